This design comes from an exercise in tuning for a short achievable clock period and few clock cycles on the open sky130 flow, not from production work.
RTL that was checked went through simulation tests only; none was proved equivalent to the original.
The runs stand in the order in which they began. Some may have run side by side, so a run need not build on the results above it, and the first need not be the original design.
Not every run is shown, and edits may drop behaviour that the tests do not exercise.
The RTL of runs 2 to 4 was laid out without a check of its function.
The clock port is modelled as an ideal driver; clocking choices that lean on that would not hold on a real chip.

File: design/flow/run.sh
#!/bin/bash
# synth_recipe.tcl (not shown) runs the flow's synth.tcl, then flattens the netlist and writes it again
# the make line also repeats each setting of config.mk as NAME=value (left out here)
make -C /OpenROAD-flow-scripts/flow DESIGN_CONFIG=/design/flow/config.mk WORK_HOME=/design/flow/orfs CLKGATE_MAP_FILE= SYNTH_SCRIPT=/design/flow/synth_recipe.tcl finish
File: design/flow/config.mk
export PLATFORM = sky130hd
export DESIGN_NAME = cpu16
export DESIGN_NICKNAME = cpu16
export VERILOG_FILES = /design/flow/design.v
export SDC_FILE = /design/flow/constraint.sdc
export NUM_CORES = 4
export LEC_CHECK = 0
export CAP_MARGIN = 20
export CORE_MARGIN = 2
export CORE_UTILIZATION = 40
export SLEW_MARGIN = 20
File: design/flow/constraint.sdc
create_clock -name core_clock -period 12.5 [get_ports {clk}]
set_input_delay 2.5000 -clock core_clock [delete_from_list [all_inputs] [get_ports {clk}]]
set_output_delay 2.5000 -clock core_clock [all_outputs]
set_load 0.01 [all_outputs]
File: design/flow/design.v
module adder(
        input [15:0]a,
		input [15:0]b,
		output  [15:0]out
	);
	assign 	out=a+b;
endmodule
module sign_extend(
	input [3:0] imm,
	output [16-1:0] imm_sign_extend
);
assign imm_sign_extend = {{12{imm[3]}}, imm[3:0]};
endmodule
module PC1(
       	clk,
		rst,       
		nextPC,		 
		currPC);
		input clk,rst;		 
		input [16 - 1:0]nextPC;		  
		output reg [16 - 1:0]currPC;
always @( posedge clk)
begin
	if (rst) 
	begin
		 currPC <= 0;
	end 
	else 
	begin
		 currPC <= nextPC;
	end
end
endmodule	
module control(
  input [3:0] inst,
  output reg wen,
  output reg [2:0] aluop,
  output reg branch,
  output reg mem_to_reg,
  output reg mem_write,
  output reg ALUSrc,
  output reg RegDst
  );
  always@(*)
  begin
    wen = 1'b0;
    aluop = inst[2:0];
    case(inst)
        4'b0000, 4'b0001, 4'b0010, 4'b0011, 4'b0100, 4'b0101, 4'b0110, 4'b0111: begin
            wen=1;
            aluop=inst[2:0];
        end
        4'b1000:  begin
            wen=1;
            aluop=4'b0000;
        end
        4'b1001:  begin
            wen=0;
            aluop=4'b0000;
        end
        4'b1010: begin
            wen=0;
            aluop=4'b0001;
        end
        default: begin
            wen=0;
            aluop=inst[2:0];
        end
    endcase
    branch = (inst == 4'b1010)? 1'b1 : 1'b0;
    mem_to_reg = (inst == 4'b1000)? 1'b1 : 1'b0;
    mem_write = (inst == 4'b1001)? 1'b1 : 1'b0;
    ALUSrc = (inst == 4'b0100 || inst == 4'b0101 || inst == 4'b1000 || inst == 4'b1001)? 1'b1 : 1'b0;
    RegDst = (inst == 4'b1001 || inst == 4'b1010)? 1'b1 : 1'b0;
  end
endmodule
module alu(
   a,    
   b,    
   op,    
   result,    
   zero
   );
   input [16-1:0] a, b;
   input [2:0] op;
	output reg zero;
   output reg [16-1:0] result;
always @(*)
begin
   case(op)
       4'b0000: result = a + b;
       4'b0001: result = a - b;
       4'b0010: result = a & b;
       4'b0011:  result = a ^ b;
       4'b0100: result = a << b;
       4'b0101: result = a >> b;
       4'b0110: result = a <= b;
       4'b0111: result = a * b;
       default: result = a + b;  
   endcase
   zero = (a == b)? 1'b1 : 1'b0;
end
endmodule
module regfile (
	clk,
	rst,
	wen,
	raddr1, 
	raddr2, 
	waddr, 
	wdata, 
	rdata1,
	rdata2
	);
	input clk;
	input rst;
	input wen;
	input [4-1:0] raddr1; 
	input [4-1:0] raddr2; 
	input [4-1:0] waddr; 
	input [16-1:0] wdata; 
	output [16-1:0] rdata1;
	output [16-1:0] rdata2;
	reg [16-1:0] regdata [0:16-1];
integer i;
	always@(posedge clk)
		begin
			if(rst)
				begin
					for (i=0; i<16; i=i+1)
					regdata[i] <=0;
					regdata[1] <=5; 
				end
			else
				regdata[waddr] <= ((wen == 1) && (waddr != 0)) ? wdata : regdata[waddr];
		end
	assign rdata1 = regdata[raddr1];
	assign rdata2 = regdata[raddr2];
endmodule 
module cpu16(clk, rst, imem_addr, imem_data, dmem_we, dmem_addr, dmem_wdata, dmem_rdata);
input clk;
input rst;
output [16-1:0] imem_addr;
input  [16-1:0] imem_data;
output dmem_we;
output [4-1:0] dmem_addr;
output [16-1:0] dmem_wdata;
input  [16-1:0] dmem_rdata;
wire [16-1:0] rdata1;
wire [16-1:0] rdata2;
wire [4-1:0] raddr2;
wire [16-1:0] alu_in2;
wire [16-1:0] aluout;
wire [16-1:0] INST;
wire [2:0] aluop;
wire [16-1:0] imm_extended;
wire [16-1:0] branch_adder_out;
wire mem_write, mem_to_reg;
wire branch, zero, PCSrc;
wire RegDst;
wire ALUSrc;
wire [16-1:0] PCOUT, nPC;
wire [16-1:0] PCIN;
wire wen;
wire [16-1:0] wdata;
PC1 pc(.clk(clk),.rst(rst),.nextPC(PCIN),.currPC(PCOUT));
assign imem_addr = PCOUT;
assign INST = imem_data;
assign PCSrc = (branch & zero)? 1'b1: 1'b0;
adder PCAdder(.a(PCOUT), .b(16'b1), .out(nPC));
adder BranchAdder(.a(nPC), .b(imm_extended), .out(branch_adder_out));
assign PCIN = (PCSrc)? branch_adder_out : nPC;
assign raddr2 = (RegDst)? INST[11:8] : INST[3:0];
assign alu_in2 = (ALUSrc)? imm_extended : rdata2;
assign wdata = (mem_to_reg)? dmem_rdata : aluout;
sign_extend SE (.imm(INST[3:0]), .imm_sign_extend(imm_extended));
control C0 (.inst(INST[15:12]), .wen(wen), .aluop(aluop), .branch(branch), .mem_to_reg(mem_to_reg), .mem_write(mem_write), .ALUSrc(ALUSrc), .RegDst(RegDst));
regfile  RF0 ( .clk(clk), .rst(rst), .wen(wen), .raddr1(INST[7:4]), .raddr2(raddr2), .waddr(INST[11:8]), .wdata(wdata), .rdata1(rdata1), .rdata2(rdata2));
alu ALU0 ( .a(rdata1), .b(alu_in2), .op(aluop), .result(aluout), .zero(zero));
assign dmem_we = mem_write & ~rst;
assign dmem_addr = aluout[4-1:0];
assign dmem_wdata = rdata2;
endmodule
==> summary.txt, run 1 <==
- DR iter-0 viols: 3,402
- Clk sinks: 272
- Number of gates resized after CTS: 0
- Via count: 24,100
- P&R area growth vs syn: 11.9%
- Final Critical Period: 12.22 ns
- GRT Total Usage: 34.5%
- Synth area leaders: edfxtp_1 30%, mux4_2 7.1%, fa_1 6.5%, nor2_1 5.4%, ha_1 4.8%
- Flops & latches, synth: 272
- Fin Setup TNS: 0 ns
- Die area: 65,500 um2
- Most common cell after layout, fill and taps aside: nor2_1
- Dominant synthesized flop cell: edfxtp_1
- Worst setup path start: imem_data[12]
- Status: complete, no violations
- Post-synthesis async set-or-reset flop share: 0%
- Arr. time, crit path: 9.72 ns
- Max Fclk: 81.9 MHz
- Cell area after synthesis: 25,400 um2
- TritonCTS clock tree: done
- GP Congestion: 1.01
- Final setup fails: 0
- Distinct cells, synth: approximately 110
- Clock root buffer: clkbuf_16
- Post-CTS Setup Bufs: 0
- Final hold violations: 0
- Rows: 92
- Final nets: 3,002
- Non-filler instance count after layout: 3,660
- Pins Over Slew Limit: 0
- Min-Delay Path Class: register to register
- CP Data Required Time: 10.00 ns
- Synth Area per Inst: roughly 9.2 um2
- Global-route wire length before repair: around 170 mm
- Area of the core: 63,000 um2
- Cts bufs inserted: 34
- Pre-antenna DRT Iters: 8
- Warnings from Yosys: 4
- Vias per cell: 6.58
- Post-synth EDFFs: approximately 260
- Longest Clk Path Bufs: 3
- Initial antenna violation count: 0
- Most frequent cells in the layout: 366 x nor2_1, 256 x edfxtp_1, 231 x nand2_1
- Hold buffers post-CTS: 0
- Max-slew headroom: 23.5%
- PortBufs: 70
- Routed Antenna Nets: 0
- Seq/Total Area, Yosys: 31.5%
- I/O pin count: 71
- Vias in the first global route: approximately 24,000
- Worst-Skew Late Latency: roughly 0.58 ns
- Worst r2r src: RF0.regdata[2][7]
- Placed cell count: ~3,600
- Final wirelength: 115 mm
- Die Height: 256 um
- Starting Density: 40.3%
- DP Wirelength: 83.0 mm
- WL per Instance: 31.5 um
- CTS H-Tree Depth: 2
- Max-Cap Viols: 0
- Overflow after GRT: 0
- HP Start: pc.currPC[15]
- Setup crit end kind: output pin
- Final Core Density: between 40% and 50%
- WHS: 0.637 ns
- Critical path class: input port to output pin
- Tcrit/Tclk final: 97.7%
- Actual slew at the worst max-slew pin: 1.14 ns
- Share of cells above drive strength 1: approximately an eighth
- Clock skew: approximately 0.044 ns
- Critical Path Source Type: input port
- Die span in x: roughly 260 um
- Yosys top cell by area: edfxtp_1
- RSZ-0062 raised after global routing: no
- Yosys top cell area share: a little under a third
- Cells after synthesis: ~2,800
- Largest net degree at the start of global routing: 51
- # DRC: 0
- Clock transition at path regs: around 0.060 ns
- Max FO, Critical Path: 13
==> synthesized netlist by cell type, types with 27 or more instances <==
| master | instances |
|---|---|
| edfxtp_1 | 256 |
| nand3_1 | 99 |
| o21ai_0 | 102 |
| ha_1 | 97 |
| nor2_1 | 366 |
| nand2_1 | 233 |
| and3_1 | 27 |
| mux2i_1 | 51 |
| buf_2 | 79 |
| inv_1 | 164 |
| a22oi_1 | 27 |
| a311oi_1 | 49 |
| nand2b_1 | 131 |
| nor3_1 | 30 |
| clkbuf_1 | 111 |
| fa_1 | 83 |
| a21oi_1 | 139 |
| a211oi_1 | 85 |
| xnor2_1 | 47 |
| and2_1 | 29 |
| mux4_2 | 80 |
==> stage by stage <==
stage | setup slack, ns | instance area, um2
2_1_floorplan | 2.12 | 25500
3_3_place_gp | 0.294 | 27300
3_5_place_dp | 0.149 | 27300
4_1_cts | 0.454 | 28400
5_1_grt | 0.0937 | 28400
6_report | 0.284 | 28400
==> final timing paths <==
path / to / slack [ns] / depth (start not counted)
setup reg to reg: RF0.regdata[4][15] / 4.00 / 29
hold reg to reg: pc.currPC[15] / 0.64 / 3
hold / removal: pc.currPC[15] / 0.64 / 3
setup / recovery: dmem_addr[3] / 0.28 / 20
==> cell type report <==
cell class	count	area [um2]
flip-flops and latches	272	8010
clock inverters	21	235
repair buffers	211	1820
well taps	846	1060
inverters	171	644
fillers	6070	34500
multi-input cells	2098	15800
diodes	1	2.50
clock buffers	40	895
==> worst max-delay path, cell delays in order <==
cell,delay (ns)
clkdlybuf4s50_1,0.62
xnor2_4,0.57
o21ai_1,0.35
a211oi_1,1.03
a32oi_1,0.30
and4_1,0.46
nor3_4,0.20
inv_2,0.20
ha_1,0.33
ha_1,0.21
ha_1,0.28
ha_1,0.30
ha_1,0.27
ha_1,0.28
a221oi_1,0.56
nand2_1,0.11
a21oi_1,0.24
o221ai_1,0.16
and3_1,0.24
clkdlybuf4s50_1,0.49
==> per-layer routing <==
metal | GRT usage (%) | vias up | share of wire [%]
li1 | - | 10100 | -
met1 | 44.9 | 11900 | 38
met2 | 54.7 | 1680 | 45
met3 | 6.14 | 361 | 10
met4 | 18.6 | 0 | 6.5
met5 | 0 | - | 0
==> sequential cells by signal (all words and copies together), names as in the netlist <==
signal and flops:
RF0.regdata 256, pc.currPC 16
==> cell families (layout without fill, tap and decap cells) <==
family	count (synthesis)	in the layout	share of synthesized area, %
mux	146	146	9.79
buf+inv	399	443	6.89
flops	272	272	31.5
fa+ha+maj	180	180	11.3
other cells	1	17	0.0148
xor+xnor	70	70	2.83
simple gates	1016	1016	18.9
compound gates	670	670	18.7
Power of run 1 is not shown: the default activity estimate is doubtful for this run.
==> run 2, diff against run 1 <==
==> design/flow/design.v (replaced) <==
module adder(
        input [15:0]a,
		input [15:0]b,
		output  [15:0]out
	);
	assign 	out=a+b;
endmodule
module mul_csa(
	input  [15:0] a,
	input  [15:0] b,
	output [15:0] s,
	output [15:0] c
);
wire [15:0] p0  = b[0]  ? a         : 16'd0;
wire [15:0] p1  = b[1]  ? a << 1    : 16'd0;
wire [15:0] p2  = b[2]  ? a << 2    : 16'd0;
wire [15:0] p3  = b[3]  ? a << 3    : 16'd0;
wire [15:0] p4  = b[4]  ? a << 4    : 16'd0;
wire [15:0] p5  = b[5]  ? a << 5    : 16'd0;
wire [15:0] p6  = b[6]  ? a << 6    : 16'd0;
wire [15:0] p7  = b[7]  ? a << 7    : 16'd0;
wire [15:0] p8  = b[8]  ? a << 8    : 16'd0;
wire [15:0] p9  = b[9]  ? a << 9    : 16'd0;
wire [15:0] p10 = b[10] ? a << 10   : 16'd0;
wire [15:0] p11 = b[11] ? a << 11   : 16'd0;
wire [15:0] p12 = b[12] ? a << 12   : 16'd0;
wire [15:0] p13 = b[13] ? a << 13   : 16'd0;
wire [15:0] p14 = b[14] ? a << 14   : 16'd0;
wire [15:0] p15 = b[15] ? a << 15   : 16'd0;
wire [15:0] s1a, c1a, s1b, c1b, s1c, c1c, s1d, c1d, s1e, c1e;
csa3 l1a(p0, p1, p2, s1a, c1a);
csa3 l1b(p3, p4, p5, s1b, c1b);
csa3 l1c(p6, p7, p8, s1c, c1c);
csa3 l1d(p9, p10, p11, s1d, c1d);
csa3 l1e(p12, p13, p14, s1e, c1e);
wire [15:0] s2a, c2a, s2b, c2b, s2c, c2c;
csa3 l2a(s1a, c1a, s1b, s2a, c2a);
csa3 l2b(c1b, s1c, c1c, s2b, c2b);
csa3 l2c(s1d, c1d, s1e, s2c, c2c);
wire [15:0] s3a, c3a, s3b, c3b;
csa3 l3a(s2a, c2a, s2b, s3a, c3a);
csa3 l3b(c2b, s2c, c2c, s3b, c3b);
wire [15:0] s4a, c4a, s4b, c4b;
csa3 l4a(s3a, c3a, s3b, s4a, c4a);
csa3 l4b(c3b, c1e, p15, s4b, c4b);
wire [15:0] s5, c5;
csa3 l5(s4a, c4a, s4b, s5, c5);
csa3 l6(s5, c5, c4b, s, c);
endmodule
module csa3(
	input  [15:0] x,
	input  [15:0] y,
	input  [15:0] z,
	output [15:0] s,
	output [15:0] c
);
assign s = x ^ y ^ z;
wire [15:0] m = (x & y) | (x & z) | (y & z);
assign c = {m[14:0], 1'b0};
endmodule
module sign_extend(
	input [3:0] imm,
	output [16-1:0] imm_sign_extend
);
assign imm_sign_extend = {{12{imm[3]}}, imm[3:0]};
endmodule
module PC1(
       	clk,
		rst,
		en,
		nextPC,
		currPC);
		input clk,rst,en;
		input [16 - 1:0]nextPC;
		output reg [16 - 1:0]currPC;
always @( posedge clk)
begin
	if (rst)
		 currPC <= 0;
	else if (en)
		 currPC <= nextPC;
end
endmodule
module control(
  input  [3:0] op,
  output is_alu,     
  output is_lw,
  output is_sw,
  output is_mul,
  output is_beq,
  output uses_rt,    
  output uses_rd     
);
  assign is_alu  = (op[3] == 1'b0) & (op[2:0] != 3'b111);
  assign is_mul  = (op == 4'b0111);
  assign is_lw   = (op == 4'b1000);
  assign is_sw   = (op == 4'b1001);
  assign is_beq  = (op == 4'b1010);
  assign uses_rt = (op[3] == 1'b0) & (op[2:1] != 2'b10);
  assign uses_rd = is_sw | is_beq;
endmodule
module alu(
   input  [16-1:0] a,
   input  [16-1:0] b,
   input  [3:0] imm,
   input  [2:0] op,
   output reg [16-1:0] result
);
wire [3:0] sh = imm[3] ? 4'd0 : imm[3:0];    
wire       shz = imm[3];                      
always @(*) begin
   case(op)
       3'd0: result = a + b;
       3'd1: result = a - b;
       3'd2: result = a & b;
       3'd3: result = a ^ b;
       3'd4: result = shz ? 16'd0 : (a << sh);
       3'd5: result = shz ? 16'd0 : (a >> sh);
       3'd6: result = {15'd0, (a <= b)};
       default: result = a + b;
   endcase
end
endmodule
module regfile #(parameter NR = 8) (
	input clk,
	input rst,
	input [4*NR-1:0] raddr,
	input f0_en,
	input [3:0] f0_addr,
	input [15:0] f0_data,
	input f1_en,
	input [3:0] f1_addr,
	input [15:0] f1_data,
	input w2_en,
	input [3:0] w2_addr,
	input [15:0] w2_data,
	output [16*NR-1:0] rdata
);
reg [15:0] r [1:15];
wire [15:0] v [0:15];
assign v[0] = 16'd0;
genvar j, k;
generate
	for (j = 1; j < 16; j = j + 1) begin : g
		assign v[j] = (f1_en && f1_addr == j) ? f1_data :
		              (f0_en && f0_addr == j) ? f0_data : r[j];
		always @(posedge clk) begin
			if (rst)
				r[j] <= (j == 1) ? 16'd5 : 16'd0;
			else if ((f1_en && f1_addr == j) || (f0_en && f0_addr == j))
				r[j] <= v[j];
			else if (w2_en && w2_addr == j)
				r[j] <= w2_data;
		end
	end
	for (k = 0; k < NR; k = k + 1) begin : rd
		assign rdata[16*k +: 16] = v[raddr[4*k +: 4]];
	end
endgenerate
endmodule
module cpu16(clk, rst, imem_addr, imem_data, dmem_we, dmem_addr, dmem_wdata, dmem_rdata);
input clk;
input rst;
output [16-1:0] imem_addr;
input  [16-1:0] imem_data;
output dmem_we;
output [4-1:0] dmem_addr;
output [16-1:0] dmem_wdata;
input  [16-1:0] dmem_rdata;
reg        x0_wr, x0_lw;     
reg  [2:0] x0_op;
reg  [3:0] x0_rd, x0_imm;
reg [15:0] x0_a, x0_b;
reg        x1_wr, x1_lw;     
reg  [2:0] x1_op;
reg  [3:0] x1_rd, x1_imm;
reg [15:0] x1_a, x1_b;
reg        x_sw;             
reg  [3:0] x_addr;           
reg [15:0] x_wdata;          
reg        xm_wr;            
reg  [3:0] xm_rd;
reg [15:0] x_ma, x_mb;
reg        m_wr;             
reg  [3:0] m_rd;
reg [15:0] m_s, m_c;         
reg        bt_v, bt_cj;      
reg [15:0] bt_trig;          
reg [15:0] bt_jt;            
reg [15:0] bt_ct;            
reg  [3:0] bt_crd, bt_crs;   
reg        v_pend;           
reg        p_cnt;            
reg [15:0] p_ct;
reg  [3:0] p_crd, p_crs;
localparam NC = 8;
reg        c_v   [0:NC-1];
reg [15:0] c_tag [0:NC-1];
reg [15:0] c_dat [0:NC-1];
reg  [2:0] c_ptr;
wire [16-1:0] pc;
wire [16-1:0] pc1, pc2;
adder PCAdder(.a(pc), .b(16'd1), .out(pc1));
adder PCAdder2(.a(pc), .b(16'd2), .out(pc2));
wire [NC-1:0] hv0, hv1;
wire [15:0] cd [0:NC];
assign cd[0] = 16'd0;
genvar ci;
generate
    for (ci = 0; ci < NC; ci = ci + 1) begin : cl
        assign hv0[ci] = c_v[ci] & (c_tag[ci] == pc);
        assign hv1[ci] = c_v[ci] & (c_tag[ci] == pc1);
        assign cd[ci+1] = cd[ci] | (hv1[ci] ? c_dat[ci] : 16'd0);
        always @(posedge clk) begin
            if (rst)
                c_v[ci] <= 1'b0;
            else if (~|hv0 && c_ptr == ci) begin
                c_v[ci]   <= 1'b1;
                c_tag[ci] <= pc;
                c_dat[ci] <= imem_data;
            end
        end
    end
endgenerate
always @(posedge clk) begin
    if (~|hv0)
        c_ptr <= c_ptr + 3'd1;
end
wire h1 = |hv1;
wire [15:0] ins0 = imem_data;
wire [15:0] ins1 = cd[NC];
wire [3:0] op0 = ins0[15:12], rd0 = ins0[11:8], rs0 = ins0[7:4], rt0 = ins0[3:0];
wire [3:0] op1 = ins1[15:12], rd1 = ins1[11:8], rs1 = ins1[7:4], rt1 = ins1[3:0];
wire [15:0] imm0;
sign_extend SE(.imm(rt0), .imm_sign_extend(imm0));
wire is_alu0, is_lw0, is_sw0, is_mul0, is_beq0, uses_rt0, uses_rd0;
wire is_alu1, is_lw1, is_sw1, is_mul1, is_beq1, uses_rt1, uses_rd1;
control C0(.op(op0), .is_alu(is_alu0), .is_lw(is_lw0), .is_sw(is_sw0), .is_mul(is_mul0),
           .is_beq(is_beq0), .uses_rt(uses_rt0), .uses_rd(uses_rd0));
control C1(.op(op1), .is_alu(is_alu1), .is_lw(is_lw1), .is_sw(is_sw1), .is_mul(is_mul1),
           .is_beq(is_beq1), .uses_rt(uses_rt1), .uses_rd(uses_rd1));
wire is_jmp0  = is_beq0 & (rd0 == rs0);      
wire is_cbeq0 = is_beq0 & (rd0 != rs0);
wire d_wr0 = (is_alu0 | is_lw0 | is_mul0) & (rd0 != 4'd0);
wire d_wr1 = (is_alu1 | is_lw1 | is_mul1) & (rd1 != 4'd0);
wire mem0 = is_lw0 | is_sw0;
wire mem1 = is_lw1 | is_sw1;
wire [15:0] alu0_out, alu1_out;
alu ALU0(.a(x0_a), .b(x0_b), .imm(x0_imm), .op(x0_op), .result(alu0_out));
alu ALU1(.a(x1_a), .b(x1_b), .imm(x1_imm), .op(x1_op), .result(alu1_out));
wire [15:0] x0_res = x0_lw ? dmem_rdata : alu0_out;
wire [15:0] x1_res = x1_lw ? dmem_rdata : alu1_out;
wire [15:0] pp_s, pp_c;
mul_csa MUL0(.a(x_ma), .b(x_mb), .s(pp_s), .c(pp_c));
wire [15:0] product;
adder MADD(.a(m_s), .b(m_c), .out(product));
function pend_mul(input [3:0] r);
    pend_mul = (xm_wr & (xm_rd == r)) | (m_wr & (m_rd == r));
endfunction
wire stall = pend_mul(rs0) | (uses_rt0 & pend_mul(rt0)) | (uses_rd0 & pend_mul(rd0));
wire blk1  = pend_mul(rs1) | (uses_rt1 & pend_mul(rt1)) | (uses_rd1 & pend_mul(rd1));
wire [15:0] va0, vb0, vd0, va1, vb1, vd1, vc1, vc2;
regfile #(.NR(8)) RF0(.clk(clk), .rst(rst),
            .raddr({bt_crs, bt_crd, rd1, rt1, rs1, rd0, rt0, rs0}),
            .f0_en(x0_wr), .f0_addr(x0_rd), .f0_data(x0_res),
            .f1_en(x1_wr), .f1_addr(x1_rd), .f1_data(x1_res),
            .w2_en(m_wr), .w2_addr(m_rd), .w2_data(product),
            .rdata({vc2, vc1, vd1, vb1, va1, vd0, vb0, va0}));
wire taken  = is_beq0 & (vd0 == va0);
wire squash = v_pend & (vc1 == vc2);
wire go     = ~squash & ~stall;
wire raw    = d_wr0 & ((rd0 == rs1) | (uses_rt1 & (rd0 == rt1)) | (uses_rd1 & (rd0 == rd1)));
wire ok     = h1 & ~is_beq1 & ~blk1 & ~is_beq0 & ~raw &
              ~(mem0 & mem1) & ~(is_mul0 & is_mul1) & ~(is_mul0 & d_wr1 & (rd1 == rd0));
wire [16-1:0] target;
adder BranchAdder(.a(pc1), .b(imm0), .out(target));
wire hit_p0 = bt_v & (pc == bt_trig);
wire hit_p1 = bt_v & (pc1 == bt_trig);
wire fold   = ok ? hit_p1 : (hit_p0 & ~taken);
function wr_c(input d_wr, input [3:0] r);
    wr_c = d_wr & ((r == bt_crd) | (r == bt_crs));
endfunction
function sub_c(input d_wr, input [3:0] o, input [3:0] r);
    sub_c = d_wr & ((o == 4'b0001) | (o == 4'b0011)) &
            (((r == bt_crd) & (bt_crs == 4'd0)) | ((r == bt_crs) & (bt_crd == 4'd0)));
endfunction
wire wc0   = wr_c(d_wr0, rd0);
wire wc1   = wr_c(d_wr1, rd1);
wire wc    = wc0 | (ok & wc1);
wire xc    = xm_wr & ((xm_rd == bt_crd) | (xm_rd == bt_crs));
wire mc    = m_wr & ((m_rd == bt_crd) | (m_rd == bt_crs));
wire subx  = ok ? sub_c(d_wr1, op1, rd1) : sub_c(d_wr0, op0, rd0);
wire eqx   = ok ? (va1 == vb1) : (va0 == vb0);
wire c_now = (~wc & ~xc & ~mc) | subx;
wire c_tk  = subx ? eqx : (vc1 == vc2);
wire blk   = bt_cj & ((is_mul0 & wc0) | (ok & is_mul1 & wc1) | xc);
wire fold_ok = fold & ~blk;
wire fold_c  = fold_ok & bt_cj & c_now & c_tk;    
wire pend    = fold_ok & bt_cj & ~c_now;           
wire [16-1:0] npc = squash  ? bt_ct :
                        taken   ? target :
                        fold_c  ? bt_ct :
                        fold_ok ? bt_jt :
                        ok      ? pc2 : pc1;
PC1 pc0(.clk(clk), .rst(rst), .en(go | squash), .nextPC(npc), .currPC(pc));
wire [15:0] pcm1 = pc - 16'd1;
wire [15:0] pcm2 = pc - 16'd2;
always @(posedge clk) begin
    if (rst) begin
        bt_v   <= 1'b0;
        v_pend <= 1'b0;
        p_cnt  <= 1'b0;
    end else begin
        v_pend <= go & pend;
        p_cnt  <= go & is_cbeq0 & ~taken & ~fold_ok;
        if (go & is_jmp0) begin
            bt_v  <= 1'b1;
            bt_cj <= p_cnt;
            bt_trig <= p_cnt ? pcm2 : pcm1;
            bt_jt <= target;
            bt_ct <= p_ct;
            bt_crd <= p_crd;
            bt_crs <= p_crs;
        end
    end
    p_ct  <= target;
    p_crd <= rd0;
    p_crs <= rs0;
end
wire go1 = go & ok;
always @(posedge clk) begin
    if (rst) begin
        x0_wr <= 1'b0;
        x1_wr <= 1'b0;
        x_sw  <= 1'b0;
        xm_wr <= 1'b0;
        m_wr  <= 1'b0;
    end else begin
        x0_wr <= go & (is_alu0 | is_lw0) & (rd0 != 4'd0);
        x1_wr <= go1 & (is_alu1 | is_lw1) & (rd1 != 4'd0);
        x_sw  <= go & is_sw0 | go1 & is_sw1;
        xm_wr <= go & is_mul0 & (rd0 != 4'd0) | go1 & is_mul1 & (rd1 != 4'd0);
        m_wr  <= xm_wr;
    end
    x0_lw   <= is_lw0;
    x0_op   <= op0[2:0];
    x0_rd   <= rd0;
    x0_imm  <= rt0;
    x0_a    <= va0;
    x0_b    <= vb0;
    x1_lw   <= is_lw1;
    x1_op   <= op1[2:0];
    x1_rd   <= rd1;
    x1_imm  <= rt1;
    x1_a    <= va1;
    x1_b    <= vb1;
    x_addr  <= mem0 ? va0[3:0] + rt0 : va1[3:0] + rt1;
    x_wdata <= mem0 ? vd0 : vd1;
    xm_rd   <= is_mul0 ? rd0 : rd1;
    x_ma    <= is_mul0 ? va0 : va1;
    x_mb    <= is_mul0 ? vb0 : vb1;
    m_rd    <= xm_rd;
    m_s     <= pp_s;
    m_c     <= pp_c;
end
assign imem_addr  = pc;
assign dmem_we    = x_sw & ~rst;
assign dmem_addr  = x_addr;
assign dmem_wdata = x_wdata;
endmodule
==> design/flow/flow/run.sh (new file) <==
#!/bin/bash
# The standard layout, with the timing repair aiming for more setup slack
# than the clock needs, so that it shortens paths below the period.
set -euo pipefail
bash standard.sh SETUP_SLACK_MARGIN=8 TNS_END_PERCENT=100 MATCH_CELL_FOOTPRINT=0 finish > make_finish.log 2>&1
==> design/flow/standard.sh (new file) <==
#!/bin/bash
# synth_recipe.tcl (not shown) runs the flow's synth.tcl, then flattens the netlist and writes it again
# the make line also repeats each setting of config.mk as NAME=value (left out here)
make -C /OpenROAD-flow-scripts/flow DESIGN_CONFIG=/design/flow/config.mk WORK_HOME=/design/flow/orfs CLKGATE_MAP_FILE= SYNTH_SCRIPT=/design/flow/synth_recipe.tcl "${@:-finish}"
--- a/design/flow/config.mk
+++ b/design/flow/config.mk
@@ -5,6 +5,7 @@
 export SDC_FILE = /design/flow/constraint.sdc
 export NUM_CORES = 4
 export LEC_CHECK = 0
+export ABC_CLOCK_PERIOD_IN_PS = 3000
 export CAP_MARGIN = 20
 export CORE_MARGIN = 2
 export CORE_UTILIZATION = 40
removed: design/flow/run.sh
==> run 2 against run 1 <==
- synthesized cell count increased to 3.6 times the previous value
- area after synthesis increased to 3.0 times the previous value
- the flow now stops in global routing (5_1_grt)
==> summary.txt, run 2 <==
- I/O pin count: 71 (unchanged)
- Yosys top cell area share: 12.7% (-18 points)
- Cts bufs inserted: 98 (+190%)
- Die Height: 437 um (+71%)
- Post-synth EDFFs: 316 (+23%)
- Clock root buffer: clkbuf_16
- Dominant synthesized flop cell: dfxtp_1
- Synth cell count leaders: 1,169 x nor2_1, 1,096 x nand2_1, 628 x a21oi_1, 526 x clkbuf_1, 465 x dfxtp_1
- Overflow after GRT: 2,080
- Global-route wire length before repair: 1170 mm
- Distinct cells, synth: 127 (+18%)
- Rows: 158 (+72%)
- Warnings from Yosys: 8 (+4)
- Yosys top cell by area: edfxtp_1
- DP Wirelength: 556 mm (+570%)
- Post-synthesis async set-or-reset flop share: 0% (unchanged)
- GP Congestion: 1.52 (+50%)
- Hold buffers post-CTS: 0 (unchanged)
- Vias in the first global route: 122,000
- Starting Density: 40.3% (about the same)
- PortBufs: 70 (unchanged)
- Run Error: [ERROR GRT-0116] Global routing finished with congestion. Check the congestion regions in the DRC Viewer.
- Flops & latches, synth: 781 (+190%)
- Count leader, synth: nor2_1
- Synth area leaders: edfxtp_1 13%, dfxtp_1 12%, nor2_1 5.9%, nand2_1 5.5%, a21oi_1 4.2%
- Longest Clk Path Bufs: 3 (unchanged)
- Stop stage: global routing (5_1_grt)
- Largest net degree at the start of global routing: 131
- Clk sinks: 781 (+190%)
- Status: aborted with a tool error
- CTS H-Tree Depth: 3 (+1)
- Die span in x: 437 um (+71%)
- Cells after synthesis: 9,930 (+260%)
- GRT Total Usage: a little under nine tenths
- Seq/Total Area, Yosys: 25.1% (-6.4 points)
- Synth Area per Inst: 7.55 um2 (-18%)
- Cell area after synthesis: 75,000 um2 (+200%)
-- run 2: worst max-delay path by stage --
| stage | start | end | slack (ns) | depth (start not counted) |
|---|---|---|---|---|
| after floorplan | imem_data[4] | pc0.currPC[4] | 5.81 | 19 |
| after global placement | pc0.currPC[1] | pc0.currPC[7] | 0.86 | 22 |
| after detailed placement | pc0.currPC[1] | pc0.currPC[3] | 1.42 | 21 |
| after CTS | imem_data[10] | pc0.currPC[10] | 5.49 | 25 |
-- run 2: what timing repair did --
item,CTS
resized for setup,1544
pin swaps,250
setup endpoints to repair,637
cloned,33
buffers inserted,496
endpoints found under the hold margin,0
-- run 2: through the flow --
step / instance area (um2) / setup WS (ns) / hold WS (ns) / std cells
floorplan: 76400 / 5.81 / 0.329 / 9930
global placement: 83300 / 0.863 / 0.386 / 12500
detailed placement: 83500 / 1.42 / 0.389 / 12500
CTS: 98400 / 5.49 / 0.402 / 13200
-- run 2: logic make-up after synthesis --
group	Yosys count	synth area share, %
AND/OR/NAND/NOR	3814	24.3
AO/OA/AOI/OAI	3382	31.4
buffers and inverters	1020	5.52
flip-flops	781	25.1
XOR/XNOR	458	5.39
multiplexers	248	3.60
adder cells (fa/ha/maj)	227	4.70
-- run 2: metal layers --
layer,global-route usage (%),GRT overflow
met5,57.6,46
met4,81.2,626
met3,76.7,266
met2,96.1,892
met1,88.2,250
==> run 3, diff against run 2 <==
--- a/design/flow/design.v
+++ b/design/flow/design.v
@@ -134,7 +134,8 @@
 	input w2_en,
 	input [3:0] w2_addr,
 	input [15:0] w2_data,
-	output [16*NR-1:0] rdata
+	output [16*NR-1:0] rdata,
+	output [255:0] eq          
 );
 reg [15:0] r [1:15];
 wire [15:0] v [0:15];
@@ -156,6 +157,17 @@
 	for (k = 0; k < NR; k = k + 1) begin : rd
 		assign rdata[16*k +: 16] = v[raddr[4*k +: 4]];
 	end
+	for (j = 0; j < 16; j = j + 1) begin : ea
+		for (k = 0; k < 16; k = k + 1) begin : eb
+			if (j == k) begin : same
+				assign eq[16*j + k] = 1'b1;
+			end else if (j < k) begin : cmp
+				assign eq[16*j + k] = (v[j] == v[k]);
+			end else begin : sym
+				assign eq[16*j + k] = eq[16*k + j];
+			end
+		end
+	end
 endgenerate
 endmodule
 module cpu16(clk, rst, imem_addr, imem_data, dmem_we, dmem_addr, dmem_wdata, dmem_rdata);
@@ -259,15 +271,20 @@
 endfunction
 wire stall = pend_mul(rs0) | (uses_rt0 & pend_mul(rt0)) | (uses_rd0 & pend_mul(rd0));
 wire blk1  = pend_mul(rs1) | (uses_rt1 & pend_mul(rt1)) | (uses_rd1 & pend_mul(rd1));
-wire [15:0] va0, vb0, vd0, va1, vb1, vd1, vc1, vc2;
-regfile #(.NR(8)) RF0(.clk(clk), .rst(rst),
-            .raddr({bt_crs, bt_crd, rd1, rt1, rs1, rd0, rt0, rs0}),
+wire [15:0] va0, vb0, vd0, va1, vb1, vd1;
+wire [255:0] eqm;
+regfile #(.NR(6)) RF0(.clk(clk), .rst(rst),
+            .raddr({rd1, rt1, rs1, rd0, rt0, rs0}),
             .f0_en(x0_wr), .f0_addr(x0_rd), .f0_data(x0_res),
             .f1_en(x1_wr), .f1_addr(x1_rd), .f1_data(x1_res),
             .w2_en(m_wr), .w2_addr(m_rd), .w2_data(product),
-            .rdata({vc2, vc1, vd1, vb1, va1, vd0, vb0, va0}));
-wire taken  = is_beq0 & (vd0 == va0);
-wire squash = v_pend & (vc1 == vc2);
+            .rdata({vd1, vb1, va1, vd0, vb0, va0}), .eq(eqm));
+wire eq_d0  = eqm[{rd0, rs0}];           
+wire eq_st0 = eqm[{rs0, rt0}];           
+wire eq_st1 = eqm[{rs1, rt1}];           
+wire eq_c   = eqm[{bt_crd, bt_crs}];     
+wire taken  = is_beq0 & eq_d0;
+wire squash = v_pend & eq_c;
 wire go     = ~squash & ~stall;
 wire raw    = d_wr0 & ((rd0 == rs1) | (uses_rt1 & (rd0 == rt1)) | (uses_rd1 & (rd0 == rd1)));
 wire ok     = h1 & ~is_beq1 & ~blk1 & ~is_beq0 & ~raw &
@@ -290,9 +307,9 @@
 wire xc    = xm_wr & ((xm_rd == bt_crd) | (xm_rd == bt_crs));
 wire mc    = m_wr & ((m_rd == bt_crd) | (m_rd == bt_crs));
 wire subx  = ok ? sub_c(d_wr1, op1, rd1) : sub_c(d_wr0, op0, rd0);
-wire eqx   = ok ? (va1 == vb1) : (va0 == vb0);
+wire eqx   = ok ? eq_st1 : eq_st0;
 wire c_now = (~wc & ~xc & ~mc) | subx;
-wire c_tk  = subx ? eqx : (vc1 == vc2);
+wire c_tk  = subx ? eqx : eq_c;
 wire blk   = bt_cj & ((is_mul0 & wc0) | (ok & is_mul1 & wc1) | xc);
 wire fold_ok = fold & ~blk;
 wire fold_c  = fold_ok & bt_cj & c_now & c_tk;    
==> run 3 against run 2 <==
- the run again fails in global routing (5_1_grt)
- area after synthesis rose by 31%
- synthesized cell count rose by 32%
==> summary.txt, run 3 <==
- Status: aborted with a tool error
- Stop stage: global routing (5_1_grt)
- Run Error: [ERROR GRT-0116] Global routing finished with congestion. Check the congestion regions in the DRC Viewer.
- Flops & latches, synth: 781 (unchanged)
- Cts bufs inserted: 98 (unchanged)
- Clk sinks: 781 (unchanged)
- Clock root buffer: clkbuf_16
- Overflow after GRT: 5,170
- Yosys top cell area share: 11.7% (-1.0 points)
- Synth area leaders: xnor2_1 12%, edfxtp_1 9.6%, dfxtp_1 9.5%, xor2_1 4.8%, nand2_1 4.4%
- Synth cell count leaders: 1,311 x xnor2_1, 1,163 x nand2_1, 1,099 x nor2_1, 690 x a21oi_1, 686 x clkbuf_1
- Dominant synthesized flop cell: dfxtp_1
- Post-synth EDFFs: 316 (unchanged)
- Post-synthesis async set-or-reset flop share: 0% (unchanged)
- Synth Area per Inst: 7.53 um2 (-0.24%)
- Hold buffers post-CTS: 0 (unchanged)
- Warnings from Yosys: 8 (unchanged)
- CTS H-Tree Depth: 3 (unchanged)
- Starting Density: 40.1% (-0.23 points)
- Vias in the first global route: 166,000
- Die Height: 500 um (+14%)
- DP Wirelength: 692 mm (+24%)
- Cells after synthesis: 13,100 (+32%)
- Cell area after synthesis: 98,500 um2 (+31%)
- GRT Total Usage: 89.7%
- Global-route wire length before repair: approximately 1600 mm
- Longest Clk Path Bufs: 3 (unchanged)
- Die span in x: 500 um (+14%)
- Distinct cells, synth: 150 (+18%)
- Rows: 182 (+15%)
- I/O pin count: 71 (unchanged)
- Placed cell count: 16,100 (+29%)
- Seq/Total Area, Yosys: 19.1% (-6.0 points)
- GP Congestion: 1.39 (-9.1%)
- Largest net degree at the start of global routing: 80
- Yosys top cell by area: xnor2_1
- PortBufs: 70 (unchanged)
- Count leader, synth: xnor2_1
## run 3: worst max path at each step
| stage | to | slack (ns) | cells past startpoint |
|---|---|---|---|
| floorplan | bt_cj | 4.63 | 18 |
| global placement | pc0.currPC[7] | 0.64 | 20 |
| detailed placement | pc0.currPC[5] | 1.05 | 20 |
| CTS | pc0.currPC[7] | 4.77 | 24 |
## run 3: kinds of logic after synthesis
kind of cell / Yosys count / synth area share [%]
buffers and inverters: 1541 / 6.72
AOI/OAI and AO/OA: 3896 / 28.0
DFF: 781 / 19.1
xor gates and xnor gates: 1855 / 16.5
muxes: 281 / 3.34
and+or+nand+nor: 4494 / 22.7
adders and majority gates: 227 / 3.58
## run 3: repair_timing
item | in CTS
endpoints found under the setup margin | 688
pin swaps | 486
gates cloned | 46
resized for setup | 2192
buffers inserted | 924
## run 3: per-layer routing
metal,overflow,GRT usage (%)
met1,284,88.7
met2,2949,99.9
met3,308,81.3
met4,1590,90.3
met5,39,62.6
## run 3: through the flow
step / worst slack, ns / hold WS [ns] / area [um2]
2_1_floorplan: 4.63 / 0.329 / 101000
3_3_place_gp: 0.639 / 0.387 / 108000
4_1_cts: 4.77 / 0.396 / 130000
3_5_place_dp: 1.05 / 0.389 / 108000
==> run 4, diff against run 3 <==
--- a/design/flow/design.v
+++ b/design/flow/design.v
@@ -135,7 +135,9 @@
 	input [3:0] w2_addr,
 	input [15:0] w2_data,
 	output [16*NR-1:0] rdata,
-	output [255:0] eq          
+	input [3:0] qaddr1,        
+	input [3:0] qaddr2,
+	output eq_q                
 );
 reg [15:0] r [1:15];
 wire [15:0] v [0:15];
@@ -154,20 +156,15 @@
 				r[j] <= w2_data;
 		end
 	end
+	wire [15:0] q [0:15];
+	assign q[0] = 16'd0;
+	for (j = 1; j < 16; j = j + 1) begin : gq
+		assign q[j] = r[j];
+	end
+	assign eq_q = (q[qaddr1] == q[qaddr2]);
 	for (k = 0; k < NR; k = k + 1) begin : rd
 		assign rdata[16*k +: 16] = v[raddr[4*k +: 4]];
 	end
-	for (j = 0; j < 16; j = j + 1) begin : ea
-		for (k = 0; k < 16; k = k + 1) begin : eb
-			if (j == k) begin : same
-				assign eq[16*j + k] = 1'b1;
-			end else if (j < k) begin : cmp
-				assign eq[16*j + k] = (v[j] == v[k]);
-			end else begin : sym
-				assign eq[16*j + k] = eq[16*k + j];
-			end
-		end
-	end
 endgenerate
 endmodule
 module cpu16(clk, rst, imem_addr, imem_data, dmem_we, dmem_addr, dmem_wdata, dmem_rdata);
@@ -188,47 +185,55 @@
 reg  [3:0] x1_rd, x1_imm;
 reg [15:0] x1_a, x1_b;
 reg        x_sw;             
-reg  [3:0] x_addr;           
+reg  [3:0] x_base, x_off;    
 reg [15:0] x_wdata;          
 reg        xm_wr;            
 reg  [3:0] xm_rd;
 reg [15:0] x_ma, x_mb;
+reg        x_br;             
+reg        x_pt;             
+reg [15:0] x_alt;            
+reg [15:0] x_bd;             
+reg        x_f0, x_f1;       
+reg [15:0] x_falt;           
 reg        m_wr;             
 reg  [3:0] m_rd;
 reg [15:0] m_s, m_c;         
 reg        bt_v, bt_cj;      
 reg [15:0] bt_trig;          
+reg [15:0] bt_trigm1;        
 reg [15:0] bt_jt;            
 reg [15:0] bt_ct;            
 reg  [3:0] bt_crd, bt_crs;   
-reg        v_pend;           
+reg  [3:0] bt_trs, bt_trt;   
 reg        p_cnt;            
 reg [15:0] p_ct;
 reg  [3:0] p_crd, p_crs;
 localparam NC = 8;
 reg        c_v   [0:NC-1];
-reg [15:0] c_tag [0:NC-1];
+reg [15:0] c_tag [0:NC-1];   
 reg [15:0] c_dat [0:NC-1];
 reg  [2:0] c_ptr;
 wire [16-1:0] pc;
 wire [16-1:0] pc1, pc2;
 adder PCAdder(.a(pc), .b(16'd1), .out(pc1));
 adder PCAdder2(.a(pc), .b(16'd2), .out(pc2));
+wire [15:0] pcm1 = pc - 16'd1;
 wire [NC-1:0] hv0, hv1;
 wire [15:0] cd [0:NC];
 assign cd[0] = 16'd0;
 genvar ci;
 generate
     for (ci = 0; ci < NC; ci = ci + 1) begin : cl
-        assign hv0[ci] = c_v[ci] & (c_tag[ci] == pc);
-        assign hv1[ci] = c_v[ci] & (c_tag[ci] == pc1);
+        assign hv0[ci] = c_v[ci] & (c_tag[ci] == pcm1);
+        assign hv1[ci] = c_v[ci] & (c_tag[ci] == pc);
         assign cd[ci+1] = cd[ci] | (hv1[ci] ? c_dat[ci] : 16'd0);
         always @(posedge clk) begin
             if (rst)
                 c_v[ci] <= 1'b0;
             else if (~|hv0 && c_ptr == ci) begin
                 c_v[ci]   <= 1'b1;
-                c_tag[ci] <= pc;
+                c_tag[ci] <= pcm1;
                 c_dat[ci] <= imem_data;
             end
         end
@@ -272,77 +277,110 @@
 wire stall = pend_mul(rs0) | (uses_rt0 & pend_mul(rt0)) | (uses_rd0 & pend_mul(rd0));
 wire blk1  = pend_mul(rs1) | (uses_rt1 & pend_mul(rt1)) | (uses_rd1 & pend_mul(rd1));
 wire [15:0] va0, vb0, vd0, va1, vb1, vd1;
-wire [255:0] eqm;
+wire eq_t;
 regfile #(.NR(6)) RF0(.clk(clk), .rst(rst),
             .raddr({rd1, rt1, rs1, rd0, rt0, rs0}),
             .f0_en(x0_wr), .f0_addr(x0_rd), .f0_data(x0_res),
             .f1_en(x1_wr), .f1_addr(x1_rd), .f1_data(x1_res),
             .w2_en(m_wr), .w2_addr(m_rd), .w2_data(product),
-            .rdata({vd1, vb1, va1, vd0, vb0, va0}), .eq(eqm));
-wire eq_d0  = eqm[{rd0, rs0}];           
-wire eq_st0 = eqm[{rs0, rt0}];           
-wire eq_st1 = eqm[{rs1, rt1}];           
-wire eq_c   = eqm[{bt_crd, bt_crs}];     
-wire taken  = is_beq0 & eq_d0;
-wire squash = v_pend & eq_c;
-wire go     = ~squash & ~stall;
+            .rdata({vd1, vb1, va1, vd0, vb0, va0}),
+            .qaddr1(e_trs), .qaddr2(e_trt), .eq_q(eq_t));
+reg        l_en, l_cj;
+reg [15:0] l_trig, l_trigm1, l_jt, l_ct;
+reg  [3:0] l_crd, l_crs, l_trs, l_trt;
+reg  [3:0] q_rs, q_rt;       
+reg  [3:0] p_trs, p_trt;     
+wire        e_v    = l_en | bt_v;
+wire        e_cj   = l_en ? l_cj   : bt_cj;
+wire [15:0] e_trig = l_en ? l_trig : bt_trig;
+wire [15:0] e_trigm1 = l_en ? l_trigm1 : bt_trigm1;
+wire [15:0] e_jt   = l_en ? l_jt   : bt_jt;
+wire [15:0] e_ct   = l_en ? l_ct   : bt_ct;
+wire  [3:0] e_crd  = l_en ? l_crd  : bt_crd;
+wire  [3:0] e_crs  = l_en ? l_crs  : bt_crs;
+wire  [3:0] e_trs  = l_en ? l_trs  : bt_trs;
+wire  [3:0] e_trt  = l_en ? l_trt  : bt_trt;
+wire ptk    = is_jmp0 | (is_cbeq0 & imm0[15]);           
+wire x_beq  = x_br & (x_bd == x0_a);                     
+wire mis    = (x_br & (x_beq != x_pt)) |
+              (x_f0 & (x0_a == x0_b)) | (x_f1 & (x1_a == x1_b));
+wire go     = ~mis & ~stall;
 wire raw    = d_wr0 & ((rd0 == rs1) | (uses_rt1 & (rd0 == rt1)) | (uses_rd1 & (rd0 == rd1)));
 wire ok     = h1 & ~is_beq1 & ~blk1 & ~is_beq0 & ~raw &
               ~(mem0 & mem1) & ~(is_mul0 & is_mul1) & ~(is_mul0 & d_wr1 & (rd1 == rd0));
 wire [16-1:0] target;
 adder BranchAdder(.a(pc1), .b(imm0), .out(target));
-wire hit_p0 = bt_v & (pc == bt_trig);
-wire hit_p1 = bt_v & (pc1 == bt_trig);
-wire fold   = ok ? hit_p1 : (hit_p0 & ~taken);
-function wr_c(input d_wr, input [3:0] r);
-    wr_c = d_wr & ((r == bt_crd) | (r == bt_crs));
-endfunction
+wire hit_p0 = e_v & (pc == e_trig);
+wire hit_p1 = e_v & (pc == e_trigm1);
 function sub_c(input d_wr, input [3:0] o, input [3:0] r);
     sub_c = d_wr & ((o == 4'b0001) | (o == 4'b0011)) &
-            (((r == bt_crd) & (bt_crs == 4'd0)) | ((r == bt_crs) & (bt_crd == 4'd0)));
+            (((r == e_crd) & (e_crs == 4'd0)) | ((r == e_crs) & (e_crd == 4'd0)));
 endfunction
-wire wc0   = wr_c(d_wr0, rd0);
-wire wc1   = wr_c(d_wr1, rd1);
-wire wc    = wc0 | (ok & wc1);
-wire xc    = xm_wr & ((xm_rd == bt_crd) | (xm_rd == bt_crs));
-wire mc    = m_wr & ((m_rd == bt_crd) | (m_rd == bt_crs));
-wire subx  = ok ? sub_c(d_wr1, op1, rd1) : sub_c(d_wr0, op0, rd0);
-wire eqx   = ok ? eq_st1 : eq_st0;
-wire c_now = (~wc & ~xc & ~mc) | subx;
-wire c_tk  = subx ? eqx : eq_c;
-wire blk   = bt_cj & ((is_mul0 & wc0) | (ok & is_mul1 & wc1) | xc);
-wire fold_ok = fold & ~blk;
-wire fold_c  = fold_ok & bt_cj & c_now & c_tk;    
-wire pend    = fold_ok & bt_cj & ~c_now;           
-wire [16-1:0] npc = squash  ? bt_ct :
-                        taken   ? target :
-                        fold_c  ? bt_ct :
-                        fold_ok ? bt_jt :
-                        ok      ? pc2 : pc1;
-PC1 pc0(.clk(clk), .rst(rst), .en(go | squash), .nextPC(npc), .currPC(pc));
-wire [15:0] pcm1 = pc - 16'd1;
-wire [15:0] pcm2 = pc - 16'd2;
+wire f_p1   = hit_p1 & (~e_cj | sub_c(d_wr1, op1, rd1));
+wire f_p0   = hit_p0 & ~ptk & (~e_cj | sub_c(d_wr0, op0, rd0));
+wire fold   = ok ? f_p1 : f_p0;
+function w_t(input [3:0] r);
+    w_t = (x0_wr & (x0_rd == r)) | (x1_wr & (x1_rd == r)) | pend_mul(r);
+endfunction
+wire t_src  = ok ? ((rs1 == e_trs) & (rt1 == e_trt)) : ((rs0 == e_trs) & (rt0 == e_trt));
+wire t_now  = t_src & ~w_t(e_trs) & ~w_t(e_trt);
+wire fold_c = fold & e_cj & t_now & eq_t;        
+wire fold_j = fold & ~(e_cj & t_now & eq_t);     
+wire [16-1:0] npc = mis  ? (x_br ? x_alt : x_falt) :
+                        ptk  ? target :
+                        fold_c ? e_ct :
+                        fold_j ? e_jt :
+                        ok   ? pc2 : pc1;
+PC1 pc0(.clk(clk), .rst(rst), .en(go | mis), .nextPC(npc), .currPC(pc));
 always @(posedge clk) begin
     if (rst) begin
         bt_v   <= 1'b0;
-        v_pend <= 1'b0;
+        l_en   <= 1'b0;
         p_cnt  <= 1'b0;
+        x_br   <= 1'b0;
+        x_f0   <= 1'b0;
+        x_f1   <= 1'b0;
     end else begin
-        v_pend <= go & pend;
-        p_cnt  <= go & is_cbeq0 & ~taken & ~fold_ok;
-        if (go & is_jmp0) begin
+        l_en   <= go & is_jmp0;
+        p_cnt  <= go & is_cbeq0 & ~ptk & ~fold;
+        x_br   <= go & is_cbeq0;
+        x_f0   <= go & fold & e_cj & ~t_now & ~ok;
+        x_f1   <= go & fold & e_cj & ~t_now & ok;
+        if (l_en) begin
             bt_v  <= 1'b1;
-            bt_cj <= p_cnt;
-            bt_trig <= p_cnt ? pcm2 : pcm1;
-            bt_jt <= target;
-            bt_ct <= p_ct;
-            bt_crd <= p_crd;
-            bt_crs <= p_crs;
+            bt_cj <= l_cj;
+            bt_trig <= l_trig;
+            bt_trigm1 <= l_trigm1;
+            bt_jt <= l_jt;
+            bt_ct <= l_ct;
+            bt_crd <= l_crd;
+            bt_crs <= l_crs;
+            bt_trs <= l_trs;
+            bt_trt <= l_trt;
         end
     end
+    l_cj  <= p_cnt;
+    l_trig <= p_cnt ? pc - 16'd2 : pcm1;
+    l_trigm1 <= p_cnt ? pc - 16'd3 : pc - 16'd2;
+    l_jt  <= target;
+    l_ct  <= p_ct;
+    l_crd <= p_crd;
+    l_crs <= p_crs;
+    l_trs <= p_trs;
+    l_trt <= p_trt;
+    if (go) begin
+        q_rs <= ok ? rs1 : rs0;
+        q_rt <= ok ? rt1 : rt0;
+    end
+    p_trs <= q_rs;
+    p_trt <= q_rt;
     p_ct  <= target;
     p_crd <= rd0;
     p_crs <= rs0;
+    x_pt  <= ptk;
+    x_alt <= ptk ? pc1 : target;
+    x_bd  <= vd0;
+    x_falt <= e_ct;
 end
 wire go1 = go & ok;
 always @(posedge clk) begin
@@ -371,7 +409,8 @@
     x1_imm  <= rt1;
     x1_a    <= va1;
     x1_b    <= vb1;
-    x_addr  <= mem0 ? va0[3:0] + rt0 : va1[3:0] + rt1;
+    x_base  <= mem0 ? va0[3:0] : va1[3:0];
+    x_off   <= mem0 ? rt0 : rt1;
     x_wdata <= mem0 ? vd0 : vd1;
     xm_rd   <= is_mul0 ? rd0 : rd1;
     x_ma    <= is_mul0 ? va0 : va1;
@@ -382,6 +421,6 @@
 end
 assign imem_addr  = pc;
 assign dmem_we    = x_sw & ~rst;
-assign dmem_addr  = x_addr;
+assign dmem_addr  = x_base + x_off;
 assign dmem_wdata = x_wdata;
 endmodule
==> design/flow/flow/run.sh (replaced) <==
#!/bin/bash
# The standard layout, with these changes to how it is made:
#  - the timing repair aims for more setup slack than the clock needs, so
#    that it shortens paths below the period;
#  - rst and dmem_we get neighbouring pins (flow/io.tcl);
#  - after CTS, flow/post_cts.tcl sizes the port buffers and the rst ->
#    dmem_we path (see that file);
#  - the global router gets less of met1 and met2 (flow/fastroute.tcl).
set -euo pipefail
here=$(pwd)
bash standard.sh SETUP_SLACK_MARGIN=7.2 TNS_END_PERCENT=10 MATCH_CELL_FOOTPRINT=0 \
  PRE_IO_PLACEMENT_TCL="$here/flow/io.tcl" POST_CTS_TCL="$here/flow/post_cts.tcl" \
  FASTROUTE_TCL="$here/flow/fastroute.tcl" finish > make_finish.log 2>&1
==> design/flow/flow/fastroute.tcl (new file) <==
# FASTROUTE_TCL: the platform's global routing setup, but with less of met1
# and met2 offered to the global router, so that the detailed router is
# left room for pin access and more wiring goes to met3 and met4.
set_global_routing_layer_adjustment met1 0.55
set_global_routing_layer_adjustment met2 0.4
set_global_routing_layer_adjustment met3-$::env(MAX_ROUTING_LAYER) 0.2

set_routing_layers -clock $::env(MIN_CLK_ROUTING_LAYER)-$::env(MAX_ROUTING_LAYER)
set_routing_layers -signal $::env(MIN_ROUTING_LAYER)-$::env(MAX_ROUTING_LAYER)
==> design/flow/flow/io.tcl (new file) <==
# IO_CONSTRAINTS: keep rst and dmem_we next to each other on one edge, so
# that the rst -> dmem_we path (the only port-to-port path) stays short.
set_io_pin_constraint -pin_names {rst dmem_we} -group -order
==> design/flow/flow/post_cts.tcl (new file) <==
# Sourced by ORFS at the end of CTS (POST_CTS_TCL), before 4_1_cts.odb is
# written. The only path from an input port to an output port is rst ->
# dmem_we (the store enable is forced low during reset); it sets the
# shortest period the design can reach, so give it strong cells and keep
# the rst input buffer's other loads off it. Port buffers that came out as
# delay cells are replaced with plain buffers. Only buffers are added and
# cells resized: the logic and the registers stay as they are.

proc drv_pin {net} {
  foreach p [get_pins -of_objects $net] {
    if {[get_property $p direction] == "output"} { return $p }
  }
  return ""
}
proc lib_cell_name {inst} { return [get_property $inst ref_name] }
proc try_replace {inst cell} {
  if {[lib_cell_name $inst] != $cell} {
    puts "post_cts: [get_full_name $inst] [lib_cell_name $inst] -> $cell"
    replace_cell $inst [get_lib_cells */$cell]
  }
}

# port buffers: plain strong buffers
foreach port [get_ports -filter "direction==input"] {
  set pname [get_full_name $port]
  if {$pname == "clk"} { continue }
  set net [get_nets [get_full_name $port]]
  foreach p [get_pins -of_objects $net] {
    set inst [get_cells -of_objects $p]
    set cell [lib_cell_name $inst]
    if {[string match "*buf*" $cell] || [string match "*dly*" $cell]} {
      try_replace $inst sky130_fd_sc_hd__buf_12
    }
  }
}
foreach port [get_ports -filter "direction==output"] {
  set net [get_nets [get_full_name $port]]
  set d [drv_pin $net]
  if {$d == ""} { continue }
  set inst [get_cells -of_objects $d]
  set cell [lib_cell_name $inst]
  if {[string match "*buf*" $cell] || [string match "*dly*" $cell]} {
    try_replace $inst sky130_fd_sc_hd__buf_6
  }
}

# rst -> dmem_we
set ob [get_cells -of_objects [drv_pin [get_nets dmem_we]]]
set ob_in ""
foreach p [get_pins -of_objects $ob -filter "direction==input"] { set ob_in [get_nets -of_objects $p] }
set g [get_cells -of_objects [drv_pin $ob_in]]
set gcell [lib_cell_name $g]
regsub {_[0-9]+$} $gcell {_4} g4
if {[llength [get_lib_cells -quiet */$g4]] > 0} { try_replace $g $g4 }
# the rst buffer's net: keep only the gate (and a new buffer for the rest) on it
set rbuf ""
foreach p [get_pins -of_objects [get_nets rst]] {
  set i [get_cells -of_objects $p]
  if {[get_property $p direction] == "input"} { set rbuf $i }
}
if {$rbuf != ""} {
  set rnet [get_nets -of_objects [get_pins -of_objects $rbuf -filter "direction==output"]]
  set gpin ""
  set others {}
  foreach p [get_pins -of_objects $rnet -filter "direction==input"] {
    if {[get_full_name [get_cells -of_objects $p]] == [get_full_name $g]} {
      set gpin $p
    } else {
      lappend others $p
    }
  }
  if {$gpin != "" && [llength $others] > 0} {
    puts "post_cts: rst net [get_full_name $rnet]: [llength $others] loads moved behind a new buffer"
    insert_buffer -buffer_cell sky130_fd_sc_hd__buf_16 -net $rnet -load_pins $others -buffer_name rst_split_buf
  }
}

detailed_placement
check_placement -verbose
--- a/design/flow/config.mk
+++ b/design/flow/config.mk
@@ -9,4 +9,5 @@
 export CAP_MARGIN = 20
 export CORE_MARGIN = 2
 export CORE_UTILIZATION = 40
+export PLACE_DENSITY = 0.5
 export SLEW_MARGIN = 20
==> run 4 against run 3 <==
- the flow again stops in global routing (5_1_grt)
- area after synthesis decreased by 26%
- synthesized cell count decreased by 30%
==> summary.txt, run 4 <==
- Status: aborted with a tool error
- Stop stage: global routing (5_1_grt)
- Run Error: [ERROR GRT-0116] Global routing finished with congestion. Check the congestion regions in the DRC Viewer.
- Warnings from Yosys: 8 (unchanged)
- Die span in x: 431 um (-14%)
- Starting Density: 40.3% (+0.22 points)
- Synth area leaders: dfxtp_1 16%, edfxtp_1 14%, nand2_1 5.3%, nor2_1 4.8%, xnor2_1 4.4%
- Global-route wire length before repair: 943 mm
- Die Height: 431 um (-14%)
- Cells after synthesis: 9,210 (-30%)
- PortBufs: 70 (unchanged)
- GP Congestion: 1.29 (-7.0%)
- Flops & latches, synth: 942 (+21%)
- I/O pin count: 71 (unchanged)
- Largest net degree at the start of global routing: 135
- Distinct cells, synth: 106 (-29%)
- Yosys top cell by area: dfxtp_1
- GRT Total Usage: ~91%
- Rows: 156 (-14%)
- Vias in the first global route: 113,000
- Dominant synthesized flop cell: dfxtp_1
- Clk sinks: 942 (+21%)
- Overflow after GRT: around 2,200
- Cell area after synthesis: 73,000 um2 (-26%)
- DP Wirelength: 434 mm (-37%)
- Post-synth EDFFs: 348 (+10%)
- Yosys top cell area share: 16.3% (+4.6 points)
- Synth Area per Inst: 7.92 um2 (+5.2%)
- Seq/Total Area, Yosys: 30.6% (+12 points)
- Synth cell count leaders: 1,025 x nand2_1, 936 x nor2_1, 594 x dfxtp_1, 585 x a21oi_1, 582 x clkbuf_1
- Post-synthesis async set-or-reset flop share: 0% (unchanged)
- Count leader, synth: nand2_1
- Pre-CTS setup slack: 5.03 ns (+3.98 ns)
==> run 4: worst max-delay path by stage <==
stage	slack, ns	from	cells past startpoint	endpoint
floorplan	7.15	rst	3	dmem_we
global placement	5.11	imem_data[13]	14	pc0.currPC[10]
detailed placement	5.03	imem_data[13]	14	pc0.currPC[10]
==> run 4: metrics by stage <==
step | instance area, um2 | std cells
2_1_floorplan | 73000 | 9210
3_3_place_gp | 79200 | 11500
3_5_place_dp | 79300 | 11500
==> run 4: layer usage <==
layer	GRT overflow	track usage, %
met1	212	92.2
met2	896	97.9
met3	277	87.3
met4	766	87.5
met5	37	71.7
==> run 4: kinds of logic after synthesis <==
logic type | Yosys count | share of synthesized area (%)
buffers and inverters | 1005 | 5.34
AO/OA/AOI/OAI | 2859 | 26.5
AND/OR/NAND/NOR | 3352 | 21.4
multiplexers | 291 | 4.93
flip-flops | 942 | 30.6
XOR/XNOR | 537 | 6.48
adder cells (fa/ha/maj) | 224 | 4.77
==> run 5, diff against run 4 <==
--- a/design/flow/design.v
+++ b/design/flow/design.v
@@ -219,28 +219,37 @@
 adder PCAdder(.a(pc), .b(16'd1), .out(pc1));
 adder PCAdder2(.a(pc), .b(16'd2), .out(pc2));
 wire [15:0] pcm1 = pc - 16'd1;
-wire [NC-1:0] hv0, hv1;
+reg         f_v;
+reg  [15:0] f_tag, f_dat;
+wire [NC-1:0] hvf, hv1;
 wire [15:0] cd [0:NC];
 assign cd[0] = 16'd0;
+wire fill = f_v & ~|hvf;
 genvar ci;
 generate
     for (ci = 0; ci < NC; ci = ci + 1) begin : cl
-        assign hv0[ci] = c_v[ci] & (c_tag[ci] == pcm1);
+        assign hvf[ci] = c_v[ci] & (c_tag[ci] == f_tag);
         assign hv1[ci] = c_v[ci] & (c_tag[ci] == pc);
         assign cd[ci+1] = cd[ci] | (hv1[ci] ? c_dat[ci] : 16'd0);
         always @(posedge clk) begin
             if (rst)
                 c_v[ci] <= 1'b0;
-            else if (~|hv0 && c_ptr == ci) begin
+            else if (fill && c_ptr == ci) begin
                 c_v[ci]   <= 1'b1;
-                c_tag[ci] <= pcm1;
-                c_dat[ci] <= imem_data;
+                c_tag[ci] <= f_tag;
+                c_dat[ci] <= f_dat;
             end
         end
     end
 endgenerate
 always @(posedge clk) begin
-    if (~|hv0)
+    if (rst)
+        f_v <= 1'b0;
+    else
+        f_v <= ~(f_v & (f_tag == pcm1));
+    f_tag <= pcm1;
+    f_dat <= imem_data;
+    if (fill)
         c_ptr <= c_ptr + 3'd1;
 end
 wire h1 = |hv1;
==> design/flow/flow/run.sh (replaced) <==
#!/bin/bash
# The standard layout, with these changes to how it is made:
#  - the timing repair aims for more setup slack than the clock needs, so
#    that it shortens paths below the period;
#  - rst and dmem_we get neighbouring pins (flow/io.tcl);
#  - after CTS, flow/post_cts.tcl sizes the port buffers and the rst ->
#    dmem_we path (see that file).
set -euo pipefail
here=$(pwd)
bash standard.sh SETUP_SLACK_MARGIN=7.2 TNS_END_PERCENT=10 MATCH_CELL_FOOTPRINT=0 \
  PRE_IO_PLACEMENT_TCL="$here/flow/io.tcl" POST_CTS_TCL="$here/flow/post_cts.tcl" finish > make_finish.log 2>&1
--- a/design/flow/config.mk
+++ b/design/flow/config.mk
@@ -8,6 +8,6 @@
 export ABC_CLOCK_PERIOD_IN_PS = 3000
 export CAP_MARGIN = 20
 export CORE_MARGIN = 2
-export CORE_UTILIZATION = 40
-export PLACE_DENSITY = 0.5
+export CORE_UTILIZATION = 30
+export PLACE_DENSITY = 0.45
 export SLEW_MARGIN = 20
removed: design/flow/flow/fastroute.tcl
==> run 5 against run 4 <==
- now clean on timing, DRC and antenna
- area after synthesis fell by 1.1%
- synthesized cell count fell by 4.0%
==> summary.txt, run 5 <==
- Largest regs: RF0.r x240, c_dat x128, c_tag x128
- Synth cell count leaders: 1,029 x nand2_1, 851 x nor2_1, 612 x dfxtp_1, 522 x clkbuf_1, 503 x a21oi_1
- DR iter-0 viols: 14,100
- # DRC: 0
- Synth Area in Simple Gates: 20.3% (-1.1 points)
- GRT Total Usage: 47.5%
- GRT met1 Usage: 55.0%
- Pins Over Slew Limit: 0
- Critical Path Source Type: register
- Main combinational cell family by area after synthesis: compound AO/OA/AOI/OAI gates
- Area of the core: 240,000 um2
- Setup crit end kind: register
- Synth Area per Inst: 8.16 um2 (+3.0%)
- Max FO, Critical Path: 15
- Met2 Usage GRT: 69.2%
- Min-Delay Path Class: register to register
- Critical path's most frequent cell: o21ai_0
- Final hold violations: 0
- Max-Cap Viols: 0
- Post-synthesis xor/xnor area fraction: 7.34% (+0.87 points)
- Yosys top cell by area: dfxtp_1
- Cells after synthesis: 8,843 (-4.0%)
- Largest net degree at the start of global routing: 66
- Vias in the first global route: about 81,000
- Bufs and invs on worst path: 2
- Share of cells above drive strength 1: 18.6%
- Final nets: 9,379
- Final wirelength: 602 mm
- Filler Cell Count: 24,800
- Fin area: 87,400 um2
- Area after DPL: 79,400 um2 (+0.18%)
- CP Cell Sequence: inv_1, ha_1, nand2b_1, a21oi_1, o21ai_0, a21oi_2, o211a_1, nor3_1, nor3b_1, o31ai_4, buf_4, o21ai_0, o21a_1, a2bb2oi_1, o221ai_1, a2111oi_0, nand3_1, mux2_2
- Biggest register: RF0.r
- Pre-antenna DRT Iters: 10
- Dominant synthesized flop cell: dfxtp_1
- GP Congestion: 1.10 (-15%)
- Max FFs per register: 240
- FF/Latch Area: around 23,000 um2
- Most frequent cells in the layout: 1,004 x nand2_1, 771 x nor2_1, 664 x buf_4
- Rows: 180 (+15%)
- Die area: about 240,000 um2
- Global route hottest layer: met2
- Post-synthesis mux area share: 4.94% (+0.0068 points)
- PortBufs: 70 (unchanged)
- Count leader, synth: nand2_1
- Clk sinks: 960 (+1.9%)
- DP Wirelength: 439 mm (+1.1%)
- Critical-path top delay cell: nor3b_1
- Synth Area in Compound Gates: 26.0% (-0.50 points)
- Warnings from Yosys: 8 (unchanged)
- Tcrit/Tclk final: 44.8%
- Die Height: 494 um (+15%)
- Post-synth EDFFs: 348 (unchanged)
- Flops & latches, synth: 960 (+1.9%)
- P&R area growth vs syn: 21.2%
- Max Fclk: around 180 MHz
- TritonCTS clock tree: done
- WL per Instance: slightly below 50 um
- Yosys top cell area share: 17.0% (+0.69 points)
- Worst-Skew Late Latency: about 0.86 ns
- Die span in x: 494 um (+15%)
- Clock skew: 0.0774 ns
- CP Data Required Time: 13.23 ns
- Synth area leaders: dfxtp_1 17%, edfxtp_1 14%, nand2_1 5.4%, xnor2_1 4.6%, nor2_1 4.4%
- Actual slew at the worst max-slew pin: 1.29 ns
- Status: complete, no violations
- Routed Antenna Nets: 0
- Vias per cell: 6.94
- Crit-path max cell delay: 0.97 ns
- Clock transition at path regs: 0.06 ns
- Multi-input combinational cell area: 47,800 um2
- Via count: roughly 86,000
- Final Critical Period: 5.60 ns
- Critical path class: register to register
- Max-slew headroom: 13.2%
- Most common cell after layout, fill and taps aside: nand2_1
- Post-synthesis async set-or-reset flop share: 0% (unchanged)
- Final setup fails: 0
- Crit path max-delay family: compound AO/OA/AOI/OAI gates
- Cell area after synthesis: 72,100 um2 (-1.1%)
- Fin Setup TNS: 0 ns
- Initial antenna violation count: 64
- Distinct cells, synth: 102 (-3.8%)
- Overflow after GRT: 0
- Post-Synth Adder-Cell Area: 4.82% (+0.055 points)
- Seq/Total Area, Yosys: 31.5% (+0.85 points)
- Starting Density: 30.1% (-10 points)
- Global-route wire length before repair: 782 mm
- WHS: approximately 0.33 ns
- RSZ-0062 raised after global routing: yes
- GR Layer Usage met3: around 17%
- I/O pin count: 71 (unchanged)
- Arr. time, crit path: 6.32 ns
-- run 5: changes by cell type after synthesis, moves of 33 or more --
cell / change
a222oi_1: +34
a31oi_1: -37
nand4_1: +89
a21oi_1: -82
o22ai_1: +33
a22oi_1: +65
nor2_1: -85
xor2_1: +52
o21ai_0: -56
clkbuf_1: -60
nand3_1: -182
-- run 5: cell type report, clock buffers not listed --
cell class	instances	share of cell area [%]
Multi-Input combinational cell	6960	54.7
Sequential cell	960	26.0
Timing Repair Buffer	804	8.23
Tap cell	3185	4.56
Inverter	265	1.17
Clock inverter	66	1.07
Antenna cell	44	0.126
-- run 5: per-stage QoR --
| step | instances | utilization [%] | setup slack (ns) |
|---|---|---|---|
| final | 12500 | 36.5 | 6.90 |
| after floorplan | 8843 | - | 7.15 |
| after global routing | 12400 | 36.4 | 6.95 |
| after global placement | 12000 | 33.1 | 4.14 |
| after detailed placement | 12000 | 33.1 | 4.93 |
-- run 5: worst paths after layout --
check,depth (start not counted),to,slack (ns),from
min,0,l_trs[2],0.33,p_trs[2]
min reg2reg,0,l_trs[2],0.33,p_trs[2]
max,18,x_mb[7],6.90,x0_b[1]
max reg2reg,18,x_mb[7],6.90,x0_b[1]
-- run 5: layer usage --
layer  wire length, um  up-vias
met1            218000    42900
met4             64500       26
met5               240        -
met3             71000     2461
li1                  -    33700
met2            249000     7271
-- run 5: cell families (layout without fill, tap and decap cells) --
| family | after synthesis | after routing |
|---|---|---|
| other | 0 | 44 |
| multiplexers | 290 | 290 |
| adder cells (fa/ha/maj) | 224 | 224 |
| AO/OA/AOI/OAI | 2735 | 2735 |
| AND/OR/NAND/NOR | 3109 | 3111 |
| flip-flops | 960 | 960 |
| buffers and inverters | 925 | 1302 |
| XOR/XNOR | 600 | 600 |
Testbench counts for the RTL of run 5, summed over its fixed seeds: cycles 37,079.
Power of run 5 is not shown: the default activity estimate is doubtful for this run.
==> run 6, diff against run 5 <==
--- a/design/flow/design.v
+++ b/design/flow/design.v
@@ -146,14 +146,14 @@
 generate
 	for (j = 1; j < 16; j = j + 1) begin : g
 		assign v[j] = (f1_en && f1_addr == j) ? f1_data :
-		              (f0_en && f0_addr == j) ? f0_data : r[j];
+		              (f0_en && f0_addr == j) ? f0_data :
+		              (w2_en && w2_addr == j) ? w2_data : r[j];
 		always @(posedge clk) begin
 			if (rst)
 				r[j] <= (j == 1) ? 16'd5 : 16'd0;
-			else if ((f1_en && f1_addr == j) || (f0_en && f0_addr == j))
+			else if ((f1_en && f1_addr == j) || (f0_en && f0_addr == j) ||
+			         (w2_en && w2_addr == j))
 				r[j] <= v[j];
-			else if (w2_en && w2_addr == j)
-				r[j] <= w2_data;
 		end
 	end
 	wire [15:0] q [0:15];
@@ -243,14 +243,16 @@
     end
 endgenerate
 always @(posedge clk) begin
-    if (rst)
-        f_v <= 1'b0;
-    else
-        f_v <= ~(f_v & (f_tag == pcm1));
+    if (rst) begin
+        f_v   <= 1'b0;
+        c_ptr <= 3'd0;
+    end else begin
+        f_v   <= ~(f_v & (f_tag == pcm1));
+        if (fill)
+            c_ptr <= c_ptr + 3'd1;
+    end
     f_tag <= pcm1;
     f_dat <= imem_data;
-    if (fill)
-        c_ptr <= c_ptr + 3'd1;
 end
 wire h1 = |hv1;
 wire [15:0] ins0 = imem_data;
@@ -283,8 +285,11 @@
 function pend_mul(input [3:0] r);
     pend_mul = (xm_wr & (xm_rd == r)) | (m_wr & (m_rd == r));
 endfunction
-wire stall = pend_mul(rs0) | (uses_rt0 & pend_mul(rt0)) | (uses_rd0 & pend_mul(rd0));
-wire blk1  = pend_mul(rs1) | (uses_rt1 & pend_mul(rt1)) | (uses_rd1 & pend_mul(rd1));
+function pend_x(input [3:0] r);
+    pend_x = xm_wr & (xm_rd == r);
+endfunction
+wire stall = pend_x(rs0) | (uses_rt0 & pend_x(rt0)) | (uses_rd0 & pend_x(rd0));
+wire blk1  = pend_x(rs1) | (uses_rt1 & pend_x(rt1)) | (uses_rd1 & pend_x(rd1));
 wire [15:0] va0, vb0, vd0, va1, vb1, vd1;
 wire eq_t;
 regfile #(.NR(6)) RF0(.clk(clk), .rst(rst),
@@ -309,7 +314,15 @@
 wire  [3:0] e_crs  = l_en ? l_crs  : bt_crs;
 wire  [3:0] e_trs  = l_en ? l_trs  : bt_trs;
 wire  [3:0] e_trt  = l_en ? l_trt  : bt_trt;
-wire ptk    = is_jmp0 | (is_cbeq0 & imm0[15]);           
+wire x0_sx  = x0_wr & ~x0_lw & ((x0_op == 3'd1) | (x0_op == 3'd3));
+wire x1_sx  = x1_wr & ~x1_lw & ((x1_op == 3'd1) | (x1_op == 3'd3));
+wire [3:0] bz_r = (rd0 == 4'd0) ? rs0 : rd0;             
+wire bz     = (rd0 == 4'd0) | (rs0 == 4'd0);
+wire bz1    = x1_wr & (x1_rd == bz_r);
+wire bz0    = x0_wr & (x0_rd == bz_r);
+wire fz     = is_cbeq0 & bz & (bz1 ? x1_sx : (bz0 & x0_sx));
+wire fz_eq  = bz1 ? (x1_a == x1_b) : (x0_a == x0_b);
+wire ptk    = is_jmp0 | (is_cbeq0 & (fz ? fz_eq : imm0[15]));    
 wire x_beq  = x_br & (x_bd == x0_a);                     
 wire mis    = (x_br & (x_beq != x_pt)) |
               (x_f0 & (x0_a == x0_b)) | (x_f1 & (x1_a == x1_b));
@@ -352,7 +365,7 @@
     end else begin
         l_en   <= go & is_jmp0;
         p_cnt  <= go & is_cbeq0 & ~ptk & ~fold;
-        x_br   <= go & is_cbeq0;
+        x_br   <= go & is_cbeq0 & ~fz;
         x_f0   <= go & fold & e_cj & ~t_now & ~ok;
         x_f1   <= go & fold & e_cj & ~t_now & ok;
         if (l_en) begin
@@ -377,7 +390,10 @@
     l_crs <= p_crs;
     l_trs <= p_trs;
     l_trt <= p_trt;
-    if (go) begin
+    if (rst) begin
+        q_rs <= 4'd0;
+        q_rt <= 4'd0;
+    end else if (go) begin
         q_rs <= ok ? rs1 : rs0;
         q_rt <= ok ? rt1 : rt0;
     end
==> run 6 against run 5 <==
- the layout now fails its checks (capacitance limit, slew limit)
- area after synthesis shrank 2.1%
- routed wire length shrank 6.5%
- clock skew grew 0.0091 ns
- register-to-register slack gained 0.05 ns
- first-iteration DRC count shrank 8.2%
- sequential share of layout area shrank 0.11 points
- final cell count shrank 1.6%
- sequential cell count is the same
- via count shrank 4.1%
- largest cell class unchanged
==> summary.txt, run 6 <==
- Status: complete, but fails checks
- Layout Check Fails: capacitance limit, slew limit
- Starting Density: 30.1% (about the same)
- Met2 Usage GRT: 69.2% (about the same)
- Tcrit/Tclk final: 44.4% (-0.39 points)
- Clock skew: 0.0865 ns (+0.00911 ns)
- Synth area leaders: dfxtp_1 18%, edfxtp_1 14%, nor2_1 5.1%, xnor2_1 5.1%, nand2_1 4.2%
- Final wirelength: 563 mm (-6.5%)
- Die area: 239,000 um2 (-2.0%)
- Max FFs per register: 240 (unchanged)
- P&R area growth vs syn: 23.8%
- Max FO, Critical Path: 20 (+5)
- Rows: 178 (-1.1%)
- Min-Delay Path Class: register to register
- Area of the core: 235,000 um2 (-2.1%)
- Max-Cap Viols: 1 (+1)
- # DRC: 0 (unchanged)
- Crit-path max cell delay: 0.86 ns (-0.11 ns)
- Most common cell after layout, fill and taps aside: nor2_1
- CP Cell Sequence: inv_1, ha_1, inv_1, fa_1, a21o_1, a21o_1, a221o_1, a41o_1, a21oi_1, xnor2_1, a2111oi_2, nor2_1, nor2_1, clkbuf_8, nor2_1, a21oi_1, o221ai_1, nor3_1, o21ai_0
- Die Height: 489 um (-1.0%)
- Fin worst setup slack: 6.95 ns (+0.0489 ns)
- Final hold violations: 0 (unchanged)
- Reg2reg path depth: 19 (+1)
- Count leader, synth: nor2_1
- RSZ-0062 raised after global routing: yes
- I/O pin count: 71 (unchanged)
- Global-route wire length before repair: 739 mm (-5.5%)
- Synth Area per Inst: 8.23 um2 (+0.82%)
- Largest regs: RF0.r x240, c_dat x128, c_tag x128
- GRT met1 Usage: 53.1% (-1.9 points)
- WL per Instance: 46.0 um (-5.0%)
- Vias per cell: 6.76 (-2.6%)
- Yosys top cell area share: 17.7% (+0.67 points)
- CP Data Required Time: 13.16 ns (-0.07 ns)
- Worst-Skew Late Latency: 0.86 ns (about the same)
- Critical path class: register to register
- Global route hottest layer: met2
- R2r setup slk: 6.95 ns (+0.05 ns)
- Max-slew headroom: -3.72% (-17 points)
- Post-synth EDFFs: 337 (-3.2%)
- Pre-CTS setup slack: 5.18 ns (+0.246 ns)
- Actual slew at the worst max-slew pin: 1.54 ns (+0.252 ns)
- Hold Crit Endpoint: l_trs[0]
- WHS: 0.291 ns (-0.0345 ns)
- Pins Over Slew Limit: 13 (+13)
- Worst r2r src: x1_a[0]
- Cell area after synthesis: 70,700 um2 (-2.1%)
- Most frequent cells in the layout: 904 x nor2_1, 752 x nand2_1, 723 x buf_4
- DR iter-0 viols: 12,900 (-8.2%)
- GRT Total Usage: 45.5% (-2.0 points)
- DP Wirelength: 415 mm (-5.4%)
- Yosys top cell by area: dfxtp_1
- Post-synthesis async set-or-reset flop share: 0% (unchanged)
- Largest net degree at the start of global routing: 67 (+1.5%)
- Die span in x: 489 um (-1.0%)
- GP Congestion: 1.09 (-1.5%)
- Critical path's most frequent cell: nor2_1
- Distinct cells, synth: 105 (+2.9%)
- PortBufs: 70 (unchanged)
- Final Critical Period: 5.55 ns (-0.0489 ns)
- Fin Setup TNS: 0 ns (unchanged)
- GR Layer Usage met3: 13.7% (-3.3 points)
- TritonCTS clock tree: done
- Clock transition at path regs: 0.07 ns (about the same)
- Initial antenna violation count: 56 (-13%)
- Via count: 82,800 (-4.1%)
- Clk sinks: 960 (unchanged)
- Max Fclk: 180 MHz (+0.88%)
- Overflow after GRT: 0 (unchanged)
- Critical-path top delay cell: a21oi_1
- Seq/Total Area, Yosys: 32.0% (+0.51 points)
- Share of cells above drive strength 1: 20.0% (+1.4 points)
- Cells after synthesis: 8,590 (-2.9%)
- Dominant synthesized flop cell: dfxtp_1
- Flops & latches, synth: 960 (unchanged)
- Arr. time, crit path: 6.21 ns (-0.11 ns)
- Filler Cell Count: 24,300 (-1.9%)
- Final setup fails: 0 (unchanged)
- Synth cell count leaders: 957 x nor2_1, 783 x nand2_1, 623 x dfxtp_1, 521 x clkbuf_1, 468 x o22ai_1
- Vias in the first global route: 78,100 (-3.1%)
- Biggest register: RF0.r
- Warnings from Yosys: 8 (unchanged)
- HP Start: p_trs[0]
- Final nets: 9,212 (-1.8%)
- Pre-antenna DRT Iters: 10 (unchanged)
- Hold depth: 0 (unchanged)
- Reg-to-Reg End: x_wdata[12]
- Critical Path Source Type: register
- Routed Antenna Nets: 0 (unchanged)
- Setup crit end kind: register
==> run 6: changes by cell type in the layout (fill, tap and decap cells not counted), sizes merged, moves of 54 or more <==
cell / before / now
buf: 799 / 877
nand2: 1029 / 784
a211oi: 211 / 154
nor2: 852 / 960
o22ai: 374 / 468
a31o: 58 / 4
o21ai: 449 / 337
nor4: 118 / 174
xor2: 222 / 160
==> run 6: how the worst max path moves through the flow <==
stage	slack (ns)	from	to
3_3_place_gp	4.98	x1_b[2]	x_ma[0]
3_5_place_dp	5.18	imem_data[8]	pc0.currPC[4]
6_report	6.95	x1_a[0]	x_wdata[12]
2_1_floorplan	6.94	rst	dmem_we
5_1_grt	6.97	x1_a[0]	x_ma[12]
==> run 6: through the flow <==
step | area, um2 | utilization (%) | instances
2_1_floorplan | 70800 | - | 8590
3_5_place_dp | 78300 | 33.3 | 11800
3_3_place_gp | 78200 | 33.3 | 11800
5_1_grt | 87400 | 37.2 | 12200
6_report | 87500 | 37.3 | 12300
==> run 6: area by class of cell, clock buffers not listed <==
| type | instances | area [um2] | area share (%) |
|---|---|---|---|
| diodes | 45 | 113 | 0.129 |
| repair inverters | 2 | 15.0 | 0.0172 |
| flip-flops and latches | 960 | 22700 | 25.9 |
| well taps | 3150 | 3940 | 4.50 |
| inverters | 244 | 938 | 1.07 |
| clock inverters | 64 | 1040 | 1.19 |
| repair buffers | 895 | 8200 | 9.38 |
| multi-input cells | 6721 | 46900 | 53.6 |
==> run 6: cell families (layout without fill, tap and decap cells) <==
logic type      count (synthesis)  count (layout)  share of synthesized area (%)
buf+inv                       910            1376                           5.14
other cells                     0              45                              0
compound gates               2530            2530                           24.5
flops                         960             960                           32.0
mux                           293             293                           5.17
fa+ha+maj                     224             224                           4.92
simple gates                 3103            3104                           21.2
xor+xnor                      570             570                           7.07
==> run 6: worst max-delay path, delay by kind of cell (launching register included) <==
kind                       cells  cell delay (ns)
AOI/OAI and AO/OA              9             3.19
and+or+nand+nor                4             0.56
adders and majority gates      2             0.55
buffers and inverters          3             0.45
DFF                            1             0.44
xor gates and xnor gates       1             0.11
==> run 6: routing by layer <==
metal  wire, um  share of wire (%)
met1     205000                 36
met2     241000                 43
met3      59700                 11
met4      56800                 10
met5         93              0.017
Testbench counts for the RTL of run 6, summed over its fixed seeds: cycles 36,568.
Power of run 6 is not shown: the default activity estimate is doubtful for this run.
==> run 7, diff against run 6 <==
--- a/design/flow/design.v
+++ b/design/flow/design.v
@@ -185,11 +185,11 @@
 reg  [3:0] x1_rd, x1_imm;
 reg [15:0] x1_a, x1_b;
 reg        x_sw;             
-reg  [3:0] x_base, x_off;    
-reg [15:0] x_wdata;          
+reg        x_m1;             
+reg [15:0] x1_d;             
 reg        xm_wr;            
 reg  [3:0] xm_rd;
-reg [15:0] x_ma, x_mb;
+reg        x_mm1;            
 reg        x_br;             
 reg        x_pt;             
 reg [15:0] x_alt;            
@@ -279,7 +279,7 @@
 wire [15:0] x0_res = x0_lw ? dmem_rdata : alu0_out;
 wire [15:0] x1_res = x1_lw ? dmem_rdata : alu1_out;
 wire [15:0] pp_s, pp_c;
-mul_csa MUL0(.a(x_ma), .b(x_mb), .s(pp_s), .c(pp_c));
+mul_csa MUL0(.a(x_mm1 ? x1_a : x0_a), .b(x_mm1 ? x1_b : x0_b), .s(pp_s), .c(pp_c));
 wire [15:0] product;
 adder MADD(.a(m_s), .b(m_c), .out(product));
 function pend_mul(input [3:0] r);
@@ -304,10 +304,7 @@
 reg  [3:0] l_crd, l_crs, l_trs, l_trt;
 reg  [3:0] q_rs, q_rt;       
 reg  [3:0] p_trs, p_trt;     
-wire        e_v    = l_en | bt_v;
 wire        e_cj   = l_en ? l_cj   : bt_cj;
-wire [15:0] e_trig = l_en ? l_trig : bt_trig;
-wire [15:0] e_trigm1 = l_en ? l_trigm1 : bt_trigm1;
 wire [15:0] e_jt   = l_en ? l_jt   : bt_jt;
 wire [15:0] e_ct   = l_en ? l_ct   : bt_ct;
 wire  [3:0] e_crd  = l_en ? l_crd  : bt_crd;
@@ -332,8 +329,8 @@
               ~(mem0 & mem1) & ~(is_mul0 & is_mul1) & ~(is_mul0 & d_wr1 & (rd1 == rd0));
 wire [16-1:0] target;
 adder BranchAdder(.a(pc1), .b(imm0), .out(target));
-wire hit_p0 = e_v & (pc == e_trig);
-wire hit_p1 = e_v & (pc == e_trigm1);
+wire hit_p0 = l_en ? (pc == l_trig)   : (bt_v & (pc == bt_trig));
+wire hit_p1 = l_en ? (pc == l_trigm1) : (bt_v & (pc == bt_trigm1));
 function sub_c(input d_wr, input [3:0] o, input [3:0] r);
     sub_c = d_wr & ((o == 4'b0001) | (o == 4'b0011)) &
             (((r == e_crd) & (e_crs == 4'd0)) | ((r == e_crs) & (e_crd == 4'd0)));
@@ -434,18 +431,16 @@
     x1_imm  <= rt1;
     x1_a    <= va1;
     x1_b    <= vb1;
-    x_base  <= mem0 ? va0[3:0] : va1[3:0];
-    x_off   <= mem0 ? rt0 : rt1;
-    x_wdata <= mem0 ? vd0 : vd1;
+    x_m1    <= ~mem0;
+    x1_d    <= vd1;
     xm_rd   <= is_mul0 ? rd0 : rd1;
-    x_ma    <= is_mul0 ? va0 : va1;
-    x_mb    <= is_mul0 ? vb0 : vb1;
+    x_mm1   <= ~is_mul0;
     m_rd    <= xm_rd;
     m_s     <= pp_s;
     m_c     <= pp_c;
 end
 assign imem_addr  = pc;
 assign dmem_we    = x_sw & ~rst;
-assign dmem_addr  = x_base + x_off;
-assign dmem_wdata = x_wdata;
+assign dmem_addr  = x_m1 ? x1_a[3:0] + x1_imm : x0_a[3:0] + x0_imm;
+assign dmem_wdata = x_m1 ? x1_d : x_bd;
 endmodule
--- a/design/flow/flow/run.sh
+++ b/design/flow/flow/run.sh
@@ -7,5 +7,5 @@
 #    dmem_we path (see that file).
 set -euo pipefail
 here=$(pwd)
-bash standard.sh SETUP_SLACK_MARGIN=7.2 TNS_END_PERCENT=10 MATCH_CELL_FOOTPRINT=0 \
+bash standard.sh SETUP_SLACK_MARGIN=7.5 TNS_END_PERCENT=30 MATCH_CELL_FOOTPRINT=0 \
   PRE_IO_PLACEMENT_TCL="$here/flow/io.tcl" POST_CTS_TCL="$here/flow/post_cts.tcl" finish > make_finish.log 2>&1
--- a/design/flow/config.mk
+++ b/design/flow/config.mk
@@ -6,8 +6,8 @@
 export NUM_CORES = 4
 export LEC_CHECK = 0
 export ABC_CLOCK_PERIOD_IN_PS = 3000
-export CAP_MARGIN = 20
+export CAP_MARGIN = 40
 export CORE_MARGIN = 2
 export CORE_UTILIZATION = 30
 export PLACE_DENSITY = 0.45
-export SLEW_MARGIN = 20
+export SLEW_MARGIN = 40
==> run 7 against run 6 <==
- via count down 1.5%
- final cell count down 2.6%
- largest cell class unchanged
- area after synthesis is 1.4% lower
- worst setup slack improved by 0.24 ns
- final area down 2.1%
- the run now finishes clean
- maximum frequency rose by 4.6%
- core utilization down 0.080 points
- clock skew rose by 0.032 ns
- first-iteration DRC count grew 6.6%
- sequential share of layout area down 0.33 points
- routed wire length is 5.3% lower
==> summary.txt, run 7 <==
- Yosys top cell by area: dfxtp_1
- Count leader, synth: nor2_1
- Biggest register: RF0.r
- Filler Cell Count: 23,600 (-3.0%)
- Tcrit/Tclk final: 42.5% (-1.9 points)
- Actual slew at the worst max-slew pin: 0.996 ns (-0.548 ns)
- Hold depth: 0 (unchanged)
- Critical-path top delay cell: a21oi_2
- Max-slew headroom: 33.3% (+37 points)
- Synth Area in Simple Gates: 21.6% (+0.35 points)
- Overflow after GRT: 0 (unchanged)
- Cells after synthesis: 8,439 (-1.8%)
- Max Fclk: 188 MHz (+4.6%)
- Yosys top cell area share: 16.8% (-0.84 points)
- Worst-Skew Late Latency: 0.89 ns (+0.03 ns)
- Status: complete, no violations
- HP Start: q_rt[2]
- Post-Synth Adder-Cell Area: 5.08% (+0.15 points)
- I/O pin count: 71 (unchanged)
- Flops & latches, synth: 922 (-4.0%)
- Die span in x: 486 um (-0.70%)
- # DRC: 0 (unchanged)
- Share of cells above drive strength 1: 19.6% (-0.40 points)
- Final nets: 9,046 (-1.8%)
- Pins Over Slew Limit: 0 (-13)
- WL per Instance: 44.7 um (-2.8%)
- Post-synth EDFFs: 337 (unchanged)
- Largest net degree at the start of global routing: 153 (+130%)
- Arr. time, crit path: 5.93 ns (-0.28 ns)
- Most frequent cells in the layout: 838 x nor2_1, 829 x nand2_1, 676 x buf_4
- Warnings from Yosys: 8 (unchanged)
- Distinct cells, synth: 123 (+17%)
- Synth Area per Inst: 8.25 um2 (+0.36%)
- Cell area after synthesis: 69,700 um2 (-1.4%)
- Main combinational cell family by area after synthesis: compound AO/OA/AOI/OAI gates
- Setup crit end kind: register
- Clock skew: 0.119 ns (+0.0323 ns)
- GP Congestion: 1.09 (+0.62%)
- Final hold violations: 0 (unchanged)
- Synth cell count leaders: 890 x nor2_1, 854 x nand2_1, 585 x dfxtp_1, 467 x clkbuf_1, 429 x o22ai_1
- P&R area growth vs syn: 23.0%
- Critical path class: register to register
- Die area: 236,000 um2 (-1.4%)
- Global-route wire length before repair: 702 mm (-4.9%)
- Vias in the first global route: 76,900 (-1.5%)
- DR iter-0 viols: 13,800 (+6.6%)
- Reg2reg path depth: 17 (-2)
- Max FO, Critical Path: 16 (-20%)
- Post-synthesis mux area share: 4.97% (-0.21 points)
- Routed Antenna Nets: 0 (unchanged)
- Final wirelength: 533 mm (-5.3%)
- Crit-path max cell delay: 0.76 ns (-0.10 ns)
- Rows: 176 (-1.1%)
- Vias per cell: 6.83 (+1.2%)
- CP Data Required Time: 13.13 ns (-0.03 ns)
- Worst setup path start: x0_a[0]
- Max FFs per register: 240 (unchanged)
- Clock transition at path regs: 0.06 ns (about the same)
- DP Wirelength: 389 mm (-6.2%)
- Area of the core: 230,000 um2 (-1.9%)
- Post-synthesis async set-or-reset flop share: 0% (unchanged)
- Largest regs: RF0.r x240, c_dat x128, c_tag x128
- Synth area leaders: dfxtp_1 17%, edfxtp_1 15%, nor2_1 4.8%, nand2_1 4.6%, xnor2_1 4.1%
- Via count: 81,600 (-1.5%)
- Min-Delay Path Class: register to register
- Synth Area in Compound Gates: 24.1% (-0.44 points)
- Seq/Total Area, Yosys: 31.3% (-0.64 points)
- Pre-antenna DRT Iters: 10 (unchanged)
- Fin Setup TNS: 0 ns (unchanged)
- Critical Path Source Type: register
- PortBufs: 70 (unchanged)
- Most common cell after layout, fill and taps aside: nor2_1
- Max-Cap Viols: 0 (-1)
- CP Cell Sequence: buf_12, ha_1, fa_1, nor2b_1, o21a_1, o21bai_1, a21oi_1, o21ai_1, a2111oi_2, buf_4, o311a_1, o31ai_2, nand2_1, buf_4, a21oi_1, nand2_1, a21oi_2
- Worst r2r src: x0_a[0]
- TritonCTS clock tree: done
- Final setup fails: 0 (unchanged)
- Die Height: 486 um (-0.70%)
- Post-synthesis xor/xnor area fraction: 7.78% (+0.72 points)
- Dominant synthesized flop cell: dfxtp_1
- Clk sinks: 922 (-4.0%)
- GRT Total Usage: 43.3% (-2.3 points)
- RSZ-0062 raised after global routing: yes
- Initial antenna violation count: 45 (-20%)
- Starting Density: 30.2% (+0.14 points)
- Final Critical Period: 5.31 ns (-0.242 ns)
[run 7: layer usage]
layer	up-vias	GRT usage, %	part of all wire [%]
met5	-	0	0.052
met4	24	32.4	9.3
met3	2027	14.5	12
met2	6578	64.1	42
met1	40400	51.8	37
li1	32500	-	-
[run 7: area by class of cell, clock buffers not listed]
cell class | instances | area, um2 | share of cell area (%)
multi-input combinational | 6649 | 46800 | 54.7
sequential | 922 | 21900 | 25.6
timing repair buffer | 860 | 8010 | 9.34
tap | 3026 | 3790 | 4.42
clock inverter | 57 | 913 | 1.07
inverter | 236 | 908 | 1.06
antenna | 25 | 62.6 | 0.0730
timing repair inverter | 1 | 5.00 | 0.00584
[run 7: stage by stage]
stage	hold WS (ns)	utilization [%]	setup slack, ns	instances	instance area, um2
after floorplan	0.310	-	7.15	8439	69900
after global placement	0.310	33.3	5.25	11500	76800
after detailed placement	0.312	33.6	5.31	11500	77400
after global routing	0.287	37.2	7.19	11900	85600
final	0.293	37.2	7.19	11900	85700
[run 7: final timing paths]
check                               endpoint  slack [ns]
worst max-delay path            RF0.r[9][12]        7.19
worst min-delay path                p_trt[2]        0.29
worst max register to register  RF0.r[9][12]        7.19
worst min register to register      p_trt[2]        0.29
[run 7: logic make-up (layout without fill, tap and decap cells)]
logic type      count (synthesis)  in the layout
simple gates                 3095           3099
compound gates               2423           2423
flops                         922            922
buf+inv                       874           1314
xor+xnor                      614            614
mux                           283            285
fa+ha+maj                     228            228
other cells                     0             25
[run 7: worst max-delay path: cells and delay by family, from the launching register on]
kind	cells	cell delay, ns
AO/OA/AOI/OAI	9	2.93
adder cells (fa/ha/maj)	2	0.66
buffers and inverters	3	0.57
flip-flops	1	0.32
AND/OR/NAND/NOR	3	0.58
Testbench counts for the RTL of run 7, summed over its fixed seeds: cycles 36,568.
Power of run 7 is not shown: the default activity estimate is doubtful for this run.
==> run 8, diff against run 7 <==
==> design/flow/design.v: back to that of run 6 <==
--- a/design/flow/flow/run.sh
+++ b/design/flow/flow/run.sh
@@ -7,5 +7,5 @@
 #    dmem_we path (see that file).
 set -euo pipefail
 here=$(pwd)
-bash standard.sh SETUP_SLACK_MARGIN=7.5 TNS_END_PERCENT=30 MATCH_CELL_FOOTPRINT=0 \
+bash standard.sh SETUP_SLACK_MARGIN=7.2 TNS_END_PERCENT=10 MATCH_CELL_FOOTPRINT=0 \
   PRE_IO_PLACEMENT_TCL="$here/flow/io.tcl" POST_CTS_TCL="$here/flow/post_cts.tcl" finish > make_finish.log 2>&1
==> run 8 against run 7 <==
- core utilization rose by 0.083 points
- global-route usage increased by 2.3 points
- sequential cell count grew 38
- critical path depth unchanged
- critical endpoint is now x_wdata[15]
==> summary.txt, run 8 <==
- Final wirelength: 565 mm (+6.0%)
- Most common cell after layout, fill and taps aside: nor2_1
- Fin worst setup slack: 7.00 ns (-0.191 ns)
- Flops & latches, synth: 960 (+4.1%)
- Via count: 83,100 (+1.9%)
- R2r setup slk: 7.00 ns (-0.19 ns)
- Reg2reg path depth: 17 (unchanged)
- Max FO, Critical Path: 10 (-6)
- Clock skew: 0.0935 ns (-0.0254 ns)
- Final setup fails: 0 (unchanged)
- GP Congestion: 1.09 (-0.61%)
- Setup crit end kind: register
- Max-Cap Viols: 0 (unchanged)
- Clock transition at path regs: 0.06 ns (about the same)
- Non-filler instance count after layout: 12,200 (+2.6%)
- DR iter-0 viols: 12,900 (-6.4%)
- Share of cells above drive strength 1: 20.5% (+0.87 points)
- WP depth: 17 (unchanged)
- Area of the core: 235,000 um2 (+1.9%)
- Clk sinks: 960 (+4.1%)
- Dominant synthesized flop cell: dfxtp_1
- Overflow after GRT: 0 (unchanged)
- Critical-path top delay cell: o21ai_1
- Actual slew at the worst max-slew pin: 0.987 ns (-0.00896 ns)
- CP endpoint: x_wdata[15]
- Critical path's most frequent cell: nor2_1
- Distinct cells, synth: 105 (-15%)
- Vias in the first global route: 78,200 (+1.7%)
- Final hold violations: 0 (unchanged)
- Routed Antenna Nets: 0 (unchanged)
- # DRC: 0 (unchanged)
- Starting Density: 30.1% (-0.14 points)
- Die area: 239,000 um2 (+1.4%)
- WL per Instance: 46.1 um (+3.3%)
- Cells after synthesis: 8,590 (+1.8%)
- Rows: 178 (+1.1%)
- WHS: 0.325 ns (+0.0328 ns)
- Die span in x: 489 um (+0.71%)
- Worst-Skew Late Latency: 0.87 ns (-0.02 ns)
- Final nets: 9,211 (+1.8%)
- P&R area growth vs syn: 23.9%
- Critical Path Source Type: register
- Crit path max-delay family: compound AO/OA/AOI/OAI gates
- Final Critical Period: 5.50 ns (+0.191 ns)
- Initial antenna violation count: 49 (+8.9%)
- Pre-antenna DRT Iters: 10 (unchanged)
- Global-route wire length before repair: 738 mm (+5.1%)
- TritonCTS clock tree: done
- CP Data Required Time: 13.20 ns (+0.07 ns)
- Arr. time, crit path: 6.19 ns (+0.26 ns)
- Min-Delay Path Class: register to register
- Placed cell count: 11,800 (+2.4%)
- Cell area after synthesis: 70,700 um2 (+1.4%)
- GRT Total Usage: 45.5% (+2.3 points)
- Max Fclk: 182 MHz (-3.5%)
- PortBufs: 70 (unchanged)
- Largest regs: RF0.r x240, c_dat x128, c_tag x128
- Yosys top cell by area: dfxtp_1
- Pre-CTS setup slack: 5.21 ns (-0.104 ns)
- Count leader, synth: nor2_1
- Post-synthesis async set-or-reset flop share: 0% (unchanged)
- Yosys top cell area share: 17.7% (+0.84 points)
- Reg-to-Reg End: x_wdata[15]
- Critical path class: register to register
- Die Height: 489 um (+0.71%)
- I/O pin count: 71 (unchanged)
- Biggest register: RF0.r
- Status: complete, no violations
- Largest net degree at the start of global routing: 67 (-56%)
- Fin Setup TNS: 0 ns (unchanged)
- Vias per cell: 6.79 (-0.68%)
- Synth area leaders: dfxtp_1 18%, edfxtp_1 14%, nor2_1 5.1%, xnor2_1 5.1%, nand2_1 4.2%
- HP Start: p_trs[3]
- Seq/Total Area, Yosys: 32.0% (+0.64 points)
- RSZ-0062 raised after global routing: yes
- Synth cell count leaders: 957 x nor2_1, 783 x nand2_1, 623 x dfxtp_1, 521 x clkbuf_1, 468 x o22ai_1
- DP Wirelength: 416 mm (+6.7%)
- Worst setup path start: x0_a[4]
- CP Cell Sequence: ha_1, o21a_1, o21ai_0, a311o_1, buf_4, a21oi_1, nor2_1, xnor2_1, a221oi_1, buf_2, o31ai_4, buf_4, a21oi_2, nor2_1, nor2_1, o21ai_1, o2bb2ai_1
- Synth Area per Inst: 8.23 um2 (-0.36%)
- Bufs and invs on worst path: 3 (unchanged)
- Worst r2r src: x0_a[4]
- Most frequent cells in the layout: 888 x nor2_1, 752 x nand2_1, 719 x buf_4
- Warnings from Yosys: 8 (unchanged)
- Max-slew headroom: 34.2% (+0.84 points)
- Post-synth EDFFs: 337 (unchanged)
- Crit-path max cell delay: 0.66 ns (-0.10 ns)
- Max FFs per register: 240 (unchanged)
- Pins Over Slew Limit: 0 (unchanged)
- Tcrit/Tclk final: 44.0% (+1.5 points)
==> run 8: layout make-up, clock buffers not listed <==
type / instances / area, um2
repair buffers: 905 / 8370
diodes: 42 / 105
repair inverters: 1 / 5.00
clock inverters: 57 / 855
flip-flops and latches: 960 / 22700
fillers: 24300 / 147000
multi-input cells: 6721 / 47300
inverters: 244 / 932
well taps: 3150 / 3940
==> run 8: kinds of logic after synthesis <==
logic type	count (synthesis)	synth area share, %
AND/OR/NAND/NOR	3103	21.2
AO/OA/AOI/OAI	2530	24.5
flip-flops	960	32.0
buffers and inverters	910	5.14
XOR/XNOR	570	7.07
multiplexers	293	5.17
adder cells (fa/ha/maj)	224	4.92
==> run 8: per-layer routing <==
layer	wire, um	vias up	part of all wire [%]	global-route usage [%]
met5	143	-	0.025	0.322
met4	58500	20	10	37.2
met3	61300	2158	11	14.1
met2	241000	6663	43	69.1
met1	204000	41300	36	52.7
li1	-	33000	-	-
==> run 8: worst min path at each step <==
stage,to,cells past startpoint,slack [ns]
6_report,l_trs[3],0,0.33
5_1_grt,l_trt[2],0,0.33
3_5_place_dp,l_trs[3],0,0.31
3_3_place_gp,l_trt[3],0,0.31
2_1_floorplan,l_trs[0],0,0.31
==> run 8: worst register-to-register path: cells and delay by family, from the launching register on <==
| kind | cells | cell delay, ns |
|---|---|---|
| and+or+nand+nor | 3 | 1.12 |
| xor gates and xnor gates | 1 | 0.15 |
| DFF | 1 | 0.61 |
| buffers and inverters | 3 | 0.70 |
| AOI/OAI and AO/OA | 9 | 2.36 |
| adders and majority gates | 1 | 0.44 |
==> run 8: stage by stage <==
step                util, %  instance area [um2]
floorplan                 -                70800
finish                 37.3                87500
global placement       33.3                78200
detailed placement     33.6                78900
global route           37.2                87400
Testbench counts for the RTL of run 8, summed over its fixed seeds: cycles 36,568.
Power of run 8 is not shown: the default activity estimate is doubtful for this run.
==> run 9, diff against run 8 <==
--- a/design/flow/design.v
+++ b/design/flow/design.v
@@ -108,16 +108,55 @@
 );
 wire [3:0] sh = imm[3] ? 4'd0 : imm[3:0];    
 wire       shz = imm[3];                      
+wire sub = (op == 3'd1) | (op == 3'd6);
+wire [15:0] bb = sub ? ~b : b;
+wire [15:0] p0 = a ^ bb;
+wire [15:0] g0 = (a & bb) | {15'd0, p0[0] & sub};
+wire [15:0] g1, p1, g2, p2, g3, p3, g4;
+genvar i;
+generate
+    for (i = 0; i < 16; i = i + 1) begin : ks
+        if (i >= 1) begin : l1
+            assign g1[i] = g0[i] | (p0[i] & g0[i-1]);
+            assign p1[i] = p0[i] & p0[i-1];
+        end else begin : l1n
+            assign g1[i] = g0[i];
+            assign p1[i] = p0[i];
+        end
+        if (i >= 2) begin : l2
+            assign g2[i] = g1[i] | (p1[i] & g1[i-2]);
+            assign p2[i] = p1[i] & p1[i-2];
+        end else begin : l2n
+            assign g2[i] = g1[i];
+            assign p2[i] = p1[i];
+        end
+        if (i >= 4) begin : l3
+            assign g3[i] = g2[i] | (p2[i] & g2[i-4]);
+            assign p3[i] = p2[i] & p2[i-4];
+        end else begin : l3n
+            assign g3[i] = g2[i];
+            assign p3[i] = p2[i];
+        end
+        if (i >= 8) begin : l4
+            assign g4[i] = g3[i] | (p3[i] & g3[i-8]);
+        end else begin : l4n
+            assign g4[i] = g3[i];
+        end
+    end
+endgenerate
+wire [15:0] carry = {g4[14:0], sub};         
+wire [15:0] sum = p0 ^ carry;
+wire        le = ~g4[15] | (a == b);          
 always @(*) begin
    case(op)
-       3'd0: result = a + b;
-       3'd1: result = a - b;
+       3'd0: result = sum;
+       3'd1: result = sum;
        3'd2: result = a & b;
        3'd3: result = a ^ b;
        3'd4: result = shz ? 16'd0 : (a << sh);
        3'd5: result = shz ? 16'd0 : (a >> sh);
-       3'd6: result = {15'd0, (a <= b)};
-       default: result = a + b;
+       3'd6: result = {15'd0, le};
+       default: result = sum;
    endcase
 end
 endmodule
@@ -185,11 +224,11 @@
 reg  [3:0] x1_rd, x1_imm;
 reg [15:0] x1_a, x1_b;
 reg        x_sw;             
-reg  [3:0] x_base, x_off;    
-reg [15:0] x_wdata;          
+reg        x_m1;             
+reg [15:0] x1_d;             
 reg        xm_wr;            
 reg  [3:0] xm_rd;
-reg [15:0] x_ma, x_mb;
+reg        x_mm1;            
 reg        x_br;             
 reg        x_pt;             
 reg [15:0] x_alt;            
@@ -279,7 +318,7 @@
 wire [15:0] x0_res = x0_lw ? dmem_rdata : alu0_out;
 wire [15:0] x1_res = x1_lw ? dmem_rdata : alu1_out;
 wire [15:0] pp_s, pp_c;
-mul_csa MUL0(.a(x_ma), .b(x_mb), .s(pp_s), .c(pp_c));
+mul_csa MUL0(.a(x_mm1 ? x1_a : x0_a), .b(x_mm1 ? x1_b : x0_b), .s(pp_s), .c(pp_c));
 wire [15:0] product;
 adder MADD(.a(m_s), .b(m_c), .out(product));
 function pend_mul(input [3:0] r);
@@ -304,10 +343,7 @@
 reg  [3:0] l_crd, l_crs, l_trs, l_trt;
 reg  [3:0] q_rs, q_rt;       
 reg  [3:0] p_trs, p_trt;     
-wire        e_v    = l_en | bt_v;
 wire        e_cj   = l_en ? l_cj   : bt_cj;
-wire [15:0] e_trig = l_en ? l_trig : bt_trig;
-wire [15:0] e_trigm1 = l_en ? l_trigm1 : bt_trigm1;
 wire [15:0] e_jt   = l_en ? l_jt   : bt_jt;
 wire [15:0] e_ct   = l_en ? l_ct   : bt_ct;
 wire  [3:0] e_crd  = l_en ? l_crd  : bt_crd;
@@ -332,8 +368,8 @@
               ~(mem0 & mem1) & ~(is_mul0 & is_mul1) & ~(is_mul0 & d_wr1 & (rd1 == rd0));
 wire [16-1:0] target;
 adder BranchAdder(.a(pc1), .b(imm0), .out(target));
-wire hit_p0 = e_v & (pc == e_trig);
-wire hit_p1 = e_v & (pc == e_trigm1);
+wire hit_p0 = l_en ? (pc == l_trig)   : (bt_v & (pc == bt_trig));
+wire hit_p1 = l_en ? (pc == l_trigm1) : (bt_v & (pc == bt_trigm1));
 function sub_c(input d_wr, input [3:0] o, input [3:0] r);
     sub_c = d_wr & ((o == 4'b0001) | (o == 4'b0011)) &
             (((r == e_crd) & (e_crs == 4'd0)) | ((r == e_crs) & (e_crd == 4'd0)));
@@ -434,18 +470,16 @@
     x1_imm  <= rt1;
     x1_a    <= va1;
     x1_b    <= vb1;
-    x_base  <= mem0 ? va0[3:0] : va1[3:0];
-    x_off   <= mem0 ? rt0 : rt1;
-    x_wdata <= mem0 ? vd0 : vd1;
+    x_m1    <= ~mem0;
+    x1_d    <= vd1;
     xm_rd   <= is_mul0 ? rd0 : rd1;
-    x_ma    <= is_mul0 ? va0 : va1;
-    x_mb    <= is_mul0 ? vb0 : vb1;
+    x_mm1   <= ~is_mul0;
     m_rd    <= xm_rd;
     m_s     <= pp_s;
     m_c     <= pp_c;
 end
 assign imem_addr  = pc;
 assign dmem_we    = x_sw & ~rst;
-assign dmem_addr  = x_base + x_off;
-assign dmem_wdata = x_wdata;
+assign dmem_addr  = x_m1 ? x1_a[3:0] + x1_imm : x0_a[3:0] + x0_imm;
+assign dmem_wdata = x_m1 ? x1_d : x_bd;
 endmodule
--- a/design/flow/flow/run.sh
+++ b/design/flow/flow/run.sh
@@ -7,5 +7,5 @@
 #    dmem_we path (see that file).
 set -euo pipefail
 here=$(pwd)
-bash standard.sh SETUP_SLACK_MARGIN=7.2 TNS_END_PERCENT=10 MATCH_CELL_FOOTPRINT=0 \
+bash standard.sh SETUP_SLACK_MARGIN=7.5 TNS_END_PERCENT=30 MATCH_CELL_FOOTPRINT=0 \
   PRE_IO_PLACEMENT_TCL="$here/flow/io.tcl" POST_CTS_TCL="$here/flow/post_cts.tcl" finish > make_finish.log 2>&1
==> run 9 against run 8 <==
- area after synthesis shrank 2.4%
- sequential cell count shrank 38
- final area grew 0.73%
- final cell count shrank 0.75%
- synthesized cell count shrank 0.87%
==> summary.txt, run 9 <==
- Routed Antenna Nets: 0 (unchanged)
- Global-route wire length before repair: 749 mm (+1.5%)
- Count leader, synth: nor2_1
- GRT Total Usage: 47.2% (+1.6 points)
- Overflow after GRT: 0 (unchanged)
- RSZ-0062 raised after global routing: yes
- Post-synthesis async set-or-reset flop share: 0% (unchanged)
- Largest net degree at the start of global routing: 152 (+130%)
- Critical path class: input port to output pin
- Starting Density: 30.2% (+0.14 points)
- Share of cells above drive strength 1: 22.5% (+2.0 points)
- Vias in the first global route: 78,400 (+0.19%)
- Clock transition at path regs: 0.06 ns (about the same)
- Arr. time, crit path: 2.80 ns (-3.39 ns)
- Worst-Skew Late Latency: 0.86 ns (about the same)
- Cell area after synthesis: 68,900 um2 (-2.4%)
- DP Wirelength: 411 mm (-1.2%)
- FF/Latch Area: 21,900 um2 (-3.2%)
- Area of the core: 228,000 um2 (-2.9%)
- Yosys top cell by area: dfxtp_1
- Crit-path max cell delay: 0.10 ns (-0.56 ns)
- # DRC: 0 (unchanged)
- GP Congestion: 1.13 (+4.4%)
- Multi-input combinational cell area: 47,100 um2 (-0.33%)
- CP Data Required Time: 10.00 ns (-3.20 ns)
- Cells after synthesis: 8,515 (-0.87%)
- Pre-antenna DRT Iters: 17 (+7)
- Die Height: 483 um (-1.2%)
- Distinct cells, synth: 113 (+7.6%)
- Filler Cell Count: 23,300 (-4.2%)
- Critical Path Source Type: input port
- Vias per cell: 7.08 (+4.3%)
- Via count: 86,000 (+3.5%)
- Yosys top cell area share: 17.0% (-0.66 points)
- Seq/Total Area, Yosys: 31.7% (-0.30 points)
- DR iter-0 viols: 16,200 (+25%)
- Synth area leaders: dfxtp_1 17%, edfxtp_1 15%, xnor2_1 6.0%, nor2_1 5.8%, o22ai_1 5.2%
- Max-slew headroom: 30.5% (-3.6 points)
- Final nets: 9,243 (+0.35%)
- I/O pin count: 71 (unchanged)
- Dominant synthesized flop cell: dfxtp_1
- CP Cell Sequence: buf_12, nor2b_4, buf_6
- Max-Cap Viols: 0 (unchanged)
- Clk sinks: 922 (-4.0%)
- Status: complete, no violations
- WL per Instance: 48.2 um (+4.3%)
- Min-Delay Path Class: register to register
- Critical-path top delay cell: buf_12
- Warnings from Yosys: 8 (unchanged)
- Synth Area per Inst: 8.10 um2 (-1.6%)
- Initial antenna violation count: 81 (+65%)
- Die span in x: 483 um (-1.2%)
- Actual slew at the worst max-slew pin: 1.04 ns (+0.0507 ns)
- Fin Setup TNS: 0 ns (unchanged)
- Pins Over Slew Limit: 0 (unchanged)
- Largest regs: RF0.r x240, c_dat x128, c_tag x128
- Final Critical Period: 5.30 ns (-0.194 ns)
- Max FO, Critical Path: 2 (-8)
- P&R area growth vs syn: 27.9%
- Post-synth EDFFs: 337 (unchanged)
- Tcrit/Tclk final: 42.4% (-1.6 points)
- Final wirelength: 585 mm (+3.6%)
- Die area: 234,000 um2 (-2.4%)
- Final hold violations: 0 (unchanged)
- PortBufs: 70 (unchanged)
- Clock skew: 0.0474 ns (-0.0461 ns)
- Final setup fails: 0 (unchanged)
- TritonCTS clock tree: done
- Synth cell count leaders: 1,073 x nor2_1, 799 x nand2_1, 585 x dfxtp_1, 570 x o22ai_1, 512 x clkbuf_1
- Max FFs per register: 240 (unchanged)
- Max Fclk: 189 MHz (+3.7%)
- Biggest register: RF0.r
- Rows: 175 (-1.7%)
- Most frequent cells in the layout: 974 x nor2_1, 759 x nand2_1, 726 x buf_4
- Setup crit end kind: output pin
- Flops & latches, synth: 922 (-4.0%)
- Most common cell after layout, fill and taps aside: nor2_1
[run 9: changes by cell type in the layout (fill, tap and decap cells not counted), moves of 45 or more]
cell     previous run  this run
mux2_2            133        76
xnor2_1           405       460
buf_12             77       122
nor2_1            888       974
a22oi_1           191       145
dfxtp_1           585       536
o22ai_1           464       558
mux2i_1           103       170
and2_1            168        54
[run 9: cell families (layout without fill, tap and decap cells)]
| logic type | after synthesis | in the layout | synth area share [%] |
|---|---|---|---|
| xor gates and xnor gates | 638 | 638 | 8.18 |
| muxes | 305 | 305 | 5.04 |
| adders and majority gates | 224 | 224 | 5.04 |
| buffers and inverters | 867 | 1436 | 5.14 |
| DFF | 922 | 922 | 31.7 |
| other | 0 | 63 | 0 |
| and+or+nand+nor | 3171 | 3172 | 21.9 |
| AOI/OAI and AO/OA | 2388 | 2388 | 23.0 |
[run 9: worst paths after layout]
check / start / endpoint / slack [ns] / cells after the start
worst max-delay path: rst / dmem_we / 7.20 / 3
worst min-delay path: p_trs[3] / l_trs[3] / 0.32 / 0
worst max register to register: pc0.currPC[10] / x1_a[15] / 7.31 / 16
worst min register to register: p_trs[3] / l_trs[3] / 0.32 / 0
[run 9: per-stage QoR]
step                      cells  utilization (%)  hold slack (ns)  area [um2]  setup WS, ns
after floorplan            8515                -            0.310       69100          7.08
after global placement    11500             33.3            0.315       76000          4.74
after detailed placement  11600             33.7            0.312       76800          5.37
after global routing      12100             38.6            0.331       88000          7.19
final                     12200             38.7            0.325       88200          7.20
[run 9: final cells by class, clock buffers not listed]
class	count	share of cell area, %
tap	3009	4.27
clock inverter	55	0.927
inverter	212	0.934
sequential	922	24.9
multi-input combinational	6727	53.5
timing repair buffer	1005	11.6
antenna	63	0.179
[run 9: layer usage]
metal | global-route usage, % | share of wire (%) | vias to the layer above
met1 | 58.4 | 38 | 42700
met5 | 1.63 | 0.22 | -
li1 | - | - | 32700
met2 | 64.5 | 38 | 8066
met4 | 33.5 | 9.1 | 39
met3 | 20.7 | 15 | 2483
[run 9: worst max-delay path, delay by kind of cell]
kind | cells | cell delay, ns
buf+inv | 2 | 0.20
simple gates | 1 | 0.10
Testbench counts for the RTL of run 9, summed over its fixed seeds: cycles 36,568.
Power of run 9 is not shown: the default activity estimate is doubtful for this run.
==> run 10, diff against run 9 <==
--- a/design/flow/config.mk
+++ b/design/flow/config.mk
@@ -8,6 +8,6 @@
 export ABC_CLOCK_PERIOD_IN_PS = 3000
 export CAP_MARGIN = 40
 export CORE_MARGIN = 2
-export CORE_UTILIZATION = 30
-export PLACE_DENSITY = 0.45
+export CORE_UTILIZATION = 28
+export PLACE_DENSITY = 0.42
 export SLEW_MARGIN = 40
==> run 10 against run 9 <==
- still clean on timing, DRC and antenna
- worst setup slack worse by 0.014 ns
- routed wire length down 11%
- maximum frequency down 0.26%
- clock skew up 0.069 ns
- core utilization down 3.2 points
- hold slack better by 0.0031 ns
- critical path type unchanged
- highest routed layer unchanged
==> summary.txt, run 10 <==
- Global-route wire length before repair: 689 mm (-8.0%)
- Max FO, Critical Path: 2 (unchanged)
- Warnings from Yosys: 8 (unchanged)
- Final setup fails: 0 (unchanged)
- Worst-Skew Late Latency: 0.88 ns (+0.02 ns)
- Max FFs per register: 240 (unchanged)
- Pre-antenna DRT Iters: 13 (-4)
- Bufs and invs on worst path: 2 (unchanged)
- DP Wirelength: 371 mm (-9.7%)
- Synth cell count leaders: 1,073 x nor2_1, 799 x nand2_1, 585 x dfxtp_1, 570 x o22ai_1, 512 x clkbuf_1
- Clk sinks: 922 (unchanged)
- Share of cells above drive strength 1: 21.1% (-1.4 points)
- Arr. time, crit path: 2.82 ns (+0.02 ns)
- HP Start: p_trs[0]
- Vias in the first global route: 76,900 (-2.0%)
- Final hold violations: 0 (unchanged)
- Flops & latches, synth: 922 (unchanged)
- Clock skew: 0.116 ns (+0.0685 ns)
- Initial antenna violation count: 41 (-49%)
- Rows: 182 (+4.0%)
- Die area: 250,000 um2 (+7.1%)
- Yosys top cell by area: dfxtp_1
- Critical Path Source Type: input port
- Count leader, synth: nor2_1
- CP Data Required Time: 10.00 ns (about the same)
- R2r setup slk: 7.24 ns (-0.07 ns)
- Dominant synthesized flop cell: dfxtp_1
- Most frequent cells in the layout: 996 x nor2_1, 767 x nand2_1, 695 x buf_4
- Largest regs: RF0.r x240, c_dat x128, c_tag x128
- Distinct cells, synth: 113 (unchanged)
- Hold Crit Endpoint: l_trs[0]
- Status: complete, no violations
- Reg2reg path depth: 18 (+2)
- Cell area after synthesis: 68,900 um2 (unchanged)
- Routed Antenna Nets: 0 (unchanged)
- DR iter-0 viols: 13,900 (-14%)
- RSZ-0062 raised after global routing: yes
- Critical-path top delay cell: buf_12
- TritonCTS clock tree: done
- Starting Density: 28.1% (-2.1 points)
- Biggest register: RF0.r
- Crit path max-delay family: buffers and inverters
- Final wirelength: 524 mm (-11%)
- WL per Instance: 42.8 um (-11%)
- Die Height: 500 um (+3.5%)
- Max Fclk: 188 MHz (-0.26%)
- Vias per cell: 6.71 (-5.2%)
- Crit-path max cell delay: 0.11 ns (about the same)
- Max-slew headroom: 30.3% (-0.23 points)
- Post-synth EDFFs: 337 (unchanged)
- Tcrit/Tclk final: 42.5% (+0.11 points)
- Overflow after GRT: 0 (unchanged)
- Via count: 82,100 (-4.6%)
- Reg-to-Reg End: pc0.currPC[4]
- P&R area growth vs syn: 26.2%
- WHS: 0.328 ns (+0.00305 ns)
- Critical path class: input port to output pin
- Die span in x: 500 um (+3.5%)
- Seq/Total Area, Yosys: 31.7% (unchanged)
- Hold depth: 0 (unchanged)
- GRT Total Usage: 39.8% (-7.4 points)
- Min-Delay Path Class: register to register
- Synth Area per Inst: 8.10 um2 (unchanged)
- Setup crit end kind: output pin
- Most common cell after layout, fill and taps aside: nor2_1
- Area of the core: 245,000 um2 (+7.6%)
- # DRC: 0 (unchanged)
- I/O pin count: 71 (unchanged)
- Fin Setup TNS: 0 ns (unchanged)
- Post-synthesis async set-or-reset flop share: 0% (unchanged)
- Synth area leaders: dfxtp_1 17%, edfxtp_1 15%, xnor2_1 6.0%, nor2_1 5.8%, o22ai_1 5.2%
- Final Critical Period: 5.32 ns (+0.0139 ns)
- CP Cell Sequence: buf_12, nor2b_4, buf_6
- Clock transition at path regs: 0.06 ns (about the same)
- Pins Over Slew Limit: 0 (unchanged)
- GP Congestion: 1.12 (-1.6%)
- Yosys top cell area share: 17.0% (unchanged)
- Actual slew at the worst max-slew pin: 1.04 ns (+0.00477 ns)
- Worst r2r src: l_en
- PortBufs: 70 (unchanged)
- Largest net degree at the start of global routing: 84 (-45%)
- Cells after synthesis: 8,515 (unchanged)
- Max-Cap Viols: 0 (unchanged)
- Final nets: 9,167 (-0.82%)
## run 10: cell counts after synthesis
Identical to the previous run, type by type.
## run 10: routing by layer
| metal | global-route usage [%] | routed length [um] |
|---|---|---|
| met2 | 57.8 | 213000 |
| met5 | 0.0386 | 273 |
| met1 | 49.2 | 196000 |
| met3 | 12.4 | 64100 |
| met4 | 29.7 | 51000 |
## run 10: kinds of logic after synthesis
logic type / share of synthesized area, %
compound gates: 23.0
flops: 31.7
simple gates: 21.9
xor+xnor: 8.18
mux: 5.04
fa+ha+maj: 5.04
buf+inv: 5.14
## run 10: cell type report, clock buffers not listed
cell class	count	area [um2]
Antenna cell	7	17.5
Clock inverter	66	937
Fill cell	25400	158000
Inverter	212	821
Multi-Input combinational cell	6729	46900
Sequential cell	922	21900
Tap cell	3220	4030
Timing Repair Buffer	927	9060
## run 10: worst max path at each step
stage,from,endpoint,slack (ns),cells after the start
6_report,rst,dmem_we,7.18,3
5_1_grt,imem_data[8],pc0.currPC[4],7.16,18
3_5_place_dp,imem_data[10],pc0.currPC[4],5.36,18
3_3_place_gp,imem_data[10],pc0.currPC[4],5.27,18
2_1_floorplan,imem_data[5],pc0.currPC[4],7.08,16
## run 10: stage by stage
stage	setup WS, ns	cell area, um2	util [%]	cells
after floorplan	7.08	69100	-	8515
after detailed placement	5.36	76200	31.1	11700
after global placement	5.27	75500	30.8	11700
after global routing	7.16	87000	35.5	12200
final	7.18	87000	35.5	12200
Power of run 10 is not shown: the default activity estimate is doubtful for this run.

## port drivers added, routing unchanged
How much do the figures lean on ideal ports? The routed layouts below were timed once more, with nothing changed but the port constraints. Step 1 sets driving cells, clkbuf_16 on the clock port and buf_2 on the other inputs (assumed; they add their load-dependent delay and slew). Step 2 also shifts input and output timing later by t, the mid clock arrival at the registers, as if the neighbouring blocks saw the same clock. Three values: ideal ports, drivers, drivers and shift; two values: the first two.
run | t, ns | setup slack, ns | worst setup path after step 2 | worst data-port slew with drivers (ns)
run 1 | 0.619 | 0.284 / 0.262 / 0.033 | input to register | 0.05
run 5 | 0.916 | 6.902 / 6.902 / 6.194 | input to register | 0.16
run 6 | 0.922 | 6.951 / 6.951 / 6.199 | input to register | 0.18
run 7 | 0.918 | 7.193 / 7.151 / 6.440 | input to register | 0.11
run 8 | 0.929 | 7.003 / 7.003 / 6.175 | input to register | 0.18
run 9 | 0.945 | 7.197 / 7.082 / 6.367 | input to register | 0.17
run 10 | 0.922 | 7.183 / 7.062 / 6.327 | input to register | 0.18
The setup slack of run 10, which loses most, moves by -0.121 ns with the drivers and by -0.856 ns with both steps.
